Source: an optimization exercise on an open RTL-to-GDS flow (aim: small area). Production flows keep margins and buffers that such runs may drop.
The RTL was checked by simulation tests, not by an equivalence proof against the original design.
The runs stand in the order in which they began. Some may have run side by side, so a run need not build on the results above it, and the first need not be the original design.
Some runs may be left out. An edit can pass the tests and still lose a function that they never use.
No activity file was given, so power comes from the tool's default toggle rates.

===== flow/run.sh =====
#!/bin/bash
# synth_recipe.tcl (not shown) runs the flow's synth.tcl, then flattens the netlist and writes it again
# the make line also repeats each setting of config.mk as NAME=value (left out here)
make -C /OpenROAD-flow-scripts/flow DESIGN_CONFIG=/design/flow/config.mk WORK_HOME=/design/flow/orfs CLKGATE_MAP_FILE= SYNTH_SCRIPT=/design/flow/synth_recipe.tcl finish

===== flow/config.mk =====
export PLATFORM = sky130hd
export DESIGN_NAME = execute
export DESIGN_NICKNAME = execute
export VERILOG_FILES = /design/flow/design.v
export SDC_FILE = /design/flow/constraint.sdc
export NUM_CORES = 4
export LEC_CHECK = 0
export CAP_MARGIN = 20
export CORE_MARGIN = 2
export CORE_UTILIZATION = 40
export SLEW_MARGIN = 20

===== flow/constraint.sdc =====
create_clock -name core_clock -period 12.0 [get_ports {clk}]
set_input_delay 2.4000 -clock core_clock [delete_from_list [all_inputs] [get_ports {clk}]]
set_output_delay 2.4000 -clock core_clock [all_outputs]
set_load 0.01 [all_outputs]

===== flow/design.v =====
localparam  [31: 0] NOP        = 32'h0000_0013;      
localparam  [ 6: 0] LUI     = 7'b0110111,         
                    JAL     = 7'b1101111,         
                    JALR    = 7'b1100111,         
                    BRANCH  = 7'b1100011,         
                    LOAD    = 7'b0000011,         
                    STORE   = 7'b0100011,         
                    ARITHI  = 7'b0010011,         
                    ARITHR  = 7'b0110011;         
localparam  [ 2: 0] BEQ     = 3'b000,
                    BNE     = 3'b001,
                    BLT     = 3'b100,
                    BGE     = 3'b101,
                    BLTU    = 3'b110,
                    BGEU    = 3'b111;
localparam  [ 2: 0] LB      = 3'b000,
                    LH      = 3'b001,
                    LW      = 3'b010,
                    LBU     = 3'b100,
                    LHU     = 3'b101;
localparam  [ 2: 0] SB      = 3'b000,
                    SH      = 3'b001,
                    SW      = 3'b010;
localparam  [ 2: 0] ADD     = 3'b000,     
                    SLL     = 3'b001,
                    SLT     = 3'b010,
                    SLTU    = 3'b011,
                    XOR     = 3'b100,
                    SR      = 3'b101,     
                    OR      = 3'b110,
                    AND     = 3'b111;
`timescale 1ns/1ps
module execute
#(
	parameter [31:0] RESET = 32'h0000_0000
)
(
	input clk,
	input reset,
	input  [31:0] reg_rdata1,
	input  [31:0] reg_rdata2,
	input  [31:0] execute_imm,
	input  [31:0] pc,
	input  [31:0] fetch_pc,
	input     	immediate_sel,
	input     	mem_write,
	input     	jal,
	input     	jalr,
	input     	lui,
	input     	alu,
	input     	branch,
	input     	arithsubtype,
	input     	mem_to_reg,
	input     	stall_read,
	input  [4:0]  dest_reg_sel,
	input  [2:0]  alu_op,
	input  [1:0]  dmem_raddr,
	input     	wb_branch_i,
	input     	wb_branch_nxt_i,
	output [31:0] alu_operand1,
	output [31:0] alu_operand2,
	output [31:0] write_address,
	output    	branch_stall,
	output reg [31:0] next_pc,
	output reg    	branch_taken,
	output [31:0] wb_result,
	output    	wb_mem_write,
	output    	wb_alu_to_reg,
	output [4:0]  wb_dest_reg_sel,
	output    	wb_branch,
	output    	wb_branch_nxt,
	output    	wb_mem_to_reg,
	output [1:0]  wb_read_address,
	output [2:0]  mem_alu_operation
);
localparam  [31: 0] NOP        = 32'h0000_0013;      
localparam  [ 6: 0] LUI     = 7'b0110111,         
                    JAL     = 7'b1101111,         
                    JALR    = 7'b1100111,         
                    BRANCH  = 7'b1100011,         
                    LOAD    = 7'b0000011,         
                    STORE   = 7'b0100011,         
                    ARITHI  = 7'b0010011,         
                    ARITHR  = 7'b0110011;         
localparam  [ 2: 0] BEQ     = 3'b000,
                    BNE     = 3'b001,
                    BLT     = 3'b100,
                    BGE     = 3'b101,
                    BLTU    = 3'b110,
                    BGEU    = 3'b111;
localparam  [ 2: 0] LB      = 3'b000,
                    LH      = 3'b001,
                    LW      = 3'b010,
                    LBU     = 3'b100,
                    LHU     = 3'b101;
localparam  [ 2: 0] SB      = 3'b000,
                    SH      = 3'b001,
                    SW      = 3'b010;
localparam  [ 2: 0] ADD     = 3'b000,     
                    SLL     = 3'b001,
                    SLT     = 3'b010,
                    SLTU    = 3'b011,
                    XOR     = 3'b100,
                    SR      = 3'b101,     
                    OR      = 3'b110,
                    AND     = 3'b111;
reg  [31:0] ex_result;
wire [32:0] ex_result_subs;
wire [32:0] ex_result_subu;
wire [31:0] ex_result_sra = $signed(alu_operand1) >>> alu_operand2[4:0];
assign alu_operand1 = reg_rdata1;
assign alu_operand2 = immediate_sel ? execute_imm : reg_rdata2;  
assign ex_result_subs =
	{alu_operand1[31], alu_operand1} -
	{alu_operand2[31], alu_operand2};
assign ex_result_subu = $unsigned(alu_operand1) - $unsigned(alu_operand2);
assign write_address = alu_operand1 + execute_imm;
assign branch_stall  = wb_branch_nxt_i || wb_branch_i;
always @(*) begin
	next_pc  	= fetch_pc + 4;
	branch_taken = !branch_stall;
	case (1'b1)
    	jal  : next_pc = pc + execute_imm;
    	jalr : next_pc = alu_operand1 + execute_imm;
    	branch: begin
        	case (alu_op)
            	BEQ:  begin
                	next_pc = (ex_result_subs == 0)
                          	? pc + execute_imm
                          	: fetch_pc + 4;
                	if (ex_result_subs != 0)
                    	branch_taken = 1'b0;
            	end
            	BNE:  begin
					next_pc = (ex_result_subs != 0)
                          	? pc + execute_imm
                          	: fetch_pc + 4;
					if (ex_result_subs == 0)
                    	branch_taken = 1'b0;
            	end
            	BLT:  begin
                	next_pc = ex_result_subs[32]
                          	? pc + execute_imm
                          	: fetch_pc + 4;
                	if (!ex_result_subs[32])
                    	branch_taken = 1'b0;
            	end
            	BGE:  begin
                	next_pc = !ex_result_subs[32]
                          	? pc + execute_imm
                          	: fetch_pc + 4;
                	if (ex_result_subs[32])
                    	branch_taken = 1'b0;
            	end
            	BLTU: begin
                	next_pc = ex_result_subu[32]
                          	? pc + execute_imm
                          	: fetch_pc + 4;
                	if (!ex_result_subu[32])
                    	branch_taken = 1'b0;
            	end
            	BGEU: begin
                	next_pc = !ex_result_subu[32]
                          	? pc + execute_imm
                          	: fetch_pc + 4;
                	if (ex_result_subu[32])
                    	branch_taken = 1'b0;
            	end
            	default: next_pc = fetch_pc;  
        	endcase
    	end
    	default: begin     	 
        	next_pc  	= fetch_pc + 4;
        	branch_taken = 1'b0;
    	end
	endcase
end
always @(*) begin
	case (1'b1)
    	mem_write: ex_result = alu_operand2;
    	jal,
    	jalr:  	ex_result = pc + 4;
    	lui:   	ex_result = execute_imm;
    	alu: begin
        	case (alu_op)
            	ADD : ex_result =
                  	arithsubtype
                  	? alu_operand1 - alu_operand2
                  	: alu_operand1 + alu_operand2;
            	SLL : ex_result = alu_operand1 << alu_operand2[4:0];  
            	SLT : ex_result = ex_result_subs[32];
				SLTU: ex_result = ($unsigned(alu_operand1) < $unsigned(alu_operand2)) ? 1 : 0;  
            	XOR : ex_result = alu_operand1 ^ alu_operand2;
            	SR  : ex_result =
                  	arithsubtype
                  	? ex_result_sra
                  	: alu_operand1 >> alu_operand2[4:0];
            	OR  : ex_result = alu_operand1 | alu_operand2;
            	AND : ex_result = alu_operand1 & alu_operand2;
            	default: ex_result = 'hx;
        	endcase
    	end
    	default: ex_result = 'hx;
	endcase
end
ex_mem_wb_reg u_ex_mem_wb (
	.clk        	(clk),
	.reset_n    	(reset),
	.stall_n    	(stall_read),
	.ex_result  	(ex_result),
	.mem_write  	(mem_write && !branch_stall),
	.alu_to_reg 	(alu | lui | jal |
                  	jalr | mem_to_reg),
	.dest_reg_sel   (dest_reg_sel),
	.branch_taken   (branch_taken),
	.mem_to_reg 	(mem_to_reg),
	.read_address   (dmem_raddr),
	.alu_operation  (alu_op),
	.ex_mem_result    	(wb_result),
	.ex_mem_mem_write 	(wb_mem_write),
	.ex_mem_alu_to_reg	(wb_alu_to_reg),
	.ex_mem_dest_reg_sel  (wb_dest_reg_sel),
	.ex_mem_branch    	(wb_branch),
	.ex_mem_branch_nxt	(wb_branch_nxt),
	.ex_mem_mem_to_reg	(wb_mem_to_reg),
	.ex_mem_read_address  (wb_read_address),
	.ex_mem_alu_operation (mem_alu_operation)
);
endmodule
module ex_mem_wb_reg (
	input     	clk,
	input     	reset_n,
	input     	stall_n,
	input  [31:0] ex_result,
	input     	mem_write,
	input     	alu_to_reg,
	input  [4:0]  dest_reg_sel,
	input     	branch_taken,
	input     	mem_to_reg,
	input  [1:0]  read_address,
	input  [2:0]  alu_operation,
	output reg [31:0] ex_mem_result,
	output reg    	ex_mem_mem_write,
	output reg    	ex_mem_alu_to_reg,
	output reg [4:0]  ex_mem_dest_reg_sel,
	output reg    	ex_mem_branch,
	output reg    	ex_mem_branch_nxt,
	output reg    	ex_mem_mem_to_reg,
	output reg [1:0]  ex_mem_read_address,
	output reg [2:0]  ex_mem_alu_operation
);
always @(posedge clk or negedge reset_n) begin
	if (!reset_n) begin
    	ex_mem_result     	<= 32'h0;
    	ex_mem_mem_write  	<= 1'b0;
    	ex_mem_alu_to_reg 	<= 1'b0;
    	ex_mem_dest_reg_sel   <= 5'h0;
    	ex_mem_branch     	<= 1'b0;
    	ex_mem_branch_nxt 	<= 1'b0;
    	ex_mem_mem_to_reg 	<= 1'b0;
    	ex_mem_read_address   <= 2'h0;
    	ex_mem_alu_operation  <= 3'h0;
	end
	else if (!stall_n) begin
    	ex_mem_result     	<= ex_result;
    	ex_mem_mem_write  	<= mem_write;
    	ex_mem_alu_to_reg 	<= alu_to_reg;
    	ex_mem_dest_reg_sel   <= dest_reg_sel;
    	ex_mem_branch     	<= branch_taken;
    	ex_mem_branch_nxt 	<= ex_mem_branch;   
    	ex_mem_mem_to_reg 	<= mem_to_reg;
    	ex_mem_read_address   <= read_address;
    	ex_mem_alu_operation  <= alu_operation;
	end
end
endmodule

==> notes.md, run 1 <==
* Final Net Count at 3262
* Grt ovf at 0
* Share of layout cells above drive strength 1 at 7.89%
* Worst Skew at ~0.00026 ns
* Worst-path maximum fanout at 14
* Post-synth ARST share at 100%
* Seq pwr share at about a tenth
* Post-route ant nets at 0
* CP Capture Type: primary output
* Yosys cell types at 103
* Seq/Total Area, Yosys at 6.54%
* CTS max path bufs at 2
* Run status: complete, no violations
* Sw Ratio at a little over half
* Power share of the combinational group at 79.9%
* Post-synth top area share at 11.2%
* Antenna violations before repair at 10
* CP Class: in2out
* Post-Syn Area per Cell at 6.81 sq um
* CTS Sinks at between 40 and 50
* Power Dens Cells at 82.1 mW/mm^2
* All-Layer GR Usage at 45.1%
* Synth top cells by count: a21oi_1 (292), nor2_1 (271), nand2_1 (230), o21ai_0 (215), ha_1 (161)
* Via density at 6.79
* Unrepaired setup endpoints after global routing: no
* WL/cell at slightly above 30 um
* Hold_sp: u_ex_mem_wb.ex_mem_result[9]$_DFFE_PN0N_
* VDD IR max at between 0.06 and 0.07 mV
* Adder-cell area share of the yosys netlist at 11.6%
* CTS root buf: clkbuf_16
* Max frequency at just under 90 MHz
* Starting Density at 40.6%
* Cell taking the most area after synthesis: ha_1
* Post-synthesis compound-gate area fraction at 36.3%
* Row count at 77
* Vias in the first global route at 23100
* XOR/XNOR share of the synthesized area at 6.67%
* Crit share post-route at 94.7%
* Final Max Slew Viols at 0
* Slew HR at 22.8%
* Placed cell area at 0.0223 sq mm
* Synthesized netlist cell count at 2640
* Fin area at 0.0224 sq mm
* LEAKAGE at 9.17 nW
* Post-CTS setup buffers at 0
* Initial DRT Pass Iterations at 6
* Net Switching at 1.01 mW
* Min cycle time layout at 11.36 ns
* Clk slew on worst S/H paths at 0.08 ns
* Routed via count at 23900
* Post-synth EDFFs at 0
* Hold Path Class: reg2reg
* Gates resized, CTS repair at 0
* Critical Path, Cell by Cell: clkdlybuf4s50_1 -> mux2i_1 -> ha_1 -> nor2b_1 -> nor2_1 -> o31ai_1 -> a2111oi_0 -> nor4b_1 -> buf_4 -> o2111ai_1 -> nor4_1 -> and4b_1 -> mux2i_1 -> nand2_1 -> a21oi_1 -> buf_4 -> a21oi_1 -> o21ai_0 -> clkdlybuf4s50_1
* CP startpoint: execute_imm[10]
* Top Registers: u_ex_mem_wb.ex_mem_result: 32 flops, u_ex_mem_wb.ex_mem_dest_reg_sel: 5 flops, u_ex_mem_wb.ex_mem_alu_operation: 3 flops
* H-tree Lvls at 2
* # IOs at 361
* Port bufs at 360
* TritonCTS clock tree: built
* Detailed Route WL at between 100000 and 150000 um
* GP Congestion at 1.06
* Final setup violation count at 0
* TNS Setup at 0 ns
* Slew @ Worst Pin at 1.15 ns
* Slowest library cell on the worst path: mux2i_1
* Clk pwr share at 9.8%
* Most frequent cell after synthesis: a21oi_1
* Area grow syn2layout at 24.8%
* Max_cap viols at 0
* Largest net degree at the start of global routing at 68
* Ys flop type: dfrtp_1
* WP data required at 9.60 ns
* Post-DP HPWL at 87200 um
* Synthesized flop and latch total at 47
* Max reg flops at 32
* Clock latency (worst-skew pair) at 0.31 ns
* Num CTS Buffers at 5
* 1st-iter DRT viols at 3149
* Internal power at 0.838 mW
* Hold_buf cts at 0
* Max incr delay on CP at 0.74 ns
* Main combinational cell family by area after synthesis: compound AO/OA/AOI/OAI gates
* Synth area leaders: ha_1 (11%), a21oi_1 (8.1%), dfrtp_1 (6.5%)
* DRC viols at 0
* Design Power at 1.84 mW
* First-pass GRT wire length at roughly 160000 um
* Ys Warns at 2
* Largest register by flop count: u_ex_mem_wb.ex_mem_result
* Arr. time, crit path at 8.96 ns
* Full die area at 0.0467 sq mm
* Die Ht at approximately 220 um
* Post-synthesis mux area share at 9.64%
* Startpoint Class: input port
* Final Hold Viols at 0
* Reg2reg start: u_ex_mem_wb.ex_mem_result[11]$_DFFE_PN0N_
* Core area at 0.0443 sq mm
* Post-Synth Simple-Gate Area at 21.5%
* Die Wd at 216 um
* Mapped Area at 0.0180 sq mm
-- cell usage in the layout (no fill, tap or decap), types with 24 or more instances in the layout --
cell type        instances
o31ai_1                 28
a21oi_1                292
mux2i_1                 85
a21o_1                  57
xnor2_1                 93
nor2_1                 270
xor2_1                  42
and3_1                  34
a31oi_1                 33
dfrtp_1                 47
buf_4                  100
nor2b_1                 33
inv_1                  122
o21ai_0                215
ha_1                   161
mux2_2                  24
nand3_1                 69
clkdlybuf4s50_1        352
mux4_2                  25
nand2_1                230
or3_1                   24
o211ai_1                70
nor3_1                  41
a211oi_1                36
-- final timing paths --
| kind | slack, ns | to | depth (start not counted) |
|---|---|---|---|
| worst min register to register | 0.50 | u_ex_mem_wb.ex_mem_result[9]$_DFFE_PN0N_ | 2 |
| max in group asynchronous | 9.32 | u_ex_mem_wb.ex_mem_result[7]$_DFFE_PN0N_ | 2 |
| worst max-delay path | 0.64 | next_pc[23] | 19 |
| worst max register to register | 11.11 | u_ex_mem_wb.ex_mem_result[11]$_DFFE_PN0N_ | 1 |
| worst min-delay path | 0.50 | u_ex_mem_wb.ex_mem_result[9]$_DFFE_PN0N_ | 2 |
| min in group asynchronous | 2.22 | u_ex_mem_wb.ex_mem_branch_nxt$_DFFE_PN0N_ | 2 |
-- per-layer routing --
layer | vias to the layer above | global-route usage, % | share of wire, %
met3 | 422 | 13.3 | 12
met5 | - | 0 | 0.084
met1 | 11300 | 54.5 | 37
li1 | 10300 | - | -
met2 | 1755 | 70.3 | 43
met4 | 12 | 28.2 | 7.8
-- power by group through the flow --
| stage | combinational, mW | sequential [mW] | clock [mW] |
|---|---|---|---|
| finish | 1.47 | 0.190 | 0.181 |
| global route | 1.54 | 0.191 | 0.184 |
| CTS | 1.42 | 0.190 | 0.180 |
| detailed placement | 1.41 | 0.192 | 0 |
| global placement | 1.41 | 0.192 | 0 |
| floorplan | 0.775 | 0.197 | 0 |
-- area by class of cell --
cell class                 count  area, sq um
sequential                    47         1180
tap                          592          741
fill                        4481        21900
clock inverter                 3         46.3
clock buffer                   5          125
antenna                        5         12.5
timing repair buffer         462         4350
multi-input combinational   2264        15500
inverter                     133          499
-- worst max-delay path: cells and delay by family --
family,cells,cell delay (ns)
buffers and inverters,4,1.55
AOI/OAI and AO/OA,6,1.40
adders and majority gates,1,0.57
and+or+nand+nor,6,1.64
muxes,2,1.39
-- logic make-up after synthesis --
family / after synthesis
simple gates: 826
buf+inv: 329
compound gates: 998
mux: 139
xor+xnor: 136
flops: 47
fa+ha+maj: 165
-- through the flow --
step	setup WS (ns)	cells	hold slack (ns)	utilization, %
final	0.641	3511	0.501	50.6
after global routing	0.455	3506	0.517	50.6
after CTS	0.998	3506	0.501	50.6
after detailed placement	1.05	3498	0.483	50.2
after global placement	1.15	3498	0.469	50.2
after floorplan	1.88	2640	0.516	-
==> run 2: changes to the inputs <==
==> flow/design.v (replaced) <==
localparam  [ 2: 0] BEQ     = 3'b000,
                    BNE     = 3'b001,
                    BLT     = 3'b100,
                    BGE     = 3'b101,
                    BLTU    = 3'b110,
                    BGEU    = 3'b111;
localparam  [ 2: 0] ADD     = 3'b000,     
                    SLL     = 3'b001,
                    SLT     = 3'b010,
                    SLTU    = 3'b011,
                    XOR     = 3'b100,
                    SR      = 3'b101,     
                    OR      = 3'b110,
                    AND     = 3'b111;
`timescale 1ns/1ps
module execute
#(
	parameter [31:0] RESET = 32'h0000_0000
)
(
	input clk,
	input reset,
	input  [31:0] reg_rdata1,
	input  [31:0] reg_rdata2,
	input  [31:0] execute_imm,
	input  [31:0] pc,
	input  [31:0] fetch_pc,
	input     	immediate_sel,
	input     	mem_write,
	input     	jal,
	input     	jalr,
	input     	lui,
	input     	alu,
	input     	branch,
	input     	arithsubtype,
	input     	mem_to_reg,
	input     	stall_read,
	input  [4:0]  dest_reg_sel,
	input  [2:0]  alu_op,
	input  [1:0]  dmem_raddr,
	input     	wb_branch_i,
	input     	wb_branch_nxt_i,
	output [31:0] alu_operand1,
	output [31:0] alu_operand2,
	output [31:0] write_address,
	output    	branch_stall,
	output [31:0] next_pc,
	output    	branch_taken,
	output reg [31:0] wb_result,
	output reg    	wb_mem_write,
	output reg    	wb_alu_to_reg,
	output reg [4:0]  wb_dest_reg_sel,
	output reg    	wb_branch,
	output reg    	wb_branch_nxt,
	output reg    	wb_mem_to_reg,
	output reg [1:0]  wb_read_address,
	output reg [2:0]  mem_alu_operation
);
localparam  [ 2: 0] BEQ     = 3'b000,
                    BNE     = 3'b001,
                    BLT     = 3'b100,
                    BGE     = 3'b101,
                    BLTU    = 3'b110,
                    BGEU    = 3'b111;
localparam  [ 2: 0] ADD     = 3'b000,     
                    SLL     = 3'b001,
                    SLT     = 3'b010,
                    SLTU    = 3'b011,
                    XOR     = 3'b100,
                    SR      = 3'b101,     
                    OR      = 3'b110,
                    AND     = 3'b111;
wire [31:0] a = reg_rdata1;
wire [31:0] b = immediate_sel ? execute_imm : reg_rdata2;
assign alu_operand1 = a;
assign alu_operand2 = b;
assign branch_stall = wb_branch_i | wb_branch_nxt_i;
wire [31:0] addr_sum;
bk_add #(.N(32)) u_addr (.x(a), .y(execute_imm), .ci(1'b0), .s(addr_sum), .co());
assign write_address = addr_sum;
wire [31:0] target;
bk_add #(.N(32)) u_target (.x(pc), .y(execute_imm), .ci(1'b0), .s(target), .co());
wire [29:0] seq_hi;
inc_n #(.N(30)) u_seq (.x(fetch_pc[31:2]), .s(seq_hi));
wire [31:0] seq_pc = {seq_hi, fetch_pc[1:0]};
wire [29:0] link_hi;
inc_n #(.N(30)) u_link (.x(pc[31:2]), .s(link_hi));
wire [31:0] link_pc = {link_hi, pc[1:0]};
wire        sub = branch | (~alu_op[2] & (alu_op[1] | arithsubtype));
wire [31:0] alu_sum;
wire        alu_co;
bk_add #(.N(32)) u_alu (.x(a), .y(b ^ {32{sub}}), .ci(sub), .s(alu_sum), .co(alu_co));
wire ltu = ~alu_co;
wire lt  = (a[31] ^ b[31]) ? a[31] : alu_sum[31];
wire eq  = (a == b);
wire cmp  = alu_op[2] ? (alu_op[1] ? ltu : lt) : eq;
wire cond = cmp ^ alu_op[0];
wire to_target = jal | (branch & cond);
assign next_pc      = jalr ? addr_sum : (to_target ? target : seq_pc);
assign branch_taken = (jal | jalr | (branch & cond)) & ~branch_stall;
wire        left = ~alu_op[2];
wire [31:0] a_rev;
genvar gi;
generate for (gi = 0; gi < 32; gi = gi + 1) begin : g_rev_in
	assign a_rev[gi] = a[31 - gi];
end endgenerate
wire [31:0] sh_in = left ? a_rev : a;
wire        fill  = arithsubtype & a[31] & ~left;
wire [31:0] s0 = b[0] ? {fill, sh_in[31:1]}              : sh_in;
wire [31:0] s1 = b[1] ? {{2{fill}}, s0[31:2]}            : s0;
wire [31:0] s2 = b[2] ? {{4{fill}}, s1[31:4]}            : s1;
wire [31:0] s3 = b[3] ? {{8{fill}}, s2[31:8]}            : s2;
wire [31:0] s4 = b[4] ? {{16{fill}}, s3[31:16]}          : s3;
wire [31:0] s4_rev;
generate for (gi = 0; gi < 32; gi = gi + 1) begin : g_rev_out
	assign s4_rev[gi] = s4[31 - gi];
end endgenerate
wire [31:0] shift_res = left ? s4_rev : s4;
reg [31:0] alu_res;
always @(*) begin
	case (alu_op)
		ADD : alu_res = alu_sum;
		SLL : alu_res = shift_res;
		SLT : alu_res = {31'b0, lt};
		SLTU: alu_res = {31'b0, ltu};
		XOR : alu_res = a ^ b;
		SR  : alu_res = shift_res;
		OR  : alu_res = a | b;
		default: alu_res = a & b;
	endcase
end
wire [31:0] ex_result = mem_write    ? b :
                        (jal | jalr) ? link_pc :
                        lui          ? execute_imm :
                                       alu_res;
always @(posedge clk or negedge reset) begin
	if (!reset) begin
		wb_result         <= 32'h0;
		wb_mem_write      <= 1'b0;
		wb_alu_to_reg     <= 1'b0;
		wb_dest_reg_sel   <= 5'h0;
		wb_branch         <= 1'b0;
		wb_branch_nxt     <= 1'b0;
		wb_mem_to_reg     <= 1'b0;
		wb_read_address   <= 2'h0;
		mem_alu_operation <= 3'h0;
	end
	else if (!stall_read) begin
		wb_result         <= ex_result;
		wb_mem_write      <= mem_write & ~branch_stall;
		wb_alu_to_reg     <= alu | lui | jal | jalr | mem_to_reg;
		wb_dest_reg_sel   <= dest_reg_sel;
		wb_branch         <= branch_taken;
		wb_branch_nxt     <= wb_branch;
		wb_mem_to_reg     <= mem_to_reg;
		wb_read_address   <= dmem_raddr;
		mem_alu_operation <= alu_op;
	end
end
endmodule
module bk_add #(parameter N = 32) (
	input  [N-1:0] x,
	input  [N-1:0] y,
	input          ci,
	output [N-1:0] s,
	output         co
);
	reg [N-1:0] g, p, G, P;
	integer i, l;
	always @(*) begin
		p = x ^ y;
		g = x & y;
		G = g;
		P = p;
		G[0] = g[0] | (p[0] & ci);
		for (l = 1; l < N; l = l * 2)
			for (i = 2 * l - 1; i < N; i = i + 2 * l) begin
				G[i] = G[i] | (P[i] & G[i - l]);
				P[i] = P[i] & P[i - l];
			end
		for (l = N / 4; l >= 1; l = l / 2)
			for (i = 3 * l - 1; i < N; i = i + 2 * l) begin
				G[i] = G[i] | (P[i] & G[i - l]);
				P[i] = P[i] & P[i - l];
			end
	end
	assign s  = p ^ {G[N-2:0], ci};
	assign co = G[N-1];
endmodule
module inc_n #(parameter N = 30) (
	input  [N-1:0] x,
	output [N-1:0] s
);
	reg [N-1:0] c;
	integer i;
	always @(*) begin
		c[0] = 1'b1;
		for (i = 1; i < N; i = i + 1)
			c[i] = c[i - 1] & x[i - 1];
	end
	assign s = x ^ c;
endmodule
==> run 2 against run 1 <==
  * Still clean on timing, DRC and antenna
  * Hold slack lost 0.017 ns
  * Clock power shrank 3%
  * Clock-buffer cell count is the same
  * Combinational power is 27% lower
  * Critical path depth grew 7
  * Critical endpoint is now next_pc[19]
  * Largest power group unchanged
==> notes.md, run 2 <==
* Run status: complete, no violations
* Mapped Area at 0.0135 sq mm (-25%)
* Worst-path maximum fanout at 26 (+12)
* Clk slew on worst S/H paths at 0.07 ns (about the same)
* Most common cell after layout, fill and taps aside: clkdlybuf4s50_1
* Slew @ Worst Pin at 1.20 ns (+0.0586 ns)
* WP data required at 9.60 ns (about the same)
* Largest net degree at the start of global routing at 56 (-18%)
* Placed cell area at 0.0177 sq mm (-21%)
* H-tree Lvls at 2 (unchanged)
* Cell taking the most area after synthesis: ha_1
* Most frequent cells in the layout: clkdlybuf4s50_1 (355), ha_1 (208), a21oi_1 (159)
* Unrepaired setup endpoints after global routing: no
* Top Usage Layer GRT: met2
* WL/cell at 30.2 um (-3.1%)
* Arr. time, crit path at 9.24 ns (+0.28 ns)
* Hold_buf cts at 0 (unchanged)
* All-Layer GR Usage at 40.8% (-4.4 points)
* Synth area leaders: ha_1 (19%), dfrtp_1 (8.7%), fa_1 (7.1%)
* Met3 GRT Util at 8.72% (-4.6 points)
* Synthesized netlist cell count at 1654 (-37%)
* Power share of the combinational group at 74.6% (-5.3 points)
* Clk pwr share at 12.1% (+2.3 points)
* TNS Setup at 0 ns (unchanged)
* Top Registers: wb_result: 32 flops, wb_dest_reg_sel: 5 flops, mem_alu_operation: 3 flops
* Max_cap viols at 0 (unchanged)
* Seq pwr share at 13.3% (+3.0 points)
* CTS Sinks at 47 (unchanged)
* # IOs at 361 (unchanged)
* Row count at 67 (-13%)
* Ys flop type: dfrtp_1
* Via density at 6.27 (-7.7%)
* Post-synth ARST share at 100% (unchanged)
* Port bufs at 360 (unchanged)
* Worst Skew at 0.000148 ns (-0.000116 ns)
* Share of layout cells above drive strength 1 at 9.16% (+1.3 points)
* Synth top cells by count: ha_1 (208), a21oi_1 (159), nor2_1 (143), inv_1 (122), nand2_1 (94)
* Most frequent cell after synthesis: ha_1
* Sw Ratio at 48.4% (-6.1 points)
* Max frequency at 85.9 MHz (-2.4%)
* CTS max path bufs at 2 (unchanged)
* Detailed Route WL at 73300 um (-33%)
* First-pass GRT wire length at 105000 um (-33%)
* Clock latency (worst-skew pair) at 0.31 ns (about the same)
* Core area at 0.0334 sq mm (-25%)
* Post-synth EDFFs at 0 (unchanged)
* GP Congestion at 1.09 (+3.5%)
* Grt ovf at 0 (unchanged)
* Finished Core Util at 53.5% (+2.8 points)
* CTS root buf: clkbuf_16
* Num CTS Buffers at 5 (unchanged)
* Internal power at 0.744 mW (-11%)
* Post-synth top area share at 19.3% (+8.1 points)
* Ys Warns at 3 (+1)
* LEAKAGE at 7.96 nW (-13%)
* Routed via count at 15200 (-36%)
* Initial DRT Pass Iterations at 6 (unchanged)
* Full die area at 0.0351 sq mm (-25%)
* 1st-iter DRT viols at 1783 (-43%)
* Largest register by flop count: wb_result
* CP Capture Type: primary output
* Synthesized flop and latch total at 47 (unchanged)
* Die Wd at 187 um (-13%)
* CP Class: in2out
* Final Hold Viols at 0 (unchanged)
* Vias in the first global route at 14700 (-36%)
* Crit share post-route at 97.0% (+2.4 points)
* Post-route ant nets at 0 (unchanged)
* Final Net Count at 2416 (-26%)
* Hold Path Class: reg2reg
* DRC viols at 0 (unchanged)
* Min cycle time layout at 11.64 ns (+0.285 ns)
* Antenna violations before repair at 1 (-9)
* Slew HR at 18.9% (-3.9 points)
* Starting Density at 40.4% (-0.22 points)
* Post-DP HPWL at 59000 um (-32%)
* Seq/Total Area, Yosys at 8.74% (+2.2 points)
* GR Util met2 at 60.6% (-9.7 points)
* Area grow syn2layout at 32.5%
* Grt met1 use at 56.1% (+1.6 points)
* Final Max Slew Viols at 0 (unchanged)
* Yosys cell types at 72 (-30%)
* Die Ht at 187 um (-13%)
* Power Dens Cells at 80.9 mW/mm^2 (-1.4%)
* Fin area at 0.0178 sq mm (-21%)
* Post-Syn Area per Cell at 8.14 sq um (+20%)
* Startpoint Class: input port
* Net Switching at 0.699 mW (-30%)
* Max reg flops at 32 (unchanged)
* TritonCTS clock tree: built
* Hold slack at 0.484 ns (-0.0167 ns)
* VDD IR max at 0.0494 mV (-19%)
* Final setup violation count at 0 (unchanged)
[run 2: changes by cell type after synthesis, sizes merged, moves of 44 or more]
cell / previous run / this run
o21ai: 225 / 87
nand3: 69 / 23
ha: 161 / 208
nor2: 276 / 143
clkbuf: 123 / 72
a21oi: 294 / 159
nand2: 230 / 94
o211ai: 71 / 23
fa: 4 / 48
[run 2: per-layer routing]
metal  part of all wire (%)  wire, um
met3                     11      7810
met4                    5.8      4220
met2                     42     30600
met1                     42     30700
met5                      0         0
[run 2: cells by family after synthesis]
| family | share of synthesized area [%] |
|---|---|
| AND/OR/NAND/NOR | 12.1 |
| adder cells (fa/ha/maj) | 26.5 |
| buffers and inverters | 8.61 |
| multiplexers | 13.8 |
| XOR/XNOR | 5.27 |
| AO/OA/AOI/OAI | 25.0 |
| flip-flops | 8.74 |
[run 2: path summary, 6_finish.rpt]
path / from / end / slack [ns] / cells past startpoint
max: branch / next_pc[19] / 0.36 / 26
min: mem_alu_operation[1]$_DFFE_PN0N_ / mem_alu_operation[1]$_DFFE_PN0N_ / 0.48 / 2
max reg2reg: wb_result[14]$_DFFE_PN0N_ / wb_result[14]$_DFFE_PN0N_ / 10.71 / 4
min reg2reg: mem_alu_operation[1]$_DFFE_PN0N_ / mem_alu_operation[1]$_DFFE_PN0N_ / 0.48 / 2
max in group asynchronous: reset / wb_result[12]$_DFFE_PN0N_ / 9.27 / 2
min in group asynchronous: reset / wb_dest_reg_sel[2]$_DFFE_PN0N_ / 2.22 / 2
[run 2: what timing repair did]
action | in CTS | in global routing
setup endpoints to repair | 0 | 22
setup buffers | 0 | 0
gates resized for setup | 0 | 1
[run 2: worst max-delay path, stage by stage]
cell and delay [ns]:
clkdlybuf4s50_1 0.56, nor2_4 0.40, buf_6 0.37, xnor2_1 0.17, ha_1 0.33, o21ai_0 0.10, a21oi_1 0.19, o311a_1 0.24
o21ai_1 0.12, a211oi_1 0.48, nor2_1 0.14, o21a_1 0.24, o21bai_1 0.12, a21oi_1 0.10, fa_1 0.40, xor2_1 0.18
nor2_1 0.10, a21oi_1 0.06, o21ai_0 0.25, nor3_1 0.08, o21a_1 0.13, or4b_4 0.57, and3_1 0.31, buf_4 0.22
a221oi_2 0.36, clkdlybuf4s50_1 0.60
[run 2: power groups by stage]
| stage | clock, mW | sequential (mW) | combinational [mW] |
|---|---|---|---|
| 5_1_grt | 0.182 | 0.193 | 1.14 |
| 2_1_floorplan | 0 | 0.199 | 0.534 |
| 3_3_place_gp | 0 | 0.194 | 1.04 |
| 4_1_cts | 0.178 | 0.192 | 1.05 |
| 3_5_place_dp | 0 | 0.195 | 1.05 |
| 6_report | 0.175 | 0.192 | 1.08 |
[run 2: area by class of cell]
cell class              instances  area (sq um)
clock buffers                   5           125
well taps                     448           561
repair buffers                453          4290
multi-input cells            1342         11200
clock inverters                 3          46.3
inverters                     127           482
diodes                          1          2.50
flip-flops and latches         47          1180
fillers                      3262         15500
[run 2: per-stage QoR]
step / cells / power, mW / setup slack, ns
2_1_floorplan: 1654 / 0.733 / 1.07
3_3_place_gp: 2417 / 1.23 / 0.462
3_5_place_dp: 2417 / 1.24 / 0.367
4_1_cts: 2425 / 1.42 / 0.362
5_1_grt: 2425 / 1.51 / 0.00682
6_report: 2426 / 1.44 / 0.356
==> run 3: changes to the inputs <==
==> flow/flow/run.sh (new file) <==
#!/bin/bash
# Standard ORFS layout, with the port buffers made from the smallest buffer
# cell (buf_1) instead of the one buffer_ports picks by default.
set -euo pipefail
export BUFFER_PORTS_ARGS="-buffer_cell sky130_fd_sc_hd__buf_1"
bash standard.sh > standard_flow.log 2>&1
==> flow/standard.sh (new file) <==
#!/bin/bash
# synth_recipe.tcl (not shown) runs the flow's synth.tcl, then flattens the netlist and writes it again
# the make line also repeats each setting of config.mk as NAME=value (left out here)
make -C /OpenROAD-flow-scripts/flow DESIGN_CONFIG=/design/flow/config.mk WORK_HOME=/design/flow/orfs CLKGATE_MAP_FILE= SYNTH_SCRIPT=/design/flow/synth_recipe.tcl "${@:-finish}"
removed: flow/run.sh
==> run 3 against run 2 <==
  * Non-clock buffer count fell by 20
  * Critical path depth did not move
  * Still clean
  * Sequential share of layout area rose by 1.0 points
  * Highest routed layer unchanged
  * Critical endpoint is now next_pc[9]
  * Register-to-register slack got worse by 0.15 ns
  * Sequential power barely moved
  * Die area did not move
==> notes.md, run 3 <==
* Worst slack, placed at 1.02 ns (+0.655 ns)
* Ys Warns at 3 (unchanged)
* Most common cell after layout, fill and taps aside: buf_1
* Clk slew on worst S/H paths at 0.08 ns (about the same)
* Yosys cell types at 72 (unchanged)
* Starting Density at 40.4% (unchanged)
* Run status: complete, no violations
* Core area at 0.0334 sq mm (unchanged)
* Largest net degree at the start of global routing at 49 (-13%)
* Num CTS Buffers at 5 (unchanged)
* Most frequent cell after synthesis: ha_1
* CP most frequent cell: nor2_1
* Placed cell area at 0.0153 sq mm (-13%)
* Post-Syn Area per Cell at 8.14 sq um (unchanged)
* Hold_sp: mem_alu_operation[1]$_DFFE_PN0N_
* Via density at 6.27 (about the same)
* Post-Synth Simple-Gate Area at 12.1% (unchanged)
* Max reg flops at 32 (unchanged)
* Post-DP HPWL at 56000 um (-5.1%)
* TritonCTS clock tree: built
* Post-synth ARST share at 100% (unchanged)
* Ys flop type: dfrtp_1
* Hold_buf cts at 0 (unchanged)
* Largest register by flop count: wb_result
* Detailed Route WL at 70300 um (-4.1%)
* Hold Path Class: reg2reg
* Post-synthesis compound-gate area fraction at 25.0% (unchanged)
* Worst Skew at 0.000346 ns (+0.000198 ns)
* Grt ovf at 0 (unchanged)
* Hold Path Stages at 2 (unchanged)
* Max incr delay on CP at 0.68 ns (+0.08 ns)
* ANT cells at 0 (-1)
* Die Ht at 187 um (unchanged)
* Worst-path maximum fanout at 32 (+23%)
* Finished Core Util at 46.3% (-7.2 points)
* Arr. time, crit path at 8.71 ns (-0.53 ns)
* Port bufs at 360 (unchanged)
* Fin area at 0.0154 sq mm (-13%)
* Routed via count at 15100 (-0.96%)
* Mapped Area at 0.0135 sq mm (unchanged)
* Gates resized, CTS repair at 0 (unchanged)
* Post-CTS setup buffers at 0 (unchanged)
* 1st-iter DRT viols at 1550 (-13%)
* Final Max Slew Viols at 0 (unchanged)
* CP Capture Type: primary output
* Post-synthesis mux area share at 13.8% (unchanged)
* LEAKAGE at 6.90 nW (-13%)
* Post-synth EDFFs at 0 (unchanged)
* CP Class: in2out
* DRC viols at 0 (unchanged)
* Startpoint Class: input port
* Clock latency (worst-skew pair) at 0.30 ns (about the same)
* VDD IR max at 0.0473 mV (-4.3%)
* Synth top cells by count: ha_1 (208), a21oi_1 (159), nor2_1 (143), inv_1 (122), nand2_1 (94)
* Initial DRT Pass Iterations at 5 (-1)
* CTS Sinks at 47 (unchanged)
* XOR/XNOR share of the synthesized area at 5.27% (unchanged)
* Crit share post-route at 92.5% (-4.5 points)
* Synthesized flop and latch total at 47 (unchanged)
* Seq/Total Area, Yosys at 8.74% (unchanged)
* R2R depth at 4 (unchanged)
* Area grow syn2layout at 14.7%
* H-tree Lvls at 2 (unchanged)
* Full die area at 0.0351 sq mm (unchanged)
* Vias in the first global route at 14400 (-2.2%)
* Adder-cell area share of the yosys netlist at 26.5% (unchanged)
* WP data required at 9.60 ns (about the same)
* Slowest library cell on the worst path: or4b_4
* Power Dens Cells at 81.3 mW/mm^2 (+0.50%)
* WL/cell at 29.2 um (-3.2%)
* Share of layout cells above drive strength 1 at 8.33% (-0.82 points)
* GP Congestion at 1.02 (-7.1%)
* TNS Setup at 0 ns (unchanged)
* Reg2reg start: wb_result[14]$_DFFE_PN0N_
* Row count at 67 (unchanged)
* Post-synth top area share at 19.3% (unchanged)
* CTS root buf: clkbuf_16
* Synthesized netlist cell count at 1654 (unchanged)
* Hold slack at 0.491 ns (+0.00745 ns)
* Synth area leaders: ha_1 (19%), dfrtp_1 (8.7%), fa_1 (7.1%)
* Min cycle time layout at 11.11 ns (-0.538 ns)
* CTS max path bufs at 2 (unchanged)
* Die Wd at 187 um (unchanged)
* FF-to-FF setup slack at 10.56 ns (-0.15 ns)
* Crit Reg-Reg Endpoint: wb_result[14]$_DFFE_PN0N_
* Max frequency at 90.0 MHz (+4.8%)
* First-pass GRT wire length at 101000 um (-4.3%)
* Max_cap viols at 0 (unchanged)
* Most frequent cells in the layout: buf_1 (354), ha_1 (208), a21oi_1 (159)
* # IOs at 361 (unchanged)
* Top Registers: wb_result: 32 flops, wb_dest_reg_sel: 5 flops, mem_alu_operation: 3 flops
* Unrepaired setup endpoints after global routing: no
* Final setup violation count at 0 (unchanged)
* Main combinational cell family by area after synthesis: adder cells
* Cell taking the most area after synthesis: ha_1
* Post-route ant nets at 0 (unchanged)
* All-Layer GR Usage at 38.8% (-2.0 points)
* Hold EP: mem_alu_operation[1]$_DFFE_PN0N_
* Slew HR at 22.8% (+3.9 points)
* Antenna violations before repair at 1 (unchanged)
* Slew @ Worst Pin at 1.15 ns (-0.0578 ns)
* Final Net Count at 2396 (-0.83%)
* Final Hold Viols at 0 (unchanged)
* PnR worst setup slack at 0.894 ns (+0.538 ns)
-- run 3: critical path, delay by kind of cell --
| kind | cells | cell delay, ns |
|---|---|---|
| compound gates | 10 | 2.10 |
| xor+xnor | 2 | 0.34 |
| buf+inv | 4 | 0.73 |
| fa+ha+maj | 2 | 0.79 |
| simple gates | 7 | 1.75 |
| mux | 1 | 0.51 |
-- run 3: cell families after synthesis --
logic type | Yosys count
simple gates | 364
flops | 47
compound gates | 505
fa+ha+maj | 256
mux | 136
xor+xnor | 81
buf+inv | 265
-- run 3: routing by layer --
layer / vias to the layer above / wire [um] / track usage (%)
met2: 905 / 30200 / 59.8
met3: 142 / 7160 / 8.14
met1: 7312 / 29300 / 52.2
met4: 0 / 3590 / 17.4
met5: - / 0 / 0
li1: 6712 / - / -
-- run 3: final cells by class --
class / count / area, sq um
fill: 3455 / 17900
multi-input combinational: 1342 / 11200
timing repair buffer: 433 / 1920
sequential: 47 / 1180
tap: 448 / 561
inverter: 127 / 482
clock buffer: 6 / 139
clock inverter: 1 / 8.76
-- run 3: worst max-delay path by stage --
stage / start / to / slack (ns) / cells after the start
finish: immediate_sel / next_pc[9] / 0.89 / 26
global route: immediate_sel / next_pc[7] / 0.57 / 26
CTS: immediate_sel / next_pc[7] / 1.01 / 26
detailed placement: immediate_sel / next_pc[7] / 1.02 / 26
global placement: immediate_sel / next_pc[14] / 0.88 / 26
floorplan: alu_op[2] / next_pc[17] / 1.07 / 30
-- run 3: report_power, final --
part	internal [mW]	switching, mW
combinational	0.326	0.581
sequential	0.177	0.0159
clock	0.0831	0.0738
total	0.586	0.671
-- run 3: through the flow --
step,instances,power (mW)
after floorplan,1654,0.733
after global placement,2397,1.07
after detailed placement,2397,1.08
after CTS,2404,1.23
after global routing,2404,1.32
final,2404,1.26
==> run 4: changes to the inputs <==
==> flow/design.v (replaced) <==
localparam  [ 2: 0] BEQ     = 3'b000,
                    BNE     = 3'b001,
                    BLT     = 3'b100,
                    BGE     = 3'b101,
                    BLTU    = 3'b110,
                    BGEU    = 3'b111;
localparam  [ 2: 0] ADD     = 3'b000,     
                    SLL     = 3'b001,
                    SLT     = 3'b010,
                    SLTU    = 3'b011,
                    XOR     = 3'b100,
                    SR      = 3'b101,     
                    OR      = 3'b110,
                    AND     = 3'b111;
`timescale 1ns/1ps
module execute
#(
	parameter [31:0] RESET = 32'h0000_0000
)
(
	input clk,
	input reset,
	input  [31:0] reg_rdata1,
	input  [31:0] reg_rdata2,
	input  [31:0] execute_imm,
	input  [31:0] pc,
	input  [31:0] fetch_pc,
	input     	immediate_sel,
	input     	mem_write,
	input     	jal,
	input     	jalr,
	input     	lui,
	input     	alu,
	input     	branch,
	input     	arithsubtype,
	input     	mem_to_reg,
	input     	stall_read,
	input  [4:0]  dest_reg_sel,
	input  [2:0]  alu_op,
	input  [1:0]  dmem_raddr,
	input     	wb_branch_i,
	input     	wb_branch_nxt_i,
	output [31:0] alu_operand1,
	output [31:0] alu_operand2,
	output [31:0] write_address,
	output    	branch_stall,
	output [31:0] next_pc,
	output    	branch_taken,
	output reg [31:0] wb_result,
	output reg    	wb_mem_write,
	output reg    	wb_alu_to_reg,
	output reg [4:0]  wb_dest_reg_sel,
	output reg    	wb_branch,
	output reg    	wb_branch_nxt,
	output reg    	wb_mem_to_reg,
	output reg [1:0]  wb_read_address,
	output reg [2:0]  mem_alu_operation
);
localparam  [ 2: 0] BEQ     = 3'b000,
                    BNE     = 3'b001,
                    BLT     = 3'b100,
                    BGE     = 3'b101,
                    BLTU    = 3'b110,
                    BGEU    = 3'b111;
localparam  [ 2: 0] ADD     = 3'b000,     
                    SLL     = 3'b001,
                    SLT     = 3'b010,
                    SLTU    = 3'b011,
                    XOR     = 3'b100,
                    SR      = 3'b101,     
                    OR      = 3'b110,
                    AND     = 3'b111;
genvar gi, gk;
wire [31:0] a   = reg_rdata1;
wire [31:0] imm = execute_imm;
wire        isel  = immediate_sel;
wire        nisel = ~immediate_sel;
wire [31:0] b;
generate for (gi = 0; gi < 32; gi = gi + 1) begin : g_op2
	g_a22o u (.a1(imm[gi]), .a2(isel), .b1(reg_rdata2[gi]), .b2(nisel), .y(b[gi]));
end endgenerate
assign alu_operand1 = a;
assign alu_operand2 = b;
assign branch_stall = wb_branch_i | wb_branch_nxt_i;
wire [31:0] addr_sum;
add32 u_addr (.x(a), .y(imm), .s(addr_sum));
assign write_address = addr_sum;
wire [31:0] target;
add32 u_target (.x(pc), .y(imm), .s(target));
wire [29:0] seq_hi;
inc30_fast u_seq (.x(fetch_pc[31:2]), .s(seq_hi));
wire [31:0] seq_pc = {seq_hi, fetch_pc[1:0]};
wire [29:0] link_hi;
inc30_slow u_link (.x(pc[31:2]), .s(link_hi));
wire [31:0] link_pc = {link_hi, pc[1:0]};
wire        sub = branch | (~alu_op[2] & (alu_op[1] | arithsubtype));
wire [31:0] y;
generate for (gi = 0; gi < 32; gi = gi + 1) begin : g_suby
	g_xor2 u (.a(b[gi]), .b(sub), .y(y[gi]));
end endgenerate
wire [31:0] alu_sum;
wire        alu_co;
wire        alu_ones;
add32c u_alu (.x(a), .y(y), .ci(sub), .s(alu_sum), .co(alu_co), .ones(alu_ones));
wire ltu = ~alu_co;
wire lt  = ~(a[31] ^ b[31]) ^ alu_co;
wire eq  = alu_ones;
wire cmp  = alu_op[2] ? (alu_op[1] ? ltu : lt) : eq;
wire cond = cmp ^ alu_op[0];
wire take = jal | (branch & cond);
assign branch_taken = (jal | jalr | (branch & cond)) & ~branch_stall;
wire sel_jr  = jalr;
wire sel_tgt = ~jalr & take;
wire sel_seq = ~jalr & ~take;
generate for (gi = 0; gi < 32; gi = gi + 1) begin : g_npc
	wire n;
	g_a222oi u (.a1(addr_sum[gi]), .a2(sel_jr), .b1(target[gi]), .b2(sel_tgt),
	            .c1(seq_pc[gi]), .c2(sel_seq), .y(n));
	g_inv ui (.a(n), .y(next_pc[gi]));
end endgenerate
wire        left  = ~alu_op[2];
wire        fill  = arithsubtype & a[31] & ~left;
wire [5:0]  sel   = {b[4:0], left};
wire [5:0]  nsel  = ~sel;
wire [31:0] st [1:6];
generate
	for (gi = 0; gi < 32; gi = gi + 1) begin : g_rev
		g_o22ai u (.a1(a[31 - gi]), .a2(nsel[0]), .b1(a[gi]), .b2(sel[0]), .y(st[1][gi]));
	end
	for (gk = 0; gk < 5; gk = gk + 1) begin : g_stage
		for (gi = 0; gi < 32; gi = gi + 1) begin : g_bit
			wire hi;
			if (gi + (1 << gk) < 32) begin : g_in
				assign hi = st[gk + 1][(gi + (1 << gk)) % 32];
			end else if (gk % 2 == 0) begin : g_fill_n
				assign hi = ~fill;
			end else begin : g_fill
				assign hi = fill;
			end
			g_o22ai u (.a1(hi), .a2(nsel[gk + 1]), .b1(st[gk + 1][gi]), .b2(sel[gk + 1]), .y(st[gk + 2][gi]));
		end
	end
endgenerate
wire [31:0] shr = st[6];
wire en      = ~stall_read;
wire is_op   = en & alu;
wire selA    = is_op & (alu_op == ADD);
wire selSR   = is_op & (alu_op == SR);
wire selSL   = is_op & (alu_op == SLL);
wire selSLT  = is_op & (alu_op == SLT);
wire selSLTU = is_op & (alu_op == SLTU);
wire selJ    = en & (jal | jalr);
wire selU    = en & lui;
wire hold    = stall_read;
wire opXOR   = is_op & (alu_op == XOR);
wire opOR    = is_op & (alu_op == OR);
wire opAND   = is_op & (alu_op == AND);
wire opST    = en & mem_write;
wire [3:0] t;
assign t[0] = 1'b0;
assign t[1] = opXOR | opOR;
assign t[2] = opXOR | opOR | opST;
assign t[3] = opOR | opAND | opST;
wire [3:0] nt = ~t;
wire [31:0] d_result;
generate for (gi = 0; gi < 32; gi = gi + 1) begin : g_res
	wire n1, n2, nl;
	g_a222oi u1 (.a1(alu_sum[gi]), .a2(selA), .b1(shr[gi]), .b2(selSR), .c1(shr[31 - gi]), .c2(selSL), .y(n1));
	g_a222oi u2 (.a1(link_pc[gi]), .a2(selJ), .b1(imm[gi]), .b2(selU), .c1(wb_result[gi]), .c2(hold), .y(n2));
	g_mux4   um (.a0(nt[0]), .a1(nt[1]), .a2(nt[2]), .a3(nt[3]), .s0(a[gi]), .s1(b[gi]), .y(nl));
	if (gi == 0) begin : g_slt
		wire n3 = ~((lt & selSLT) | (ltu & selSLTU));
		g_nand4 un (.a(n1), .b(n2), .c(nl), .d(n3), .y(d_result[gi]));
	end else begin : g_nslt
		g_nand3 un (.a(n1), .b(n2), .c(nl), .y(d_result[gi]));
	end
end endgenerate
wire [14:0] ctl_q = {wb_mem_write, wb_alu_to_reg, wb_dest_reg_sel, wb_branch, wb_branch_nxt,
                     wb_mem_to_reg, wb_read_address, mem_alu_operation};
wire [14:0] ctl_new = {mem_write & ~branch_stall, alu | lui | jal | jalr | mem_to_reg, dest_reg_sel,
                       branch_taken, wb_branch, mem_to_reg, dmem_raddr, alu_op};
wire [14:0] ctl_d;
generate for (gi = 0; gi < 15; gi = gi + 1) begin : g_ctl
	g_a22o u (.a1(ctl_q[gi]), .a2(hold), .b1(ctl_new[gi]), .b2(en), .y(ctl_d[gi]));
end endgenerate
always @(posedge clk or negedge reset) begin
	if (!reset) begin
		wb_result         <= 32'h0;
		wb_mem_write      <= 1'b0;
		wb_alu_to_reg     <= 1'b0;
		wb_dest_reg_sel   <= 5'h0;
		wb_branch         <= 1'b0;
		wb_branch_nxt     <= 1'b0;
		wb_mem_to_reg     <= 1'b0;
		wb_read_address   <= 2'h0;
		mem_alu_operation <= 3'h0;
	end
	else begin
		wb_result <= d_result;
		{wb_mem_write, wb_alu_to_reg, wb_dest_reg_sel, wb_branch, wb_branch_nxt,
		 wb_mem_to_reg, wb_read_address, mem_alu_operation} <= ctl_d;
	end
end
endmodule
module add32 (
	input  [31:0] x,
	input  [31:0] y,
	output [31:0] s
);
	wire [31:0] s0;
	wire [32:0] c;
	wire [3:0]  cb;
	wire [3:0]  ones;
	wire [32:0] t;
	genvar k, j;
	generate for (k = 0; k < 4; k = k + 1) begin : g_blk
		g_ha uh (.a(x[8*k]), .b(y[8*k]), .s(s0[8*k]), .co(c[8*k+1]));
		for (j = 1; j < 8; j = j + 1) begin : g_fa
			g_fa uf (.a(x[8*k+j]), .b(y[8*k+j]), .c(c[8*k+j]), .s(s0[8*k+j]), .co(c[8*k+j+1]));
		end
		if (k == 0) begin : g_first
			assign s[7:0] = s0[7:0];
			assign cb[1] = c[8];
		end else begin : g_inc
			assign t[8*k] = cb[k];
			for (j = 0; j < 7; j = j + 1) begin : g_i
				g_ha ui (.a(s0[8*k+j]), .b(t[8*k+j]), .s(s[8*k+j]), .co(t[8*k+j+1]));
			end
			g_xor2 ux (.a(s0[8*k+7]), .b(t[8*k+7]), .y(s[8*k+7]));
			if (k < 3) begin : g_carry
				wire n0, n1;
				g_nand4 ua (.a(s0[8*k]), .b(s0[8*k+1]), .c(s0[8*k+2]), .d(s0[8*k+3]), .y(n0));
				g_nand4 ub (.a(s0[8*k+4]), .b(s0[8*k+5]), .c(s0[8*k+6]), .d(s0[8*k+7]), .y(n1));
				g_nor2  uo (.a(n0), .b(n1), .y(ones[k]));
				g_a21o  uc (.a1(cb[k]), .a2(ones[k]), .b1(c[8*k+8]), .y(cb[k+1]));
			end
		end
	end endgenerate
endmodule
module add32c (
	input  [31:0] x,
	input  [31:0] y,
	input         ci,
	output [31:0] s,
	output        co,
	output        ones
);
	wire [31:0] s0;
	wire [32:0] c;
	wire [4:0]  cb;
	wire [3:0]  bo;
	wire [32:0] t;
	assign cb[0] = ci;
	genvar k, j;
	generate for (k = 0; k < 4; k = k + 1) begin : g_blk
		g_ha uh (.a(x[8*k]), .b(y[8*k]), .s(s0[8*k]), .co(c[8*k+1]));
		for (j = 1; j < 8; j = j + 1) begin : g_fa
			g_fa uf (.a(x[8*k+j]), .b(y[8*k+j]), .c(c[8*k+j]), .s(s0[8*k+j]), .co(c[8*k+j+1]));
		end
		assign t[8*k] = cb[k];
		for (j = 0; j < 7; j = j + 1) begin : g_i
			g_ha ui (.a(s0[8*k+j]), .b(t[8*k+j]), .s(s[8*k+j]), .co(t[8*k+j+1]));
		end
		g_xor2 ux (.a(s0[8*k+7]), .b(t[8*k+7]), .y(s[8*k+7]));
		wire n0, n1;
		g_nand4 ua (.a(s0[8*k]), .b(s0[8*k+1]), .c(s0[8*k+2]), .d(s0[8*k+3]), .y(n0));
		g_nand4 ub (.a(s0[8*k+4]), .b(s0[8*k+5]), .c(s0[8*k+6]), .d(s0[8*k+7]), .y(n1));
		g_nor2  uo (.a(n0), .b(n1), .y(bo[k]));
		g_a21o  uc (.a1(cb[k]), .a2(bo[k]), .b1(c[8*k+8]), .y(cb[k+1]));
	end endgenerate
	assign co   = cb[4];
	assign ones = &bo;
endmodule
module inc30_fast (
	input  [29:0] x,
	output [29:0] s
);
	wire [30:0] t;
	wire [2:0]  all8;
	genvar k, j;
	generate for (k = 0; k < 3; k = k + 1) begin : g_and8
		wire n0, n1;
		g_nand4 ua (.a(x[8*k]), .b(x[8*k+1]), .c(x[8*k+2]), .d(x[8*k+3]), .y(n0));
		g_nand4 ub (.a(x[8*k+4]), .b(x[8*k+5]), .c(x[8*k+6]), .d(x[8*k+7]), .y(n1));
		g_nor2  uo (.a(n0), .b(n1), .y(all8[k]));
	end endgenerate
	g_inv u0 (.a(x[0]), .y(s[0]));
	assign t[1]  = x[0];
	assign t[8]  = all8[0];
	assign t[16] = all8[0] & all8[1];
	assign t[24] = all8[0] & all8[1] & all8[2];
	generate for (j = 1; j < 30; j = j + 1) begin : g_bit
		if (j == 7 || j == 15 || j == 23 || j == 29) begin : g_last
			g_xor2 ux (.a(x[j]), .b(t[j]), .y(s[j]));
		end else begin : g_ha
			g_ha uh (.a(x[j]), .b(t[j]), .s(s[j]), .co(t[j+1]));
		end
	end endgenerate
endmodule
module inc30_slow (
	input  [29:0] x,
	output [29:0] s
);
	wire [30:0] t;
	g_inv u0 (.a(x[0]), .y(s[0]));
	assign t[1] = x[0];
	genvar j;
	generate for (j = 1; j < 30; j = j + 1) begin : g_bit
		if (j == 29) begin : g_last
			g_xor2 ux (.a(x[j]), .b(t[j]), .y(s[j]));
		end else begin : g_ha
			g_ha uh (.a(x[j]), .b(t[j]), .s(s[j]), .co(t[j+1]));
		end
	end endgenerate
endmodule
module g_inv (input a, output y);
	assign y = ~a;
endmodule
module g_nor2 (input a, input b, output y);
	assign y = ~(a | b);
endmodule
module g_nand3 (input a, input b, input c, output y);
	assign y = ~(a & b & c);
endmodule
module g_nand4 (input a, input b, input c, input d, output y);
	assign y = ~(a & b & c & d);
endmodule
module g_xor2 (input a, input b, output y);
	assign y = a ^ b;
endmodule
module g_a21o (input a1, input a2, input b1, output y);
	assign y = (a1 & a2) | b1;
endmodule
module g_a22o (input a1, input a2, input b1, input b2, output y);
	assign y = (a1 & a2) | (b1 & b2);
endmodule
module g_o22ai (input a1, input a2, input b1, input b2, output y);
	assign y = ~((a1 | a2) & (b1 | b2));
endmodule
module g_a222oi (input a1, input a2, input b1, input b2, input c1, input c2, output y);
	assign y = ~((a1 & a2) | (b1 & b2) | (c1 & c2));
endmodule
module g_mux4 (input a0, input a1, input a2, input a3, input s0, input s1, output y);
	assign y = s1 ? (s0 ? a3 : a2) : (s0 ? a1 : a0);
endmodule
module g_ha (input a, input b, output s, output co);
	assign s  = a ^ b;
	assign co = a & b;
endmodule
module g_fa (input a, input b, input c, output s, output co);
	assign s  = a ^ b ^ c;
	assign co = (a & b) | (a & c) | (b & c);
endmodule
--- a/flow/config.mk
+++ b/flow/config.mk
@@ -9,3 +9,4 @@
 export CORE_MARGIN = 2
 export CORE_UTILIZATION = 40
 export SLEW_MARGIN = 20
+export SYNTH_HIERARCHICAL = 1
==> run 4 against run 3 <==
  * Still clean on timing, DRC and antenna
  * Non-clock buffer count fell by 42
  * Synthesized cell count decreased by 46%
  * Sequential share of layout area increased by 2.7 points
  * Critical path type unchanged
  * Largest cell class unchanged
==> notes.md, run 4 <==
* Synthesized netlist cell count at 888 (-46%)
* CP Class: in2out
* Unrepaired setup endpoints after global routing: no
* 1st-iter DRT viols at 1091 (-30%)
* DRC viols at 0 (unchanged)
* Seq/Total Area, Yosys at 12.5% (+3.7 points)
* Starting Density at 40.5% (+0.12 points)
* Post-DP HPWL at 30300 um (-46%)
* Ys flop type: dfrtp_1
* XOR/XNOR share of the synthesized area at 4.62% (-0.64 points)
* Area grow syn2layout at 20.7%
* Slew @ Worst Pin at 1.05 ns (-0.0934 ns)
* Run status: complete, no violations
* Most frequent cells in the layout: buf_1 (356), o22ai_1 (192), ha_1 (135)
* Final setup violation count at 0 (unchanged)
* Detailed Route WL at 38800 um (-45%)
* Post-Synth Simple-Gate Area at 5.34% (-6.7 points)
* Num CTS Buffers at 5 (unchanged)
* Slew HR at 29.7% (+7.0 points)
* Slowest library cell on the worst path: inv_1
* H-tree Lvls at 2 (unchanged)
* Fill cell count at 2352 (-32%)
* Largest net degree at the start of global routing at 51 (+4.1%)
* Post-synthesis mux area share at 7.74% (-6.1 points)
* Ys Warns at 7 (+4)
* GP Congestion at 0.981 (-3.5%)
* Placed cell area at 0.0112 sq mm (-27%)
* Max_cap viols at 0 (unchanged)
* FF-to-FF setup slack at 11.01 ns (+0.45 ns)
* Grt ovf at 0 (unchanged)
* WL/cell at 24.4 um (-16%)
* Port bufs at 360 (unchanged)
* Post-CTS setup buffers at 0 (unchanged)
* Final Max Slew Viols at 0 (unchanged)
* Power Dens Cells at 91.5 mW/mm^2 (+13%)
* Worst-path maximum fanout at 18 (-44%)
* CTS max path bufs at 2 (unchanged)
* TNS Setup at 0 ns (unchanged)
* Clk slew on worst S/H paths at 0.08 ns (about the same)
* Post-synth ARST share at 100% (unchanged)
* Top Registers: wb_result: 32 flops, wb_dest_reg_sel: 5 flops, mem_alu_operation: 3 flops
* Synthesized flop and latch total at 47 (unchanged)
* Via density at 6.40 (+2.0%)
* Adder-cell area share of the yosys netlist at 35.7% (+9.2 points)
* ANT cells at 0 (unchanged)
* Final Net Count at 1671 (-30%)
* Gates resized, CTS repair at 0 (unchanged)
* Min cycle time layout at 11.60 ns (+0.494 ns)
* Fin area at 0.0114 sq mm (-26%)
* CP most frequent cell: fa_1
* Post-synth EDFFs at 0 (unchanged)
* Row count at 56 (-16%)
* Antenna violations before repair at 0 (-1)
* Crit Reg-Reg Endpoint: wb_result[30]$_DFF_PN0_
* Die Ht at 158 um (-16%)
* Most frequent cell after synthesis: o22ai_1
* Cell taking the most area after synthesis: ha_1
* Core area at 0.0233 sq mm (-30%)
* Full die area at 0.0249 sq mm (-29%)
* Post-Syn Area per Cell at 10.6 sq um (+31%)
* Max incr delay on CP at 0.57 ns (-0.11 ns)
* Hold_sp: wb_read_address[1]$_DFF_PN0_
* Worst Skew at 0.00495 ns (+0.00460 ns)
* Yosys cell types at 34 (-53%)
* Startpoint Class: input port
* Post-synth top area share at 17.9% (-1.4 points)
* TritonCTS clock tree: built
* R2R depth at 2 (-2)
* Hold Path Class: reg2reg
* Clock latency (worst-skew pair) at 0.31 ns (about the same)
* Mapped Area at 0.00944 sq mm (-30%)
* Max frequency at 86.2 MHz (-4.3%)
* Finished Core Util at 48.9% (+2.6 points)
* Hold EP: wb_read_address[1]$_DFF_PN0_
* # IOs at 361 (unchanged)
* Vias in the first global route at 9733 (-32%)
* LEAKAGE at 4.65 nW (-33%)
* Routed via count at 10200 (-33%)
* Initial DRT Pass Iterations at 11 (+6)
* Hold Path Stages at 1 (-1)
* Crit share post-route at 96.7% (+4.1 points)
* WP data required at 9.60 ns (about the same)
* Synth area leaders: ha_1 (18%), fa_1 (18%), o22ai_1 (13%)
* Post-route ant nets at 0 (unchanged)
* CTS root buf: clkbuf_16
* Final Hold Viols at 0 (unchanged)
* CTS Sinks at 47 (unchanged)
* First-pass GRT wire length at 57100 um (-43%)
* Max reg flops at 32 (unchanged)
* Main combinational cell family by area after synthesis: adder cells
* Most common cell after layout, fill and taps aside: buf_1
* Arr. time, crit path at 9.20 ns (+0.49 ns)
* Hold_buf cts at 0 (unchanged)
* Post-synthesis compound-gate area fraction at 28.4% (+3.4 points)
* Largest register by flop count: wb_result
* Reg2reg start: wb_result[30]$_DFF_PN0_
* All-Layer GR Usage at 30.3% (-8.5 points)
* Die Wd at 158 um (-16%)
* Share of layout cells above drive strength 1 at 7.01% (-1.3 points)
* VDD IR max at 0.0567 mV (+20%)
* CP Capture Type: primary output
* Synth top cells by count: o22ai_1 (192), ha_1 (135), a222oi_1 (96), fa_1 (84), buf_4 (49)
## run 4: power breakdown
| group | internal [mW] | switching [mW] |
|---|---|---|
| combinational | 0.265 | 0.415 |
| clock | 0.0994 | 0.0731 |
| sequential | 0.179 | 0.0121 |
| total | 0.543 | 0.500 |
## run 4: cells by family after synthesis
| group | Yosys count |
|---|---|
| flops | 47 |
| mux | 33 |
| simple gates | 94 |
| compound gates | 350 |
| fa+ha+maj | 219 |
| other cells | 1 |
| xor+xnor | 49 |
| buf+inv | 95 |
## run 4: worst max-delay path: cells and delay by family
family	cells	cell delay (ns)
AOI/OAI and AO/OA	7	1.51
xor gates and xnor gates	1	0.08
buffers and inverters	6	1.17
and+or+nand+nor	4	0.85
adders and majority gates	8	3.17
## run 4: through the flow
step	instances	hold slack, ns	total power [mW]	setup WS (ns)
CTS	1588	0.520	1.04	0.454
global route	1588	0.536	1.13	0.0726
finish	1588	0.518	1.04	0.400
floorplan	919	0.546	0.622	0.177
detailed placement	1580	0.495	0.866	0.459
global placement	1580	0.494	0.865	0.657
## run 4: layout make-up
class | count | area (sq um) | share of cell area, %
tap | 319 | 399 | 3.50
timing repair buffer | 391 | 1590 | 13.9
multi-input combinational | 777 | 7890 | 69.2
clock inverter | 3 | 46.3 | 0.406
sequential | 47 | 1180 | 10.3
clock buffer | 5 | 125 | 1.10
inverter | 46 | 173 | 1.51
## run 4: worst max-delay path by stage
stage / from / slack [ns] / cells after the start / to
finish: immediate_sel / 0.40 / 26 / next_pc[7]
detailed placement: immediate_sel / 0.46 / 24 / next_pc[7]
global route: immediate_sel / 0.07 / 26 / next_pc[7]
global placement: immediate_sel / 0.66 / 24 / next_pc[13]
CTS: immediate_sel / 0.45 / 26 / next_pc[7]
floorplan: alu_op[2] / 0.18 / 23 / next_pc[0]
## run 4: modules after synthesis, one instance, submodules excluded, excerpt
module,flops+latches,cell area [sq um]
g_a21o,0,7.51
g_nand3,0,5.00
g_ha,0,12.5
g_nand4,0,6.26
g_a222oi,0,10.0
g_xor2,0,8.76
g_o22ai,0,6.26
g_fa,0,20.0
g_nor2,0,3.75
g_a22o,0,8.76
## run 4: routing by layer
layer  vias to the layer above  routed length [um]  global-route usage [%]
li1                       4528                   -                       -
met1                      5059               16400                    41.0
met2                       515               18900                    51.4
met3                        54                2540                    3.15
met4                         0                 998                    8.87
met5                         -                   0                       0
==> run 5: changes to the inputs <==
--- a/flow/design.v
+++ b/flow/design.v
@@ -87,12 +87,16 @@
 assign write_address = addr_sum;
 wire [31:0] target;
 add32 u_target (.x(pc), .y(imm), .s(target));
-wire [29:0] seq_hi;
-inc30_fast u_seq (.x(fetch_pc[31:2]), .s(seq_hi));
-wire [31:0] seq_pc = {seq_hi, fetch_pc[1:0]};
-wire [29:0] link_hi;
-inc30_slow u_link (.x(pc[31:2]), .s(link_hi));
-wire [31:0] link_pc = {link_hi, pc[1:0]};
+wire        jump  = jal | jalr;
+wire        njump = ~jump;
+wire [29:0] inc_in;
+generate for (gi = 0; gi < 30; gi = gi + 1) begin : g_incin
+	g_a22o u (.a1(pc[gi + 2]), .a2(jump), .b1(fetch_pc[gi + 2]), .b2(njump), .y(inc_in[gi]));
+end endgenerate
+wire [29:0] inc_out;
+inc30_fast u_seq (.x(inc_in), .s(inc_out));
+wire [31:0] seq_pc  = {inc_out, fetch_pc[1:0]};
+wire [31:0] link_pc = {inc_out, pc[1:0]};
 wire        sub = branch | (~alu_op[2] & (alu_op[1] | arithsubtype));
 wire [31:0] y;
 generate for (gi = 0; gi < 32; gi = gi + 1) begin : g_suby
@@ -149,30 +153,24 @@
 wire selSL   = is_op & (alu_op == SLL);
 wire selSLT  = is_op & (alu_op == SLT);
 wire selSLTU = is_op & (alu_op == SLTU);
-wire selJ    = en & (jal | jalr);
+wire selJ    = en & jump;
 wire selU    = en & lui;
 wire hold    = stall_read;
-wire opXOR   = is_op & (alu_op == XOR);
-wire opOR    = is_op & (alu_op == OR);
-wire opAND   = is_op & (alu_op == AND);
-wire opST    = en & mem_write;
-wire [3:0] t;
-assign t[0] = 1'b0;
-assign t[1] = opXOR | opOR;
-assign t[2] = opXOR | opOR | opST;
-assign t[3] = opOR | opAND | opST;
-wire [3:0] nt = ~t;
+wire tX      = is_op & ((alu_op == XOR) | (alu_op == OR));
+wire tG      = is_op & ((alu_op == AND) | (alu_op == OR));
+wire tB      = en & mem_write;
 wire [31:0] d_result;
 generate for (gi = 0; gi < 32; gi = gi + 1) begin : g_res
-	wire n1, n2, nl;
+	wire x, g, n1, n2, n3;
+	g_ha     uh (.a(a[gi]), .b(b[gi]), .s(x), .co(g));
 	g_a222oi u1 (.a1(alu_sum[gi]), .a2(selA), .b1(shr[gi]), .b2(selSR), .c1(shr[31 - gi]), .c2(selSL), .y(n1));
 	g_a222oi u2 (.a1(link_pc[gi]), .a2(selJ), .b1(imm[gi]), .b2(selU), .c1(wb_result[gi]), .c2(hold), .y(n2));
-	g_mux4   um (.a0(nt[0]), .a1(nt[1]), .a2(nt[2]), .a3(nt[3]), .s0(a[gi]), .s1(b[gi]), .y(nl));
+	g_a222oi u3 (.a1(x), .a2(tX), .b1(g), .b2(tG), .c1(b[gi]), .c2(tB), .y(n3));
 	if (gi == 0) begin : g_slt
-		wire n3 = ~((lt & selSLT) | (ltu & selSLTU));
-		g_nand4 un (.a(n1), .b(n2), .c(nl), .d(n3), .y(d_result[gi]));
+		wire n4 = ~((lt & selSLT) | (ltu & selSLTU));
+		g_nand4 un (.a(n1), .b(n2), .c(n3), .d(n4), .y(d_result[gi]));
 	end else begin : g_nslt
-		g_nand3 un (.a(n1), .b(n2), .c(nl), .y(d_result[gi]));
+		g_nand3 un (.a(n1), .b(n2), .c(n3), .y(d_result[gi]));
 	end
 end endgenerate
 wire [14:0] ctl_q = {wb_mem_write, wb_alu_to_reg, wb_dest_reg_sel, wb_branch, wb_branch_nxt,
@@ -248,11 +246,21 @@
 	wire [31:0] s0;
 	wire [32:0] c;
 	wire [4:0]  cb;
-	wire [3:0]  bo;
+	wire [3:1]  bo;
 	wire [32:0] t;
-	assign cb[0] = ci;
 	genvar k, j;
-	generate for (k = 0; k < 4; k = k + 1) begin : g_blk
+	assign c[0] = ci;
+	generate for (j = 0; j < 8; j = j + 1) begin : g_b0
+		g_fa uf (.a(x[j]), .b(y[j]), .c(c[j]), .s(s[j]), .co(c[j+1]));
+	end endgenerate
+	assign cb[1] = c[8];
+	wire z0, z1, z2, z3, nz;
+	g_nor2  uz0 (.a(s[0]), .b(s[1]), .y(z0));
+	g_nor2  uz1 (.a(s[2]), .b(s[3]), .y(z1));
+	g_nor2  uz2 (.a(s[4]), .b(s[5]), .y(z2));
+	g_nor2  uz3 (.a(s[6]), .b(s[7]), .y(z3));
+	g_nand4 uzn (.a(z0), .b(z1), .c(z2), .d(z3), .y(nz));
+	generate for (k = 1; k < 4; k = k + 1) begin : g_blk
 		g_ha uh (.a(x[8*k]), .b(y[8*k]), .s(s0[8*k]), .co(c[8*k+1]));
 		for (j = 1; j < 8; j = j + 1) begin : g_fa
 			g_fa uf (.a(x[8*k+j]), .b(y[8*k+j]), .c(c[8*k+j]), .s(s0[8*k+j]), .co(c[8*k+j+1]));
@@ -269,7 +277,7 @@
 		g_a21o  uc (.a1(cb[k]), .a2(bo[k]), .b1(c[8*k+8]), .y(cb[k+1]));
 	end endgenerate
 	assign co   = cb[4];
-	assign ones = &bo;
+	assign ones = ~nz & c[8] & bo[1] & bo[2] & bo[3];
 endmodule
 module inc30_fast (
 	input  [29:0] x,
@@ -297,22 +305,6 @@
 		end
 	end endgenerate
 endmodule
-module inc30_slow (
-	input  [29:0] x,
-	output [29:0] s
-);
-	wire [30:0] t;
-	g_inv u0 (.a(x[0]), .y(s[0]));
-	assign t[1] = x[0];
-	genvar j;
-	generate for (j = 1; j < 30; j = j + 1) begin : g_bit
-		if (j == 29) begin : g_last
-			g_xor2 ux (.a(x[j]), .b(t[j]), .y(s[j]));
-		end else begin : g_ha
-			g_ha uh (.a(x[j]), .b(t[j]), .s(s[j]), .co(t[j+1]));
-		end
-	end endgenerate
-endmodule
 module g_inv (input a, output y);
 	assign y = ~a;
 endmodule
@@ -340,9 +332,6 @@
 module g_a222oi (input a1, input a2, input b1, input b2, input c1, input c2, output y);
 	assign y = ~((a1 & a2) | (b1 & b2) | (c1 & c2));
 endmodule
-module g_mux4 (input a0, input a1, input a2, input a3, input s0, input s1, output y);
-	assign y = s1 ? (s0 ? a3 : a2) : (s0 ? a1 : a0);
-endmodule
 module g_ha (input a, input b, output s, output co);
 	assign s  = a ^ b;
 	assign co = a & b;
--- a/flow/config.mk
+++ b/flow/config.mk
@@ -8,5 +8,6 @@
 export CAP_MARGIN = 20
 export CORE_MARGIN = 2
 export CORE_UTILIZATION = 40
+export CTS_BUF_LIST = sky130_fd_sc_hd__clkbuf_8
 export SLEW_MARGIN = 20
 export SYNTH_HIERARCHICAL = 1
==> run 5 against run 4 <==
  * Synthesized cell count increased by 2.7%
  * Combinational power increased by 4.0%
  * Global-route usage increased by 3.7 points
  * Clock skew decreased by 0.0047 ns
  * Non-clock buffer count decreased by 3
  * Maximum frequency decreased by 0.64%
  * Routed wire length increased by 10%
  * Core utilization decreased by 0.25 points
  * Still clean
  * Hold slack improved by 0.0036 ns
  * Power decreased by 2.2%
  * Critical path depth decreased by 1
  * Cell count decreased by 2.6%
==> notes.md, run 5 <==
* Via density at 6.89 (+7.8%)
* Post-synth ARST share at 100% (unchanged)
* Fin area at 0.0110 sq mm (-3.5%)
* Hold Path Class: reg2reg
* Slew HR at 35.3% (+5.6 points)
* Max incr delay on CP at 0.53 ns (-0.04 ns)
* Post-synthesis compound-gate area fraction at 35.2% (+6.8 points)
* Max_cap viols at 0 (unchanged)
* Final Hold Viols at 0 (unchanged)
* Antenna violations before repair at 1 (+1)
* CTS Sinks at 47 (unchanged)
* CTS max path bufs at 2 (unchanged)
* Cells after DPL at 1537 (-2.7%)
* Synthesized netlist cell count at 912 (+2.7%)
* Worst-path maximum fanout at 23 (+5)
* # IOs at 361 (unchanged)
* WP buf/inv at 4 (-2)
* Post-synth top area share at 18.4% (+0.54 points)
* Share of layout cells above drive strength 1 at 4.29% (-2.7 points)
* Final setup violation count at 0 (unchanged)
* Run status: complete, no violations
* Detailed Route WL at 42800 um (+10%)
* Routed via count at 10700 (+5.0%)
* GP Congestion at 0.936 (-4.6%)
* Gates resized, CTS repair at 0 (unchanged)
* Final Net Count at 1659 (-0.72%)
* Max frequency at 85.7 MHz (-0.64%)
* Worst Skew at 0.000278 ns (-0.00467 ns)
* Port bufs at 360 (unchanged)
* Multi-input logic area at 0.00759 sq mm (-3.8%)
* Die Wd at 156 um (-1.1%)
* Synthesized flop and latch total at 47 (unchanged)
* Post-synth EDFFs at 0 (unchanged)
* Crit share post-route at 97.3% (+0.63 points)
* Design Power at 1.02 mW (-2.2%)
* Fill cell count at 2261 (-3.9%)
* Power Dens Cells at 92.7 mW/mm^2 (+1.3%)
* Unrepaired setup endpoints after global routing: no
* Most frequent cells in the layout: buf_1 (357), o22ai_1 (192), ha_1 (131)
* Non-filler instance count after layout at 1547 (-2.6%)
* VDD IR max at 0.0442 mV (-22%)
* CP most frequent cell: fa_1
* Top Registers: wb_result: 32 flops, wb_dest_reg_sel: 5 flops, mem_alu_operation: 3 flops
* Yosys cell types at 30 (-12%)
* Synth area leaders: fa_1 (18%), ha_1 (18%), a222oi_1 (14%)
* Post-route ant nets at 0 (unchanged)
* TNS Setup at 0 ns (unchanged)
* Post-DP HPWL at 33700 um (+11%)
* Post-Synth Simple-Gate Area at 5.58% (+0.24 points)
* Startpoint Class: input port
* Grt ovf at 0 (unchanged)
* Top cell family by delay on the critical path: adder cells
* WL/cell at 27.7 um (+13%)
* Initial DRT Pass Iterations at 15 (+4)
* CTS root buf: clkbuf_8
* Ys flop type: dfrtp_1
* Vias in the first global route at 10000 (+3.1%)
* Post-synthesis mux area share at 0.108% (-7.6 points)
* Slowest library cell on the worst path: fa_1
* Ys Warns at 7 (unchanged)
* Min cycle time layout at 11.67 ns (+0.0751 ns)
* H-tree Lvls at 2 (unchanged)
* Placed cell area at 0.0109 sq mm (-3.0%)
* WP data required at 9.60 ns (about the same)
* Post-CTS setup buffers at 0 (unchanged)
* Seq/Total Area, Yosys at 12.7% (+0.28 points)
* Clk slew on worst S/H paths at 0.10 ns (+0.02 ns)
* XOR/XNOR share of the synthesized area at 4.45% (-0.18 points)
* LEAKAGE at 4.44 nW (-4.5%)
* Row count at 55 (-1.8%)
* Post-Syn Area per Cell at 10.1 sq um (-4.8%)
* Max reg flops at 32 (unchanged)
* Largest register by flop count: wb_result
* Full die area at 0.0243 sq mm (-2.2%)
* Num CTS Buffers at 5 (unchanged)
* TritonCTS clock tree: built
* Die Ht at 156 um (-1.1%)
* Largest net degree at the start of global routing at 52 (+2.0%)
* Clock latency (worst-skew pair) at 0.33 ns (+0.02 ns)
* Most common cell after layout, fill and taps aside: buf_1
* CP Class: in2out
* All-Layer GR Usage at 34.0% (+3.7 points)
* Most frequent cell after synthesis: o22ai_1
* Adder-cell area share of the yosys netlist at 36.2% (+0.49 points)
* Cell taking the most area after synthesis: fa_1
* Final Max Slew Viols at 0 (unchanged)
* Main combinational cell family by area after synthesis: adder cells
* Sequential cell area at 0.00118 sq mm (unchanged)
* 1st-iter DRT viols at 1713 (+57%)
* Area grow syn2layout at 19.2%
* Slew @ Worst Pin at 0.970 ns (-0.0835 ns)
* CP Capture Type: primary output
* Synth top cells by count: o22ai_1 (192), ha_1 (131), a222oi_1 (128), fa_1 (85), a22o_1 (77)
* DRC viols at 0 (unchanged)
* First-pass GRT wire length at 63000 um (+10%)
* Starting Density at 40.8% (+0.31 points)
* Mapped Area at 0.00923 sq mm (-2.2%)
* Core area at 0.0226 sq mm (-3.0%)
* Hold_buf cts at 0 (unchanged)
* Arr. time, crit path at 9.27 ns (+0.07 ns)
[run 5: cell count changes after synthesis, sizes merged, moves of 2 or more]
cell / before / now
a222oi: 96 / 128
a22o: 47 / 77
ha: 135 / 131
mux4: 32 / 0
nor2: 18 / 23
xor2: 47 / 45
[run 5: layout make-up]
| cell class | count | share of cell area, % |
|---|---|---|
| clock buffer | 7 | 0.875 |
| clock inverter | 1 | 0.0682 |
| multi-input combinational | 771 | 69.0 |
| timing repair buffer | 388 | 14.5 |
| tap | 285 | 3.24 |
| antenna | 2 | 0.0455 |
| sequential | 47 | 10.7 |
| inverter | 46 | 1.57 |
[run 5: power by group]
part	switching, mW	leakage, nW	internal (mW)
sequential	0.0137	0.545	0.181
combinational	0.442	3.84	0.265
clock	0.0666	0.0505	0.0527
[run 5: cell families after synthesis]
family | count (synthesis)
XOR/XNOR | 46
adder cells (fa/ha/maj) | 216
buffers and inverters | 94
AND/OR/NAND/NOR | 98
multiplexers | 1
AO/OA/AOI/OAI | 410
flip-flops | 47
[run 5: per-layer routing]
layer	global-route usage [%]	vias to the layer above	share of wire (%)
li1	-	4662	-
met1	49.1	5284	43
met2	53.4	657	45
met3	4.94	63	9.0
met4	8.82	0	2.7
met5	0	-	0
[run 5: per-stage QoR]
stage | hold WS [ns] | util, % | worst slack [ns]
6_report | 0.521 | 48.6 | 0.325
5_1_grt | 0.531 | 48.6 | 0.0189
4_1_cts | 0.520 | 48.6 | 0.417
3_5_place_dp | 0.496 | 48.1 | 0.399
3_3_place_gp | 0.493 | 48.0 | 0.639
2_1_floorplan | 0.546 | - | 0.274
[run 5: per-module statistics from Yosys (local to each module, per instance), a selection]
| module | cells | area, sq um | flops+latches |
|---|---|---|---|
| g_nand4 | 1 | 6.26 | 0 |
| execute | 126 | 1670 | 47 |
| g_o22ai | 1 | 6.26 | 0 |
| inc30_fast | 2 | 12.5 | 0 |
| g_a22o | 1 | 8.76 | 0 |
| add32 | 8 | 60.1 | 0 |
| g_xor2 | 1 | 8.76 | 0 |
| g_a222oi | 1 | 10.0 | 0 |
| g_a21o | 1 | 7.51 | 0 |
| g_nor2 | 1 | 3.75 | 0 |
| add32c | 3 | 15.0 | 0 |
| g_nand3 | 1 | 5.00 | 0 |
[run 5: path summary, 6_finish.rpt]
| check | slack [ns] | depth (start not counted) | to | from |
|---|---|---|---|---|
| worst max-delay path | 0.33 | 25 | next_pc[24] | alu_op[1] |
| worst min-delay path | 0.52 | 1 | wb_read_address[1]$_DFF_PN0_ | wb_read_address[1]$_DFF_PN0_ |
| worst max register to register | 10.95 | 2 | wb_result[3]$_DFF_PN0_ | wb_result[3]$_DFF_PN0_ |
| worst min register to register | 0.52 | 1 | wb_read_address[1]$_DFF_PN0_ | wb_read_address[1]$_DFF_PN0_ |
| max in group asynchronous | 9.34 | 2 | wb_result[14]$_DFF_PN0_ | reset |
| min in group asynchronous | 2.18 | 2 | mem_alu_operation[1]$_DFF_PN0_ | reset |
[run 5: worst register-to-register path, cell delays in order (launching register included)]
cell and delay [ns]:
dfrtp_1 0.39, a222oi_1 0.39, nand3_1 0.14
==> run 6: changes to the inputs <==
--- a/flow/config.mk
+++ b/flow/config.mk
@@ -8,6 +8,5 @@
 export CAP_MARGIN = 20
 export CORE_MARGIN = 2
 export CORE_UTILIZATION = 40
-export CTS_BUF_LIST = sky130_fd_sc_hd__clkbuf_8
 export SLEW_MARGIN = 20
 export SYNTH_HIERARCHICAL = 1
==> run 6 against run 5 <==
  * Flip-flop and latch count stayed put
  * Cell count stayed put
  * Routed wire length is 0.23% higher
  * Clock-buffer cell count stayed put
  * First-iteration DRC count is 0.23% higher
  * Area after synthesis stayed put
  * Via count is 1.0% higher
  * Final area is 0.51% higher
  * Register-to-register slack hardly changed
  * Global-route usage hardly changed
  * Sequential share of layout area is 0.054 points lower
==> notes.md, run 6 <==
* Run status: complete, no violations
* Worst Skew at 0.000366 ns (+0.0000874 ns)
* Worst-path maximum fanout at 23 (unchanged)
* Unrepaired setup endpoints after global routing: no
* Seq pwr share at 18.4% (-0.7 points)
* Yosys cell types at 30 (unchanged)
* Initial DRT Pass Iterations at 14 (-1)
* Vias in the first global route at 10000 (-0.090%)
* # IOs at 361 (unchanged)
* Max incr delay on CP at 0.53 ns (about the same)
* Sw Ratio at 49.5% (-1.7 points)
* Cells after DPL at 1537 (unchanged)
* GR Util met2 at 53.8% (+0.46 points)
* Share of layout cells above drive strength 1 at 4.29% (unchanged)
* WL/cell at 27.7 um (+0.23%)
* PnR worst setup slack at 0.359 ns (+0.0336 ns)
* Final Max Slew Viols at 0 (unchanged)
* CTS Sinks at 47 (unchanged)
* Clk slew on worst S/H paths at 0.07 ns (-0.03 ns)
* Most frequent cells in the layout: buf_1 (357), o22ai_1 (192), ha_1 (131)
* Slowest library cell on the worst path: fa_1
* Grt ovf at 0 (unchanged)
* Clock latency (worst-skew pair) at 0.30 ns (-0.03 ns)
* Slew HR at 36.3% (+0.96 points)
* All-Layer GR Usage at 33.9% (about the same)
* Met3 GRT Util at 4.61% (-0.33 points)
* Mapped Area at 0.00923 sq mm (unchanged)
* Post-synth EDFFs at 0 (unchanged)
* Row count at 55 (unchanged)
* Most frequent cell after synthesis: o22ai_1
* Hold Path Class: reg2reg
* Net Switching at 0.524 mW (+0.47%)
* LEAKAGE at 4.46 nW (+0.58%)
* Post-DP HPWL at 33700 um (unchanged)
* Routed via count at 10800 (+1.0%)
* Finished Core Util at 48.9% (+0.25 points)
* Clk pwr share at 14.8% (+3.1 points)
* Core area at 0.0226 sq mm (unchanged)
* Post-synth ARST share at 100% (unchanged)
* Via density at 6.97 (+1.0%)
* Post-synth top area share at 18.4% (unchanged)
* CP Capture Type: primary output
* GP Congestion at 0.936 (unchanged)
* Grt met1 use at 49.3% (+0.24 points)
* Cell taking the most area after synthesis: fa_1
* Synth top cells by count: o22ai_1 (192), ha_1 (131), a222oi_1 (128), fa_1 (85), a22o_1 (77)
* CTS max path bufs at 2 (unchanged)
* CP Class: in2out
* Final setup violation count at 0 (unchanged)
* Full die area at 0.0243 sq mm (unchanged)
* Worst slack, placed at 0.399 ns (unchanged)
* Starting Density at 40.8% (unchanged)
* Hold_buf cts at 0 (unchanged)
* Ys Warns at 7 (unchanged)
* Detailed Route WL at 42900 um (+0.23%)
* Ys flop type: dfrtp_1
* Antenna violations before repair at 1 (unchanged)
* Synth area leaders: fa_1 (18%), ha_1 (18%), a222oi_1 (14%)
* Most common cell after layout, fill and taps aside: buf_1
* Largest net degree at the start of global routing at 52 (unchanged)
* Top Registers: wb_result: 32 flops, wb_dest_reg_sel: 5 flops, mem_alu_operation: 3 flops
* Num CTS Buffers at 5 (unchanged)
* Max_cap viols at 0 (unchanged)
* Seq/Total Area, Yosys at 12.7% (unchanged)
* Final Net Count at 1659 (unchanged)
* Top cell family by delay on the critical path: adder cells
* Post-Syn Area per Cell at 10.1 sq um (unchanged)
* Power share of the combinational group at 66.8% (-2.5 points)
* Gates resized, CTS repair at 0 (unchanged)
* Largest register by flop count: wb_result
* CTS root buf: clkbuf_16
* Die Wd at 156 um (unchanged)
* WP buf/inv at 4 (unchanged)
* TNS Setup at 0 ns (unchanged)
* Arr. time, crit path at 9.24 ns (-0.03 ns)
* Top Usage Layer GRT: met2
* CP most frequent cell: fa_1
* Port bufs at 360 (unchanged)
* Synthesized flop and latch total at 47 (unchanged)
* Max frequency at 85.9 MHz (+0.29%)
* Synthesized netlist cell count at 912 (unchanged)
* Slew @ Worst Pin at 0.955 ns (-0.0143 ns)
* VDD IR max at 0.0510 mV (+15%)
* Post-route ant nets at 0 (unchanged)
* Non-filler instance count after layout at 1547 (unchanged)
* First-pass GRT wire length at 63000 um (about the same)
* WP data required at 9.60 ns (about the same)
* Internal power at 0.535 mW (+7.3%)
* TritonCTS clock tree: built
* DRC viols at 0 (unchanged)
* Final Hold Viols at 0 (unchanged)
* Die Ht at 156 um (unchanged)
* Startpoint Class: input port
* Power Dens Cells at 95.8 mW/mm^2 (+3.3%)
* Max reg flops at 32 (unchanged)
* Area grow syn2layout at 19.8%
* Crit share post-route at 97.0% (-0.28 points)
* Post-CTS setup buffers at 0 (unchanged)
* H-tree Lvls at 2 (unchanged)
* Min cycle time layout at 11.64 ns (-0.0336 ns)
* 1st-iter DRT viols at 1717 (+0.23%)
## run 6: final timing paths
kind	startpoint	endpoint	slack [ns]	cells past startpoint
setup / recovery	alu_op[1]	next_pc[24]	0.36	25
hold / removal	wb_dest_reg_sel[3]$_DFF_PN0_	wb_dest_reg_sel[3]$_DFF_PN0_	0.51	1
setup reg to reg	wb_result[3]$_DFF_PN0_	wb_result[3]$_DFF_PN0_	10.96	2
hold reg to reg	wb_dest_reg_sel[3]$_DFF_PN0_	wb_dest_reg_sel[3]$_DFF_PN0_	0.51	1
max in group asynchronous	reset	wb_result[22]$_DFF_PN0_	9.29	2
min in group asynchronous	reset	mem_alu_operation[1]$_DFF_PN0_	2.21	2
## run 6: logic make-up after synthesis
family,Yosys count,synth area share (%)
simple gates,98,5.58
xor+xnor,46,4.45
compound gates,410,35.2
buf+inv,94,5.77
flops,47,12.7
fa+ha+maj,216,36.2
mux,1,0.108
## run 6: power by group through the flow
| stage | registers (mW) | clock network [mW] | logic (mW) |
|---|---|---|---|
| floorplan | 0.206 | 0 | 0.422 |
| global placement | 0.196 | 0 | 0.692 |
| detailed placement | 0.197 | 0 | 0.691 |
| CTS | 0.194 | 0.160 | 0.695 |
| global route | 0.197 | 0.168 | 0.771 |
| finish | 0.195 | 0.157 | 0.707 |
## run 6: layout make-up
cell class                      count  area, sq um
Clock inverter                      1         7.51
Tap cell                          285          357
Timing Repair Buffer              388         1600
Fill cell                        2267        11600
Sequential cell                    47         1180
Inverter                           46          173
Clock buffer                        7          153
Antenna cell                        2         5.00
Multi-Input combinational cell    771         7590
## run 6: stage by stage
| step | total power [mW] | cell area (sq um) | hold slack, ns |
|---|---|---|---|
| 2_1_floorplan | 0.629 | 9240 | 0.546 |
| 3_3_place_gp | 0.888 | 10900 | 0.493 |
| 3_5_place_dp | 0.888 | 10900 | 0.496 |
| 4_1_cts | 1.05 | 11100 | 0.513 |
| 5_1_grt | 1.14 | 11100 | 0.522 |
| 6_report | 1.06 | 11100 | 0.515 |
## run 6: modules after synthesis (local to each module, per instance), a selection
module	flip-flops and latches	copies in the design	cells	cell area (sq um)
g_a22o	0	77	1	8.76
g_nand3	0	31	1	5.00
g_nand4	0	22	1	6.26
g_fa	0	85	1	20.0
add32	0	2	8	60.1
execute	47	1	126	1670
g_xor2	0	45	1	8.76
g_inv	0	33	1	3.75
add32c	0	1	3	15.0
g_a21o	0	7	1	7.51
g_o22ai	0	192	1	6.26
inc30_fast	0	1	2	12.5
g_a222oi	0	128	1	10.0
## run 6: layer usage
metal | wire (um) | up-vias | share of wire, %
met2 | 19700 | 670 | 46
li1 | - | 4673 | -
met1 | 18200 | 5378 | 42
met3 | 4070 | 56 | 9.5
met4 | 988 | 0 | 2.3
met5 | 0 | - | 0
==> run 7: changes to the inputs <==
--- a/flow/design.v
+++ b/flow/design.v
@@ -83,10 +83,10 @@
 assign alu_operand2 = b;
 assign branch_stall = wb_branch_i | wb_branch_nxt_i;
 wire [31:0] addr_sum;
-add32 u_addr (.x(a), .y(imm), .s(addr_sum));
+add32 #(.B1(10), .B2(18), .B3(26)) u_addr (.x(a), .y(imm), .s(addr_sum));
 assign write_address = addr_sum;
 wire [31:0] target;
-add32 u_target (.x(pc), .y(imm), .s(target));
+add32 #(.B1(10), .B2(18), .B3(26)) u_target (.x(pc), .y(imm), .s(target));
 wire        jump  = jal | jalr;
 wire        njump = ~jump;
 wire [29:0] inc_in;
@@ -200,38 +200,40 @@
 	end
 end
 endmodule
-module add32 (
+module add32 #(parameter B1 = 8, parameter B2 = 16, parameter B3 = 24) (
 	input  [31:0] x,
 	input  [31:0] y,
 	output [31:0] s
 );
+	localparam [4*8-1:0] LO = {8'd32, B3[7:0], B2[7:0], B1[7:0]};
 	wire [31:0] s0;
 	wire [32:0] c;
 	wire [3:0]  cb;
-	wire [3:0]  ones;
 	wire [32:0] t;
+	g_ha uh0 (.a(x[0]), .b(y[0]), .s(s[0]), .co(c[1]));
 	genvar k, j;
-	generate for (k = 0; k < 4; k = k + 1) begin : g_blk
-		g_ha uh (.a(x[8*k]), .b(y[8*k]), .s(s0[8*k]), .co(c[8*k+1]));
-		for (j = 1; j < 8; j = j + 1) begin : g_fa
-			g_fa uf (.a(x[8*k+j]), .b(y[8*k+j]), .c(c[8*k+j]), .s(s0[8*k+j]), .co(c[8*k+j+1]));
+	generate for (j = 1; j < B1; j = j + 1) begin : g_b0
+		g_fa uf (.a(x[j]), .b(y[j]), .c(c[j]), .s(s[j]), .co(c[j+1]));
+	end endgenerate
+	assign cb[1] = c[B1];
+	generate for (k = 1; k < 4; k = k + 1) begin : g_blk
+		localparam integer L = (k == 1) ? B1 : (k == 2) ? B2 : B3;
+		localparam integer H = (k == 1) ? B2 : (k == 2) ? B3 : 32;
+		g_ha uh (.a(x[L]), .b(y[L]), .s(s0[L]), .co(c[L+1]));
+		for (j = L + 1; j < H; j = j + 1) begin : g_fa
+			g_fa uf (.a(x[j]), .b(y[j]), .c(c[j]), .s(s0[j]), .co(c[j+1]));
 		end
-		if (k == 0) begin : g_first
-			assign s[7:0] = s0[7:0];
-			assign cb[1] = c[8];
-		end else begin : g_inc
-			assign t[8*k] = cb[k];
-			for (j = 0; j < 7; j = j + 1) begin : g_i
-				g_ha ui (.a(s0[8*k+j]), .b(t[8*k+j]), .s(s[8*k+j]), .co(t[8*k+j+1]));
-			end
-			g_xor2 ux (.a(s0[8*k+7]), .b(t[8*k+7]), .y(s[8*k+7]));
-			if (k < 3) begin : g_carry
-				wire n0, n1;
-				g_nand4 ua (.a(s0[8*k]), .b(s0[8*k+1]), .c(s0[8*k+2]), .d(s0[8*k+3]), .y(n0));
-				g_nand4 ub (.a(s0[8*k+4]), .b(s0[8*k+5]), .c(s0[8*k+6]), .d(s0[8*k+7]), .y(n1));
-				g_nor2  uo (.a(n0), .b(n1), .y(ones[k]));
-				g_a21o  uc (.a1(cb[k]), .a2(ones[k]), .b1(c[8*k+8]), .y(cb[k+1]));
-			end
+		assign t[L] = cb[k];
+		for (j = L; j < H - 1; j = j + 1) begin : g_i
+			g_ha ui (.a(s0[j]), .b(t[j]), .s(s[j]), .co(t[j+1]));
+		end
+		g_xor2 ux (.a(s0[H-1]), .b(t[H-1]), .y(s[H-1]));
+		if (k < 3) begin : g_carry
+			wire n0, n1, ones;
+			g_nand4 ua (.a(s0[L]), .b(s0[L+1]), .c(s0[L+2]), .d(s0[L+3]), .y(n0));
+			g_nand4 ub (.a(s0[L+4]), .b(s0[L+5]), .c(s0[L+6]), .d(s0[L+7]), .y(n1));
+			g_nor2  uo (.a(n0), .b(n1), .y(ones));
+			g_a21o  uc (.a1(cb[k]), .a2(ones), .b1(c[H]), .y(cb[k+1]));
 		end
 	end endgenerate
 endmodule
@@ -284,21 +286,11 @@
 	output [29:0] s
 );
 	wire [30:0] t;
-	wire [2:0]  all8;
-	genvar k, j;
-	generate for (k = 0; k < 3; k = k + 1) begin : g_and8
-		wire n0, n1;
-		g_nand4 ua (.a(x[8*k]), .b(x[8*k+1]), .c(x[8*k+2]), .d(x[8*k+3]), .y(n0));
-		g_nand4 ub (.a(x[8*k+4]), .b(x[8*k+5]), .c(x[8*k+6]), .d(x[8*k+7]), .y(n1));
-		g_nor2  uo (.a(n0), .b(n1), .y(all8[k]));
-	end endgenerate
 	g_inv u0 (.a(x[0]), .y(s[0]));
-	assign t[1]  = x[0];
-	assign t[8]  = all8[0];
-	assign t[16] = all8[0] & all8[1];
-	assign t[24] = all8[0] & all8[1] & all8[2];
+	assign t[1] = x[0];
+	genvar j;
 	generate for (j = 1; j < 30; j = j + 1) begin : g_bit
-		if (j == 7 || j == 15 || j == 23 || j == 29) begin : g_last
+		if (j == 29) begin : g_last
 			g_xor2 ux (.a(x[j]), .b(t[j]), .y(s[j]));
 		end else begin : g_ha
 			g_ha uh (.a(x[j]), .b(t[j]), .s(s[j]), .co(t[j+1]));
--- a/flow/config.mk
+++ b/flow/config.mk
@@ -8,5 +8,6 @@
 export CAP_MARGIN = 20
 export CORE_MARGIN = 2
 export CORE_UTILIZATION = 40
+export CTS_BUF_LIST = sky130_fd_sc_hd__clkbuf_8
 export SLEW_MARGIN = 20
 export SYNTH_HIERARCHICAL = 1
==> run 7 against run 6 <==
  * Still clean on timing, DRC and antenna
  * Synthesized cell count decreased by 3.4%
  * Clock power shrank 14%
  * Global-route usage rose by 0.22 points
  * Power fell by 2.7%
==> notes.md, run 7 <==
* Yosys cell types at 29 (-3.3%)
* # IOs at 361 (unchanged)
* Port bufs at 360 (unchanged)
* CP Capture Type: primary output
* Unrepaired setup endpoints after global routing: no
* Internal power at 0.507 mW (-5.2%)
* Clk pwr share at 13.1% (-1.7 points)
* Die Ht at 154 um (-1.2%)
* Share of layout cells above drive strength 1 at 4.65% (+0.37 points)
* Grt ovf at 0 (unchanged)
* Synthesized flop and latch total at 47 (unchanged)
* Final Hold Viols at 0 (unchanged)
* Arr. time, crit path at 9.31 ns (+0.07 ns)
* Routed via count at 10600 (-1.2%)
* Most common cell after layout, fill and taps aside: buf_1
* PnR worst setup slack at 0.289 ns (-0.0699 ns)
* Power Dens Cells at 94.6 mW/mm^2 (-1.3%)
* Largest net degree at the start of global routing at 52 (unchanged)
* Seq/Total Area, Yosys at 13.1% (+0.31 points)
* Finished Core Util at 49.7% (+0.80 points)
* Max incr delay on CP at 0.32 ns (-0.21 ns)
* CTS max path bufs at 2 (unchanged)
* Sw Ratio at 50.8% (+1.3 points)
* Cell taking the most area after synthesis: fa_1
* Max reg flops at 32 (unchanged)
* Hold Path Class: reg2reg
* Max_cap viols at 0 (unchanged)
* Worst Skew at 0.00226 ns (+0.00189 ns)
* Post-synth EDFFs at 0 (unchanged)
* Worst-path maximum fanout at 6 (-74%)
* Post-route ant nets at 0 (unchanged)
* Net Switching at 0.524 mW (about the same)
* DRC viols at 0 (unchanged)
* Post-synth ARST share at 100% (unchanged)
* Multi-input logic area at 0.00749 sq mm (-1.4%)
* Met2 WL at 19200 um (-2.5%)
* TNS Setup at 0 ns (unchanged)
* Top Registers: wb_result: 32 flops, wb_dest_reg_sel: 5 flops, mem_alu_operation: 3 flops
* Post-synth top area share at 18.9% (+0.45 points)
* Post-DP HPWL at 33000 um (-2.0%)
* Core area at 0.0220 sq mm (-3.0%)
* Slew HR at 32.8% (-3.5 points)
* Die Wd at 154 um (-1.2%)
* WL/cell at 27.4 um (-1.2%)
* First-pass GRT wire length at 62900 um (about the same)
* Antenna violations before repair at 2 (+1)
* Most frequent cells in the layout: buf_1 (355), o22ai_1 (192), ha_1 (130)
* Fill cell count at 2192 (-3.3%)
* Clock latency (worst-skew pair) at 0.34 ns (+0.04 ns)
* Slowest library cell on the worst path: a222oi_1
* Sequential cell area at 0.00118 sq mm (unchanged)
* Post-Syn Area per Cell at 10.2 sq um (+1.0%)
* Row count at 54 (-1.8%)
* CP Class: in2out
* Final Net Count at 1645 (-0.84%)
* Power share of the combinational group at 67.9% (+1.1 points)
* Crit share post-route at 97.6% (+0.58 points)
* GP Congestion at 0.997 (+6.5%)
* Worst slack, placed at 0.316 ns (-0.0828 ns)
* Min cycle time layout at 11.71 ns (+0.0699 ns)
* Initial DRT Pass Iterations at 14 (unchanged)
* Most frequent cell after synthesis: o22ai_1
* 1st-iter DRT viols at 1763 (+2.7%)
* Hold slack at 0.525 ns (+0.0105 ns)
* Num CTS Buffers at 5 (unchanged)
* Seq pwr share at 19.0% (+0.6 points)
* Via density at 6.96 (about the same)
* VDD IR max at 0.0539 mV (+5.8%)
* H-tree Lvls at 2 (unchanged)
* Starting Density at 41.0% (+0.26 points)
* All-Layer GR Usage at 34.2% (+0.22 points)
* Max frequency at 85.4 MHz (-0.60%)
* LEAKAGE at 4.41 nW (-1.2%)
* Max layer used: met5
* Final setup violation count at 0 (unchanged)
* Synth area leaders: fa_1 (19%), ha_1 (18%), a222oi_1 (14%)
* Hold_buf cts at 0 (unchanged)
* Largest register by flop count: wb_result
* Ys Warns at 7 (unchanged)
* WP data required at 9.60 ns (about the same)
* CTS Sinks at 47 (unchanged)
* Mapped Area at 0.00901 sq mm (-2.4%)
* CP most frequent cell: ha_1
* Ys flop type: dfrtp_1
* Clk slew on worst S/H paths at 0.11 ns (+0.04 ns)
* Synthesized netlist cell count at 881 (-3.4%)
* Final Max Slew Viols at 0 (unchanged)
* TritonCTS clock tree: built
* Slew @ Worst Pin at 1.01 ns (+0.0511 ns)
* Run status: complete, no violations
* Vias in the first global route at 10100 (+1.2%)
* Area grow syn2layout at 21.0%
* Met3 wire length at 4160 um (+2.2%)
* Full die area at 0.0237 sq mm (-2.3%)
* Detailed Route WL at 41900 um (-2.3%)
* Synth top cells by count: o22ai_1 (192), ha_1 (130), a222oi_1 (128), fa_1 (85), a22o_1 (77)
* CTS root buf: clkbuf_8
* Startpoint Class: input port
* Met1 Routed Length at 17800 um (-2.2%)
[run 7: cell types whose count changed after synthesis, moves of 3 or more]
cell,previous run,this run
xor2_1,45,42
buf_4,48,32
nor2_1,23,20
nand4_1,22,16
[run 7: power groups by stage]
stage / registers (mW) / logic [mW] / clock network, mW
finish: 0.196 / 0.700 / 0.135
global placement: 0.198 / 0.682 / 0
CTS: 0.195 / 0.686 / 0.137
global route: 0.198 / 0.761 / 0.142
detailed placement: 0.199 / 0.680 / 0
floorplan: 0.206 / 0.408 / 0
[run 7: repair_timing]
action                                 in CTS  in global routing
endpoints found under the hold margin       0                  0
gates resized for setup                     0                  1
buffers inserted                            0                  0
setup endpoints to repair                   0                  1
[run 7: metrics by stage]
| step | instance area, sq um | cells | power (mW) |
|---|---|---|---|
| floorplan | 9020 | 881 | 0.615 |
| global placement | 10800 | 1519 | 0.880 |
| detailed placement | 10800 | 1519 | 0.879 |
| CTS | 10900 | 1527 | 1.02 |
| global route | 10900 | 1528 | 1.10 |
| finish | 10900 | 1529 | 1.03 |
[run 7: modules after synthesis, one instance, submodules excluded, a selection]
module    cells  area (sq um)
add32c        3          15.0
g_ha          1          12.5
g_a222oi      1          10.0
g_xor2        1          8.76
g_a22o        1          8.76
g_a21o        1          7.51
g_o22ai       1          6.26
g_inv         1          3.75
[run 7: layout make-up]
class                           count  area share [%]
Antenna cell                        2          0.0459
Clock buffer                        5           0.631
Clock inverter                      3           0.425
Inverter                           46            1.58
Multi-Input combinational cell    756            68.7
Sequential cell                    47            10.8
Tap cell                          280            3.21
Timing Repair Buffer              390            14.6
[run 7: kinds of logic (layout without fill, tap and decap cells)]
kind of cell | count (synthesis) | in the layout | share of synthesized area, %
DFF | 47 | 47 | 13.1
buffers and inverters | 78 | 444 | 4.58
AOI/OAI and AO/OA | 410 | 410 | 36.0
adders and majority gates | 215 | 215 | 36.9
and+or+nand+nor | 87 | 87 | 5.04
xor gates and xnor gates | 43 | 43 | 4.26
other | 0 | 2 | 0
muxes | 1 | 1 | 0.111
[run 7: path summary, 6_finish.rpt]
check / start / to / slack [ns] / cells after the start
setup reg to reg: wb_result[23]$_DFF_PN0_ / wb_result[23]$_DFF_PN0_ / 10.98 / 2
min in group asynchronous: reset / wb_dest_reg_sel[3]$_DFF_PN0_ / 2.17 / 2
hold reg to reg: wb_dest_reg_sel[4]$_DFF_PN0_ / wb_dest_reg_sel[4]$_DFF_PN0_ / 0.53 / 1
hold / removal: wb_dest_reg_sel[4]$_DFF_PN0_ / wb_dest_reg_sel[4]$_DFF_PN0_ / 0.53 / 1
setup / recovery: jalr / next_pc[31] / 0.29 / 36
max in group asynchronous: reset / wb_result[14]$_DFF_PN0_ / 9.36 / 2
[run 7: routing by layer]
metal / up-vias / GRT usage [%]
li1: 4609 / -
met1: 5284 / 48.8
met2: 706 / 54.5
met3: 47 / 5.78
met4: 2 / 7.30
met5: - / 0
[run 7: critical path, delay by kind of cell]
kind                     cells  cell delay [ns]
adder cells (fa/ha/maj)     28             5.49
AND/OR/NAND/NOR              1             0.18
AO/OA/AOI/OAI                2             0.55
buffers and inverters        4             0.47
XOR/XNOR                     1             0.19
==> run 8: changes to the inputs <==
--- a/flow/config.mk
+++ b/flow/config.mk
@@ -9,5 +9,7 @@
 export CORE_MARGIN = 2
 export CORE_UTILIZATION = 40
 export CTS_BUF_LIST = sky130_fd_sc_hd__clkbuf_8
+export CTS_CLUSTER_DIAMETER = 100
+export CTS_CLUSTER_SIZE = 30
 export SLEW_MARGIN = 20
 export SYNTH_HIERARCHICAL = 1
==> run 8 against run 7 <==
  * Final area did not move
  * Core utilization did not move
  * Critical path depth did not move
  * Power did not move
  * Non-clock buffer count did not move
  * Register-to-register slack barely moved
  * Flip-flop and latch count did not move
  * Area after synthesis did not move
  * Combinational power barely moved
  * Worst setup slack did not move
  * Critical endpoint unchanged
  * Largest cell class unchanged
==> notes.md, run 8 <==
* Run status: complete, no violations
* Max frequency at 85.4 MHz (unchanged)
* CP Capture Type: primary output
* Hold Path Stages at 1 (unchanged)
* CTS Sinks at 47 (unchanged)
* Area grow syn2layout at 21.0% (unchanged)
* WL/cell at 27.4 um (unchanged)
* CTS root buf: clkbuf_8
* LEAKAGE at 4.41 nW (unchanged)
* Synth top cells by count: o22ai_1 (192), ha_1 (130), a222oi_1 (128), fa_1 (85), a22o_1 (77)
* Antenna violations before repair at 2 (unchanged)
* Worst Skew at 0.00226 ns (unchanged)
* Non-filler instance count after layout at 1529 (unchanged)
* Seq pwr share at 19.0% (about the same)
* Max_cap viols at 0 (unchanged)
* Fin area at 0.0109 sq mm (unchanged)
* Gates resized, CTS repair at 0 (unchanged)
* Clk pwr share at 13.1% (about the same)
* Synthesized netlist cell count at 881 (unchanged)
* Starting Density at 41.0% (unchanged)
* Post-synthesis compound-gate area fraction at 36.0% (unchanged)
* Ys flop type: dfrtp_1
* Worst setup endpoint: next_pc[31]
* Worst-path maximum fanout at 6 (unchanged)
* Initial DRT Pass Iterations at 14 (unchanged)
* First-pass GRT wire length at 62900 um (unchanged)
* Post-CTS setup buffers at 0 (unchanged)
* Unrepaired setup endpoints after global routing: no
* TritonCTS clock tree: built
* Top cell family by delay on the critical path: adder cells
* Post-synth ARST share at 100% (unchanged)
* TNS Setup at 0 ns (unchanged)
* Die Wd at 154 um (unchanged)
* Fill cell count at 2192 (unchanged)
* Ys Warns at 7 (unchanged)
* Slew @ Worst Pin at 1.01 ns (unchanged)
* Slowest library cell on the worst path: a222oi_1
* Core area at 0.0220 sq mm (unchanged)
* Placed cell area at 0.0108 sq mm (unchanged)
* Critical path depth in cells at 36 (unchanged)
* Largest net degree at the start of global routing at 52 (unchanged)
* WP data required at 9.60 ns (about the same)
* Power Dens Cells at 94.6 mW/mm^2 (unchanged)
* CP startpoint: jalr
* Row count at 54 (unchanged)
* Min cycle time layout at 11.71 ns (unchanged)
* Detailed Route WL at 41900 um (unchanged)
* Sw Ratio at 50.8% (unchanged)
* Cell taking the most area after synthesis: fa_1
* Max incr delay on CP at 0.32 ns (about the same)
* Slew HR at 32.8% (unchanged)
* Share of layout cells above drive strength 1 at 4.65% (unchanged)
* Yosys cell types at 29 (unchanged)
* Internal power at 0.507 mW (unchanged)
* # IOs at 361 (unchanged)
* VDD IR max at 0.0539 mV (unchanged)
* Grt ovf at 0 (unchanged)
* Post-synth EDFFs at 0 (unchanged)
* Port bufs at 360 (unchanged)
* CP Class: in2out
* Post-DP HPWL at 33000 um (unchanged)
* Final setup violation count at 0 (unchanged)
* Adder-cell area share of the yosys netlist at 36.9% (unchanged)
* Post-synth top area share at 18.9% (unchanged)
* Seq/Total Area, Yosys at 13.1% (unchanged)
* Via density at 6.96 (unchanged)
* WP buf/inv at 4 (unchanged)
* Vias in the first global route at 10100 (unchanged)
* 1st-iter DRT viols at 1763 (unchanged)
* Arr. time, crit path at 9.31 ns (about the same)
* R2R depth at 2 (unchanged)
* Post-Syn Area per Cell at 10.2 sq um (unchanged)
* Final Net Count at 1645 (unchanged)
* Hold_buf cts at 0 (unchanged)
* Cells after DPL at 1519 (unchanged)
* Full die area at 0.0237 sq mm (unchanged)
* Die Ht at 154 um (unchanged)
* Post-synthesis mux area share at 0.111% (unchanged)
* Most frequent cells in the layout: buf_1 (355), o22ai_1 (192), ha_1 (130)
* Synthesized flop and latch total at 47 (unchanged)
* Crit Reg-Reg Endpoint: wb_result[23]$_DFF_PN0_
* Post-route ant nets at 0 (unchanged)
* CTS max path bufs at 2 (unchanged)
* Most frequent cell after synthesis: o22ai_1
* Power share of the combinational group at 67.9% (about the same)
* Crit share post-route at 97.6% (unchanged)
* Clock latency (worst-skew pair) at 0.34 ns (about the same)
* XOR/XNOR share of the synthesized area at 4.26% (unchanged)
* Post-Synth Simple-Gate Area at 5.04% (unchanged)
* H-tree Lvls at 2 (unchanged)
* Design Power at 1.03 mW (unchanged)
* Net Switching at 0.524 mW (unchanged)
* Num CTS Buffers at 5 (unchanged)
* Final Hold Viols at 0 (unchanged)
* Mapped Area at 0.00901 sq mm (unchanged)
* Clk slew on worst S/H paths at 0.11 ns (about the same)
* Main combinational cell family by area after synthesis: adder cells
* Synth area leaders: fa_1 (19%), ha_1 (18%), a222oi_1 (14%)
* All-Layer GR Usage at 34.2% (unchanged)
* Largest register by flop count: wb_result
* GP Congestion at 0.997 (unchanged)
* Reg2reg start: wb_result[23]$_DFF_PN0_
* Most common cell after layout, fill and taps aside: buf_1
* Startpoint Class: input port
* DRC viols at 0 (unchanged)
* Routed via count at 10600 (unchanged)
* Final Max Slew Viols at 0 (unchanged)
* CP most frequent cell: ha_1
* Hold Path Class: reg2reg
* Max reg flops at 32 (unchanged)
* Top Registers: wb_result: 32 flops, wb_dest_reg_sel: 5 flops, mem_alu_operation: 3 flops
* FF-to-FF setup slack at 10.98 ns (about the same)
run 8: cell counts after synthesis:
No cell type changed its count.
run 8: layer usage:
metal	global-route usage (%)	routed length, um
met5	0	12
met4	7.30	762
met1	48.8	17800
met3	5.78	4160
met2	54.5	19200
run 8: worst reg2reg max path: cells and delay by family, from the launching register on:
family	cells	cell delay [ns]
AO/OA/AOI/OAI	1	0.35
flip-flops	1	0.44
AND/OR/NAND/NOR	1	0.11
run 8: how the worst min path moves through the flow:
| stage | from | to | slack [ns] |
|---|---|---|---|
| 2_1_floorplan | mem_alu_operation[0]$_DFF_PN0_ | mem_alu_operation[0]$_DFF_PN0_ | 0.55 |
| 3_3_place_gp | wb_dest_reg_sel[1]$_DFF_PN0_ | wb_dest_reg_sel[1]$_DFF_PN0_ | 0.49 |
| 4_1_cts | mem_alu_operation[1]$_DFF_PN0_ | mem_alu_operation[1]$_DFF_PN0_ | 0.52 |
| 5_1_grt | mem_alu_operation[2]$_DFF_PN0_ | mem_alu_operation[2]$_DFF_PN0_ | 0.54 |
| 6_report | wb_dest_reg_sel[4]$_DFF_PN0_ | wb_dest_reg_sel[4]$_DFF_PN0_ | 0.53 |
| 3_5_place_dp | mem_alu_operation[1]$_DFF_PN0_ | mem_alu_operation[1]$_DFF_PN0_ | 0.50 |
run 8: cell type report:
class                   count  area, sq um  share of cell area, %
diodes                      2         5.00                 0.0459
inverters                  46          173                   1.58
clock buffers               5         68.8                  0.631
repair buffers            390         1600                   14.6
well taps                 280          350                   3.21
flip-flops and latches     47         1180                   10.8
multi-input cells         756         7490                   68.7
clock inverters             3         46.3                  0.425
run 8: cells by family (layout without fill, tap and decap cells):
kind of cell | after synthesis | count (layout)
flip-flops | 47 | 47
multiplexers | 1 | 1
other | 0 | 2
adder cells (fa/ha/maj) | 215 | 215
AO/OA/AOI/OAI | 410 | 410
AND/OR/NAND/NOR | 87 | 87
XOR/XNOR | 43 | 43
buffers and inverters | 78 | 444
run 8: per-stage QoR:
stage / setup WS [ns] / hold WS, ns / utilization [%]
finish: 0.289 / 0.525 / 49.7
global route: 0.0235 / 0.536 / 49.6
CTS: 0.280 / 0.523 / 49.6
detailed placement: 0.316 / 0.495 / 49.1
global placement: 0.350 / 0.492 / 49.1
floorplan: 0.274 / 0.546 / -
run 8: power groups by stage:
stage / registers, mW / clock network [mW] / logic, mW
6_report: 0.196 / 0.135 / 0.700
3_5_place_dp: 0.199 / 0 / 0.680
4_1_cts: 0.195 / 0.137 / 0.686
5_1_grt: 0.198 / 0.142 / 0.761
2_1_floorplan: 0.206 / 0 / 0.408
3_3_place_gp: 0.198 / 0 / 0.682
run 8: modules after synthesis, one instance, submodules excluded, excerpt:
module	copies in the design	cells inside	flip-flops and latches
g_ha	130	1	0
g_nor2	11	1	0
g_o22ai	192	1	0
g_a222oi	128	1	0
g_a22o	77	1	0
g_nand3	31	1	0
==> run 9: changes to the inputs <==
--- a/flow/design.v
+++ b/flow/design.v
@@ -83,10 +83,10 @@
 assign alu_operand2 = b;
 assign branch_stall = wb_branch_i | wb_branch_nxt_i;
 wire [31:0] addr_sum;
-add32 #(.B1(10), .B2(18), .B3(26)) u_addr (.x(a), .y(imm), .s(addr_sum));
+add32 #(.B1(11), .B2(19), .B3(27)) u_addr (.x(a), .y(imm), .s(addr_sum));
 assign write_address = addr_sum;
 wire [31:0] target;
-add32 #(.B1(10), .B2(18), .B3(26)) u_target (.x(pc), .y(imm), .s(target));
+add32 #(.B1(11), .B2(19), .B3(27)) u_target (.x(pc), .y(imm), .s(target));
 wire        jump  = jal | jalr;
 wire        njump = ~jump;
 wire [29:0] inc_in;
@@ -105,7 +105,8 @@
 wire [31:0] alu_sum;
 wire        alu_co;
 wire        alu_ones;
-add32c u_alu (.x(a), .y(y), .ci(sub), .s(alu_sum), .co(alu_co), .ones(alu_ones));
+wire [31:0] alu_p, alu_g;
+add32c u_alu (.x(a), .y(y), .ci(sub), .s(alu_sum), .co(alu_co), .ones(alu_ones), .p(alu_p), .g(alu_g));
 wire ltu = ~alu_co;
 wire lt  = ~(a[31] ^ b[31]) ^ alu_co;
 wire eq  = alu_ones;
@@ -161,8 +162,9 @@
 wire tB      = en & mem_write;
 wire [31:0] d_result;
 generate for (gi = 0; gi < 32; gi = gi + 1) begin : g_res
-	wire x, g, n1, n2, n3;
-	g_ha     uh (.a(a[gi]), .b(b[gi]), .s(x), .co(g));
+	wire x = alu_p[gi];
+	wire g = alu_g[gi];
+	wire n1, n2, n3;
 	g_a222oi u1 (.a1(alu_sum[gi]), .a2(selA), .b1(shr[gi]), .b2(selSR), .c1(shr[31 - gi]), .c2(selSL), .y(n1));
 	g_a222oi u2 (.a1(link_pc[gi]), .a2(selJ), .b1(imm[gi]), .b2(selU), .c1(wb_result[gi]), .c2(hold), .y(n2));
 	g_a222oi u3 (.a1(x), .a2(tX), .b1(g), .b2(tG), .c1(b[gi]), .c2(tB), .y(n3));
@@ -243,7 +245,9 @@
 	input         ci,
 	output [31:0] s,
 	output        co,
-	output        ones
+	output        ones,
+	output [31:0] p,
+	output [31:0] g
 );
 	wire [31:0] s0;
 	wire [32:0] c;
@@ -251,9 +255,14 @@
 	wire [3:1]  bo;
 	wire [32:0] t;
 	genvar k, j;
+	generate for (j = 0; j < 32; j = j + 1) begin : g_pg
+		g_ha u (.a(x[j]), .b(y[j]), .s(p[j]), .co(g[j]));
+	end endgenerate
 	assign c[0] = ci;
 	generate for (j = 0; j < 8; j = j + 1) begin : g_b0
-		g_fa uf (.a(x[j]), .b(y[j]), .c(c[j]), .s(s[j]), .co(c[j+1]));
+		wire g2;
+		g_ha uh (.a(p[j]), .b(c[j]), .s(s[j]), .co(g2));
+		g_or2 uo (.a(g[j]), .b(g2), .y(c[j+1]));
 	end endgenerate
 	assign cb[1] = c[8];
 	wire z0, z1, z2, z3, nz;
@@ -263,9 +272,12 @@
 	g_nor2  uz3 (.a(s[6]), .b(s[7]), .y(z3));
 	g_nand4 uzn (.a(z0), .b(z1), .c(z2), .d(z3), .y(nz));
 	generate for (k = 1; k < 4; k = k + 1) begin : g_blk
-		g_ha uh (.a(x[8*k]), .b(y[8*k]), .s(s0[8*k]), .co(c[8*k+1]));
+		assign s0[8*k]  = p[8*k];
+		assign c[8*k+1] = g[8*k];
 		for (j = 1; j < 8; j = j + 1) begin : g_fa
-			g_fa uf (.a(x[8*k+j]), .b(y[8*k+j]), .c(c[8*k+j]), .s(s0[8*k+j]), .co(c[8*k+j+1]));
+			wire g2;
+			g_ha uh (.a(p[8*k+j]), .b(c[8*k+j]), .s(s0[8*k+j]), .co(g2));
+			g_or2 uo (.a(g[8*k+j]), .b(g2), .y(c[8*k+j+1]));
 		end
 		assign t[8*k] = cb[k];
 		for (j = 0; j < 7; j = j + 1) begin : g_i
@@ -312,6 +324,9 @@
 module g_xor2 (input a, input b, output y);
 	assign y = a ^ b;
 endmodule
+module g_or2 (input a, input b, output y);
+	assign y = a | b;
+endmodule
 module g_a21o (input a1, input a2, input b1, output y);
 	assign y = (a1 & a2) | b1;
 endmodule
--- a/flow/config.mk
+++ b/flow/config.mk
@@ -9,7 +9,5 @@
 export CORE_MARGIN = 2
 export CORE_UTILIZATION = 40
 export CTS_BUF_LIST = sky130_fd_sc_hd__clkbuf_8
-export CTS_CLUSTER_DIAMETER = 100
-export CTS_CLUSTER_SIZE = 30
 export SLEW_MARGIN = 20
 export SYNTH_HIERARCHICAL = 1
==> run 9 against run 8 <==
  * Still clean
  * Global-route usage barely moved
  * Hold slack worse by 0.0051 ns
  * Core utilization fell by 0.14 points
  * Sequential power barely moved
  * Critical endpoint is now next_pc[25]
==> notes.md, run 9 <==
* First-pass GRT wire length at 62600 um (-0.56%)
* Post-synth ARST share at 100% (unchanged)
* Starting Density at 40.9% (-0.12 points)
* Ys Warns at 7 (unchanged)
* Post-CTS setup buffers at 0 (unchanged)
* Largest net degree at the start of global routing at 51 (-1.9%)
* CTS max path bufs at 2 (unchanged)
* Cell taking the most area after synthesis: ha_1
* Placed cell area at 0.0107 sq mm (-0.55%)
* Power share of the combinational group at 68.8% (+0.9 points)
* Crit share post-route at 97.4% (-0.23 points)
* Gates resized, CTS repair at 0 (unchanged)
* Full die area at 0.0236 sq mm (-0.58%)
* Reg2reg start: wb_result[10]$_DFF_PN0_
* Clk slew on worst S/H paths at 0.11 ns (about the same)
* Net Switching at 0.531 mW (+1.4%)
* Final Net Count at 1666 (+1.3%)
* Max frequency at 85.6 MHz (+0.23%)
* Hold slack at 0.520 ns (-0.00506 ns)
* DRC viols at 0 (unchanged)
* Max_cap viols at 0 (unchanged)
* Clock latency (worst-skew pair) at 0.33 ns (about the same)
* Cells after DPL at 1545 (+1.7%)
* Post-DP HPWL at 33800 um (+2.3%)
* Detailed Route WL at 42200 um (+0.80%)
* VDD IR max at 0.0567 mV (+5.2%)
* Top Registers: wb_result: 32 flops, wb_dest_reg_sel: 5 flops, mem_alu_operation: 3 flops
* Post-route ant nets at 0 (unchanged)
* 1st-iter DRT viols at 1669 (-5.3%)
* Hold_buf cts at 0 (unchanged)
* All-Layer GR Usage at 34.2% (about the same)
* Sequential cell area at 0.00118 sq mm (unchanged)
* Fill cell count at 2238 (+2.1%)
* Synth top cells by count: o22ai_1 (192), ha_1 (154), a222oi_1 (128), a22o_1 (77), fa_1 (56)
* Synthesized flop and latch total at 47 (unchanged)
* TNS Setup at 0 ns (unchanged)
* WP data required at 9.60 ns (about the same)
* Unrepaired setup endpoints after global routing: no
* Non-filler instance count after layout at 1555 (+1.7%)
* H-tree Lvls at 2 (unchanged)
* Worst setup endpoint: next_pc[25]
* Finished Core Util at 49.5% (-0.14 points)
* Core area at 0.0219 sq mm (-0.31%)
* Mapped Area at 0.00896 sq mm (-0.60%)
* CP startpoint: execute_imm[0]
* Max reg flops at 32 (unchanged)
* Synthesized netlist cell count at 911 (+3.4%)
* Most frequent cells in the layout: buf_1 (355), o22ai_1 (192), ha_1 (154)
* Die Ht at 154 um (-0.29%)
* Slew @ Worst Pin at 0.978 ns (-0.0279 ns)
* Num CTS Buffers at 5 (unchanged)
* Slew HR at 34.7% (+1.9 points)
* Startpoint Class: input port
* Min cycle time layout at 11.68 ns (-0.0270 ns)
* WL/cell at 27.2 um (-0.88%)
* CTS root buf: clkbuf_8
* CP Class: in2out
* Final setup violation count at 0 (unchanged)
* Port bufs at 360 (unchanged)
* # IOs at 361 (unchanged)
* Arr. time, crit path at 9.28 ns (-0.03 ns)
* Internal power at 0.519 mW (+2.5%)
* Hold Path Class: reg2reg
* Worst-path maximum fanout at 4 (-2)
* FF-to-FF setup slack at 10.94 ns (-0.04 ns)
* Sw Ratio at 50.6% (-0.26 points)
* Row count at 54 (unchanged)
* Yosys cell types at 30 (+3.4%)
* Post-Syn Area per Cell at 9.83 sq um (-3.9%)
* Seq/Total Area, Yosys at 13.1% (+0.078 points)
* Area grow syn2layout at 21.0% (about the same)
* Most common cell after layout, fill and taps aside: buf_1
* Initial DRT Pass Iterations at 14 (unchanged)
* CTS Sinks at 47 (unchanged)
* Largest register by flop count: wb_result
* Worst Skew at 0.000699 ns (-0.00156 ns)
* Final Hold Viols at 0 (unchanged)
* LEAKAGE at 4.50 nW (+2.2%)
* Routed via count at 10700 (+0.79%)
* Multi-input logic area at 0.00739 sq mm (-1.4%)
* Post-synth top area share at 21.5% (+2.6 points)
* Die Wd at 154 um (-0.29%)
* Final Max Slew Viols at 0 (unchanged)
* Grt ovf at 0 (unchanged)
* Power Dens Cells at 96.9 mW/mm^2 (+2.5%)
* Seq pwr share at 18.6% (-0.4 points)
* Run status: complete, no violations
* Antenna violations before repair at 1 (-1)
* R2R depth at 2 (unchanged)
* Most frequent cell after synthesis: o22ai_1
* Post-synth EDFFs at 0 (unchanged)
* Vias in the first global route at 10100 (-0.72%)
* TritonCTS clock tree: built
* Share of layout cells above drive strength 1 at 4.71% (+0.062 points)
* Ys flop type: dfrtp_1
* GP Congestion at 0.956 (-4.0%)
* Via density at 6.90 (-0.90%)
* CP Capture Type: primary output
* Crit Reg-Reg Endpoint: wb_result[10]$_DFF_PN0_
* Synth area leaders: ha_1 (22%), a222oi_1 (14%), o22ai_1 (13%)
* Fin area at 0.0108 sq mm (-0.59%)
* Clk pwr share at 12.5% (-0.6 points)
[run 9: cell count changes after synthesis, sizes merged]
cell / previous run / this run
buf: 32 / 38
fa: 85 / 56
or2: 2 / 31
ha: 130 / 154
[run 9: cells by family (layout without fill, tap and decap cells)]
kind of cell             after synthesis  in the layout  synth area share [%]
multiplexers                           1              1                 0.112
adder cells (fa/ha/maj)              210            210                  34.0
flip-flops                            47             47                  13.1
AND/OR/NAND/NOR                      116            116                  7.09
AO/OA/AOI/OAI                        410            410                  36.2
buffers and inverters                 84            446                  5.11
XOR/XNOR                              43             43                  4.29
other                                  0              2                     0
[run 9: how the worst min path moves through the flow]
stage | to | start | slack [ns] | cells past startpoint
3_3_place_gp | wb_dest_reg_sel[4]$_DFF_PN0_ | wb_dest_reg_sel[4]$_DFF_PN0_ | 0.49 | 1
2_1_floorplan | mem_alu_operation[0]$_DFF_PN0_ | mem_alu_operation[0]$_DFF_PN0_ | 0.55 | 1
3_5_place_dp | wb_mem_write$_DFF_PN0_ | wb_mem_write$_DFF_PN0_ | 0.50 | 1
4_1_cts | wb_mem_write$_DFF_PN0_ | wb_mem_write$_DFF_PN0_ | 0.52 | 1
5_1_grt | wb_mem_to_reg$_DFF_PN0_ | wb_mem_to_reg$_DFF_PN0_ | 0.54 | 1
6_report | wb_mem_write$_DFF_PN0_ | wb_mem_write$_DFF_PN0_ | 0.52 | 1
[run 9: metal layers]
metal	part of all wire, %	track usage [%]
met1	42	47.5
met3	10	8.09
met5	0	0
met2	45	53.0
met4	2.6	9.61
[run 9: worst max-delay path: stages]
cell      delay (ns)
buf_1           0.13
ha_1            0.22
fa_1            0.40
fa_1            0.41
fa_1            0.42
fa_1            0.41
fa_1            0.42
fa_1            0.50
fa_1            0.48
fa_1            0.41
fa_1            0.38
fa_1            0.45
a21o_1          0.29
ha_1            0.21
ha_1            0.18
ha_1            0.18
ha_1            0.21
ha_1            0.19
ha_1            0.18
ha_1            0.28
a222oi_1        0.25
inv_1           0.13
buf_1           0.15
[run 9: stage by stage]
step | power (mW) | setup slack [ns]
floorplan | 0.632 | 0.0550
global placement | 0.903 | 0.353
detailed placement | 0.901 | 0.310
CTS | 1.04 | 0.293
global route | 1.13 | 0.0651
finish | 1.05 | 0.316
[run 9: power groups by stage]
| stage | Clock (mW) | Combinational, mW | Sequential [mW] |
|---|---|---|---|
| 3_3_place_gp | 0 | 0.705 | 0.198 |
| 6_report | 0.132 | 0.723 | 0.196 |
| 3_5_place_dp | 0 | 0.703 | 0.199 |
| 4_1_cts | 0.136 | 0.708 | 0.195 |
| 5_1_grt | 0.141 | 0.788 | 0.198 |
| 2_1_floorplan | 0 | 0.425 | 0.207 |
[run 9: per-module statistics from Yosys, one instance, submodules excluded, excerpt]
| module | cells inside | flops+latches | area [sq um] | times used |
|---|---|---|---|---|
| execute | 126 | 47 | 1670 | 1 |
| add32c | 9 | 0 | 60.1 | 1 |
| g_a222oi | 1 | 0 | 10.0 | 128 |
| g_xor2 | 1 | 0 | 8.76 | 42 |
| g_a22o | 1 | 0 | 8.76 | 77 |
| g_a21o | 1 | 0 | 7.51 | 7 |
| g_or2 | 1 | 0 | 6.26 | 29 |
[run 9: cell type report]
class / count / share of cell area (%)
Inverter: 46 / 1.59
Antenna cell: 2 / 0.0462
Clock buffer: 5 / 0.635
Tap cell: 280 / 3.23
Sequential cell: 47 / 10.8
Clock inverter: 3 / 0.427
Timing Repair Buffer: 392 / 15.1
Multi-Input combinational cell: 780 / 68.1

-- re-timing with driven ports --
No port has a modelled driver above. Below, the same layouts with a new extraction and two added sets of constraints. Step 1 assumes that a clkbuf_16 drives the clock port and a buf_2 every other input. Step 2, shift: input delay + t, output delay - t, t = (earliest + latest rising clock arrival at the registers) / 2. This alone moves slack from input paths to output paths. Three values: ideal, step 1, step 2; two values: the first two.
run | shift t [ns] | setup slack, ns | worst setup path at the end | worst register clock-pin slew, ns
run 1 | 0.358 | 0.641 / 0.612 / 0.612 | input to output | 0.08 / 0.08
run 2 | 0.343 | 0.356 / 0.333 / 0.333 | input to output | 0.08 / 0.08
run 3 | 0.346 | 0.894 / 0.871 / 0.871 | input to output | 0.08 / 0.08
run 4 | 0.349 | 0.400 / 0.380 / 0.380 | input to output | 0.08 / 0.08
run 5 | 0.364 | 0.325 / 0.296 / 0.296 | input to output | 0.11 / 0.11
run 6 | 0.338 | 0.359 / 0.330 / 0.330 | input to output | 0.07 / 0.07
run 7 | 0.367 | 0.289 / 0.266 / 0.266 | input to output | 0.11 / 0.11
run 8 | 0.367 | 0.289 / 0.266 / 0.266 | input to output | 0.11 / 0.11
run 9 | 0.373 | 0.316 / 0.293 / 0.293 | input to output | 0.11 / 0.11
After both steps setup and hold are still met in every run listed.
